From an optimization exercise on the open Yosys and OpenROAD flow, aimed at small area; shortcuts taken in it are not production practice.
Function was checked by simulation only, so behaviour that the tests miss may differ from the original.
Runs are listed by start time; runs that overlapped did not see each other's results, and the first one shown may already differ from the original design.
Some runs may be left out. An edit can pass the tests and still lose a function that they never use.
No activity file was given, so power comes from the tool's default toggle rates.

### flow/config.mk
export PLATFORM = sky130hd
export DESIGN_NAME = glitch_and_exi
export DESIGN_NICKNAME = glitch_and_exi
export VERILOG_FILES = /design/flow/design.v
export SDC_FILE = /design/flow/constraint.sdc
export NUM_CORES = 4
export LEC_CHECK = 0
export CAP_MARGIN = 20
export CORE_MARGIN = 2
export CORE_UTILIZATION = 40
export SLEW_MARGIN = 20
### flow/constraint.sdc
create_clock -name core_clock -period 10.0 [get_ports {CLK}]
set_input_delay 2.0000 -clock core_clock [delete_from_list [all_inputs] [get_ports {CLK}]]
set_output_delay 2.0000 -clock core_clock [all_outputs]
set_load 0.01 [all_outputs]
### flow/design.v
module baud_tick_gen(
	input clk, rst, enable,
	output tick);
parameter clk_freq = 12000000;
parameter baud = 115200;
parameter oversampling = 1;
function integer log2(input integer v); begin log2=0; while(v >> log2) log2 = log2 + 1; end endfunction
localparam acc_width = log2(clk_freq / baud) + 8;  
reg [acc_width:0] acc;
localparam shiftlimiter = log2((baud * oversampling) >> (31 - acc_width));  
localparam inc = ((baud * oversampling << (acc_width - shiftlimiter)) + (clk_freq >> (shiftlimiter + 1))) / (clk_freq >> shiftlimiter);  
always @(posedge clk) if (rst) acc <= 0; else if (enable) acc <= acc[acc_width-1:0] + inc[acc_width:0]; else acc <= inc[acc_width:0];
assign tick = acc[acc_width];
endmodule
module uart_rx(
	input clk,
	input rst,
	input rx,
	output reg rx_ready,
	output reg [7:0] rx_data,  
	output rx_idle,  
	output reg rx_eop  
);
parameter clk_freq = 12000000;
parameter baud = 115200;
parameter oversampling = 8;  
localparam
	IDLE      = 4'b0000,
	BIT_START = 4'b0001,
	BIT0      = 4'b1000,
	BIT1      = 4'b1001,
	BIT2      = 4'b1010,
	BIT3      = 4'b1011,
	BIT4      = 4'b1100,
	BIT5      = 4'b1101,
	BIT6      = 4'b1110,
	BIT7      = 4'b1111,
	BIT_STOP  = 4'b0010;
reg [3:0] rx_state;
wire os_tick;
baud_tick_gen #(clk_freq, baud, oversampling) tickgen(.clk(clk), .rst(rst), .enable(1'b1), .tick(os_tick));
reg [1:0] rx_sync;
always @(posedge clk) if(rst) rx_sync <= 2'b11; else if(os_tick) rx_sync <= {rx_sync[0], rx};
reg [1:0] filter_cnt;
reg rx_bit;
always @(posedge clk)
	if(rst) begin
		filter_cnt <= 2'b11;
		rx_bit <= 1'b1;
	end else if(os_tick) begin
		if((rx_sync[1] == 1'b1) && (filter_cnt != 2'b11)) filter_cnt <= filter_cnt + 1'd1;
		if((rx_sync[1] == 1'b0) && (filter_cnt != 2'b00)) filter_cnt <= filter_cnt - 1'd1;
		if(filter_cnt == 2'b11) rx_bit <= 1'b1;
		else 
		if(filter_cnt == 2'b00) rx_bit <= 1'b0;
	end
function integer log2(input integer v); begin log2 = 0; while(v >> log2) log2 = log2 + 1; end endfunction
localparam l2o = log2(oversampling);
reg [l2o-2:0] os_cnt;
always @(posedge clk) if(rst) os_cnt <= 0; else if(os_tick) os_cnt <= (rx_state == IDLE) ? 1'd0 : os_cnt + 1'd1;
wire sample_now = os_tick && (os_cnt == ((oversampling / 2) - 1));
always @(posedge clk)
	if(rst) rx_state <= IDLE; else
	case(rx_state)
		IDLE:      if(~rx_bit) rx_state <= BIT_START;
		BIT_START: if(sample_now) rx_state <= BIT0;
		BIT0:      if(sample_now) rx_state <= BIT1;
		BIT1:      if(sample_now) rx_state <= BIT2;
		BIT2:      if(sample_now) rx_state <= BIT3;
		BIT3:      if(sample_now) rx_state <= BIT4;
		BIT4:      if(sample_now) rx_state <= BIT5;
		BIT5:      if(sample_now) rx_state <= BIT6;
		BIT6:      if(sample_now) rx_state <= BIT7;
		BIT7:      if(sample_now) rx_state <= BIT_STOP;
		BIT_STOP:  if(sample_now) rx_state <= IDLE;
		default:   rx_state <= IDLE;
	endcase
always @(posedge clk) begin
	if(rst) rx_data <= 0; else
	if(sample_now && rx_state[3]) begin
		rx_data <= {rx_bit, rx_data[7:1]};
	end
end
always @(posedge clk)
if(rst) rx_ready <= 0; else
begin
	rx_ready <= (sample_now && (rx_state == BIT_STOP) && rx_bit);  
end
reg [l2o+1:0] gap_cnt;
always @(posedge clk)
	if (rst) gap_cnt <= 0; else
	if (rx_state != IDLE) 
		gap_cnt <= 0;
	else
		if(os_tick & ~gap_cnt[l2o+1]) gap_cnt <= gap_cnt + 1'd1;
assign rx_idle = gap_cnt[l2o+1];
always @(posedge clk) if (rst) rx_eop <= 0; else rx_eop <= os_tick & ~gap_cnt[l2o+1] & &gap_cnt[l2o:0];
endmodule
module uart_tx(
	input clk,
	input rst,
	input tx_start,
	input [7:0] tx_data,
	output tx,
	output tx_busy);
parameter clk_freq = 12000000;
parameter baud = 115200;
wire bit_tick;
baud_tick_gen #(clk_freq, baud) tickgen(.clk(clk), .rst(rst), .enable(tx_busy), .tick(bit_tick));
localparam
	IDLE      = 4'b0000,  
	BIT_START = 4'b0100,  
	BIT0      = 4'b1000,  
	BIT1      = 4'b1001,  
	BIT2      = 4'b1010,  
	BIT3      = 4'b1011,  
	BIT4      = 4'b1100,  
	BIT5      = 4'b1101,  
	BIT6      = 4'b1110,  
	BIT7      = 4'b1111,  
	BIT_STOP1 = 4'b0010,  
	BIT_STOP2 = 4'b0011;  
reg [3:0] tx_state;
wire tx_ready = (tx_state == 0);
assign tx_busy = ~tx_ready;
reg [7:0] tx_shift;
always @(posedge clk)
if (rst) begin
	tx_shift <= 0;
	tx_state <= IDLE;
end else begin
	if (tx_ready & tx_start)
		tx_shift <= tx_data;
	else
	if (tx_state[3] & bit_tick)
		tx_shift <= (tx_shift >> 1);
	case (tx_state)
		IDLE:      if(tx_start) tx_state <= BIT_START;
		BIT_START: if(bit_tick) tx_state <= BIT0;
		BIT0:      if(bit_tick) tx_state <= BIT1;
		BIT1:      if(bit_tick) tx_state <= BIT2;
		BIT2:      if(bit_tick) tx_state <= BIT3;
		BIT3:      if(bit_tick) tx_state <= BIT4;
		BIT4:      if(bit_tick) tx_state <= BIT5;
		BIT5:      if(bit_tick) tx_state <= BIT6;
		BIT6:      if(bit_tick) tx_state <= BIT7;
		BIT7:      if(bit_tick) tx_state <= BIT_STOP1;
		BIT_STOP1: if(bit_tick) tx_state <= BIT_STOP2;
		BIT_STOP2: if(bit_tick) tx_state <= IDLE;
		default:   if(bit_tick) tx_state <= IDLE;
	endcase
end
assign tx = (tx_state < 4) | (tx_state[3] & tx_shift[0]);
endmodule
module glitch_and_exi (
	input  CLK,
	input  rst,  
	output TX,
	input RX,
	output LED1,
	output LED2,
	output LED3,
	output LED4,
	output LED5,
	input BTN1,
	input BTN2,
	input BTN3,
	output LEDR_N,
	output LEDG_N,
	input P1A9_in,
	output P1A9_out, P1A9_oe,
	input P1A1, P1A3, P1A4, P1A7, P1A8, P1A2, P1A10,
	input P1B1_in,  
	output P1B1_out, P1B1_oe,  
	output P1B3_oe,  
	input P1B7  
);
	localparam clk_freq = 12_000_000;  
	localparam baud = 1000000;
	localparam RESET_DURATION = 16'h10;
	localparam GLITCH_LEN_ROLLOVER = 16'h101;
	localparam GLITCH_ROLLOVER = 16'h300;
	localparam GLITCH_DELAY = 16'h001;  
	localparam GLITCH_LEN = 16'h180;
	localparam DELAY_0 = 24'h100000;
	localparam DELAY_1 = 16'h1FFF;
	localparam DELAY_2 = 16'h635;
	localparam DELAY_1_MAX = 16'h2000;
	wire [7:0] WIIU_DEBUG_LIVE;
	assign P1A9_out = wiiu_tx;
	assign P1A9_oe = is_serial;
	assign WIIU_DEBUG_LIVE = {P1A10, P1A9_in, P1A8, P1A7, P1A4, P1A3, P1A2, P1A1};
	reg [7:0] WIIU_DEBUG;
	reg [7:0] LAST_WIIU_DEBUG;
	reg wiiu_tx;
	reg [7:0] wiiu_tx_byte;
	wire wiiu_nrst;
	assign wiiu_nrst = P1B1_in;
	reg wiiu_nrst_read;
	reg last_wiiu_nrst_read;
	reg [511:0] uart_rx_queue;
	reg [7:0] uart_rx_queue_len;
	reg [511:0] WIIU_DEBUG_HISTORY;
	reg [7:0] WIIU_DEBUG_HISTORY_LEN;
	reg perma_stop_reset;
	wire clk_12mhz;
	assign clk_12mhz = CLK;
	reg tx1_start;
	reg [7:0] tx1_data;
	wire tx1_busy;
	uart_tx #(clk_freq, baud) utx1 (
		.clk(clk_12mhz),
		.rst(rst),
		.tx_start(tx1_start),
		.tx_data(tx1_data),
		.tx(TX),
		.tx_busy(tx1_busy)
	);
	wire rx1_ready;
	wire [7:0] rx1_data;
	uart_rx #(clk_freq, baud) urx1 (
		.clk(clk_12mhz),
		.rst(rst),
		.rx(RX),
		.rx_ready(rx1_ready),
		.rx_data(rx1_data)
	);
	reg buffer_btn1;
	reg buffer_btn2;
	reg last_buffer_btn1;
	reg last_buffer_btn2;
	reg data_check_busy;
	reg data_flag;
	reg [7:0] data_tx;
	reg reset_trigger;
	reg [15:0] button_delay_1_inc;
	reg [23:0] button_delay_0;
	reg [15:0] button_delay_1;
	reg [15:0] button_delay_2;
	reg [15:0] last_button_bounce_3;
	reg [15:0] last_button_bounce_2;
	reg [15:0] last_button_bounce;
	reg [15:0] button_bounce;
	reg [15:0] glitch_len_iter;
	reg [15:0] reset_counter;
	reg [15:0] glitch_counter;
	reg [15:0] glitch_counter_iter;
	reg [15:0] last_glitch_counter_iter;  
	reg exi_clk;
	reg last_exi_clk;
	reg [15:0] exi_clk_cnt;
	reg glitch_trigger;
	reg is_serial;
	reg [3:0] serial_bits;
	reg [7:0] serial_byte;
	reg got_bit;
	reg last_bit7;
	always @(posedge CLK) begin
		if (rst) begin
			WIIU_DEBUG <= 8'hAA;
			LAST_WIIU_DEBUG <= 8'h55;
			wiiu_tx <= 1'b0;
			wiiu_tx_byte <= 8'b0;
			wiiu_nrst_read <= 1'b1;
			last_wiiu_nrst_read <= 1'b1;
			perma_stop_reset <= 0;
			data_check_busy <= 0;
			data_flag <= 0;
			data_tx <= 0;
			reset_trigger <= 0;
			button_delay_1_inc <= DELAY_1;
			button_delay_0 <= 0;
			button_delay_1 <= 0;
			button_delay_2 <= 0;
			last_button_bounce_3 <= 0;
			last_button_bounce_2 <= 0;
			last_button_bounce <= 0;
			button_bounce <= 0;
			glitch_len_iter <= GLITCH_LEN;
			reset_counter <= 0;
			glitch_counter <= 0;
			glitch_counter_iter <= GLITCH_DELAY + GLITCH_LEN;
			last_glitch_counter_iter <= GLITCH_DELAY + GLITCH_LEN;
			exi_clk <= 0;
			last_exi_clk <= 0;
			exi_clk_cnt <= 0;
			glitch_trigger <= 0;
			is_serial <= 0;
			got_bit <= 0;
			last_bit7 <= 0;
			uart_rx_queue <= 0;
			uart_rx_queue_len <= 0;
			WIIU_DEBUG_HISTORY <= 0;
			WIIU_DEBUG_HISTORY_LEN <= 0;
			tx1_start <= 0;
			tx1_data <= 0;
			buffer_btn1 <= 0;
			buffer_btn2 <= 0;
			last_buffer_btn1 <= 0;
			last_buffer_btn2 <= 0;
			serial_bits <= 0;
			serial_byte <= 0;
		end else begin
			buffer_btn1 <= BTN1;
			last_buffer_btn1 <= buffer_btn1;
			buffer_btn2 <= BTN2;
			last_buffer_btn2 <= buffer_btn2;
			wiiu_nrst_read <= perma_stop_reset ? wiiu_nrst : 1'b1;
			last_wiiu_nrst_read <= wiiu_nrst_read;
			WIIU_DEBUG <= WIIU_DEBUG_LIVE;
			button_bounce <= button_bounce + 1;
			exi_clk <= P1B7;
			last_exi_clk <= exi_clk;
			last_glitch_counter_iter <= glitch_counter_iter;
			if(data_flag) begin
				if(data_check_busy) begin
				  	if(~tx1_busy) begin
				    	data_check_busy <= 0;
				  	end  
				end else begin  
				  	if(~tx1_busy) begin
				    	tx1_data <= data_tx;
				    	tx1_start <= 1'b1;
				  	end else begin  
				    	tx1_start <= 1'b0;
				    	data_flag <= 0;
				  	end
				end
			end
			if (rx1_ready) begin
				uart_rx_queue <= uart_rx_queue | (rx1_data << (8*uart_rx_queue_len));
				uart_rx_queue_len <= uart_rx_queue_len + 1;
			end
			else if (last_glitch_counter_iter != glitch_counter_iter && !perma_stop_reset) begin
				WIIU_DEBUG_HISTORY <= (WIIU_DEBUG_HISTORY << 72) | (16'h55aa << 56) | (exi_clk_cnt[15:0] << 40) | (exi_clk_cnt[15:0] << 24) | (exi_clk_cnt[15:0] << 8) | 8'h55;
				WIIU_DEBUG_HISTORY_LEN <= WIIU_DEBUG_HISTORY_LEN + 9;
			end
			else if (is_serial && (WIIU_DEBUG != LAST_WIIU_DEBUG) && !(BTN3 || (!wiiu_nrst_read && last_wiiu_nrst_read))) begin
				if (WIIU_DEBUG[7] && !LAST_WIIU_DEBUG[7] && ((WIIU_DEBUG & 8'h3E) == 8'h00)) begin
					if (serial_bits <= 7)  begin
						serial_byte <= (serial_byte << 1) | WIIU_DEBUG[0];
						serial_bits <= serial_bits + 1;
						wiiu_tx <= wiiu_tx_byte[7];
						wiiu_tx_byte <= wiiu_tx_byte << 1;
						WIIU_DEBUG_HISTORY <= WIIU_DEBUG_HISTORY;
						WIIU_DEBUG_HISTORY_LEN <= WIIU_DEBUG_HISTORY_LEN;
						got_bit <= 1;
					end
				end
				else if ((WIIU_DEBUG & 8'hBF) == 8'h8F && serial_bits >= 8) begin
					WIIU_DEBUG_HISTORY <= WIIU_DEBUG_HISTORY | (serial_byte << (8*WIIU_DEBUG_HISTORY_LEN));
					WIIU_DEBUG_HISTORY_LEN <= WIIU_DEBUG_HISTORY_LEN + 1;
					wiiu_tx_byte <= uart_rx_queue[7:0];
					uart_rx_queue_len <= uart_rx_queue_len - 1;
					got_bit <= 0;
					serial_byte <= 0;
					serial_bits <= 0;
				end
				else if ((WIIU_DEBUG & 8'hBF) == 8'h8F && serial_bits < 8) begin
					wiiu_tx_byte <= uart_rx_queue[7:0];
					uart_rx_queue_len <= uart_rx_queue_len - 1;
					got_bit <= 0;
					serial_byte <= 0;
					serial_bits <= 0;
				end
				else begin
					WIIU_DEBUG_HISTORY <= WIIU_DEBUG_HISTORY;
					WIIU_DEBUG_HISTORY_LEN <= WIIU_DEBUG_HISTORY_LEN;
					got_bit <= 0;
				end
				LAST_WIIU_DEBUG <= WIIU_DEBUG;
				if (WIIU_DEBUG == 8'h25) begin
					is_serial <= 0;
				end
				else if (WIIU_DEBUG == 8'h8F && LAST_WIIU_DEBUG == 8'h0F) begin
				end
				else if (WIIU_DEBUG == 8'hc3
						 || WIIU_DEBUG == 8'hda 
						 || WIIU_DEBUG == 8'he1 
						 || WIIU_DEBUG == 8'h0d 
						 || WIIU_DEBUG == 8'h1d) begin
				end
				if (buffer_btn2 && !last_buffer_btn2) begin
					is_serial <= 0;
				end
			end 
			else if (!is_serial && (WIIU_DEBUG != LAST_WIIU_DEBUG || (buffer_btn2 && !last_buffer_btn2)) && !(BTN3 || (!wiiu_nrst_read && last_wiiu_nrst_read))) begin
				WIIU_DEBUG_HISTORY <= WIIU_DEBUG_HISTORY | (WIIU_DEBUG << (8*WIIU_DEBUG_HISTORY_LEN));
				WIIU_DEBUG_HISTORY_LEN <= WIIU_DEBUG_HISTORY_LEN + 1;
				LAST_WIIU_DEBUG <= WIIU_DEBUG;
				if (WIIU_DEBUG == 8'h88) begin  
					perma_stop_reset <= 1;
					is_serial <= 0;
				end
				else if (WIIU_DEBUG == 8'h8F && LAST_WIIU_DEBUG == 8'h0F) begin
					is_serial <= 1;  
				end
				else if (WIIU_DEBUG == 8'hc3
						 || WIIU_DEBUG == 8'hda 
						 || WIIU_DEBUG == 8'he1 
						 || WIIU_DEBUG == 8'h0d 
						 || WIIU_DEBUG == 8'h1d) begin
					perma_stop_reset <= 0;
					is_serial <= 0;
				end
			end else begin
				if (!data_flag && WIIU_DEBUG_HISTORY_LEN) begin
					data_tx <= WIIU_DEBUG_HISTORY[7:0];
					WIIU_DEBUG_HISTORY_LEN <= WIIU_DEBUG_HISTORY_LEN - 1;
				    WIIU_DEBUG_HISTORY <= WIIU_DEBUG_HISTORY >> 8;
					data_flag <= 1;
					data_check_busy <= 1;
				end
			end
			if (reset_trigger) begin
				exi_clk_cnt <= 0;
			end
			else if (exi_clk && !last_exi_clk && !reset_trigger && exi_clk_cnt < 16'h80) begin
				exi_clk_cnt <= exi_clk_cnt + 1;
			end
			else if (!exi_clk && last_exi_clk && !reset_trigger && exi_clk_cnt < 16'h80) begin
			end
			if (buffer_btn1 && !last_buffer_btn1) begin
				last_button_bounce_3 <= last_button_bounce_2;
				last_button_bounce_2 <= last_button_bounce;
				last_button_bounce <= button_bounce;
				button_bounce <= 0;
				reset_counter <= RESET_DURATION;
				glitch_counter <= glitch_counter_iter; 
				if (glitch_counter_iter < GLITCH_ROLLOVER + glitch_len_iter) begin
					glitch_counter_iter <= glitch_counter_iter + 1;
				end
				else begin
					glitch_counter_iter <= GLITCH_DELAY + glitch_len_iter;
					if (glitch_len_iter < GLITCH_LEN_ROLLOVER) begin
						glitch_len_iter <= glitch_len_iter + 1;
					end
					else begin
						glitch_len_iter <= GLITCH_LEN;
					end
				end
			end
			if ((BTN3 || (!wiiu_nrst_read && last_wiiu_nrst_read))) begin
				reset_trigger <= 1;
				is_serial <= 0;
				perma_stop_reset <= 0;
			end
			else if (reset_counter) begin
				reset_counter <= reset_counter - 1;
				reset_trigger <= 1;
			end 
			else begin
				reset_trigger <= 0;
			end
			if ((BTN3 || (!wiiu_nrst_read && last_wiiu_nrst_read))) begin
				button_delay_0 <= DELAY_0;
				button_delay_1 <= button_delay_1_inc;
				button_delay_2 <= DELAY_2;
			end
			else if (button_delay_1) begin
				if (button_delay_1 == 1) begin
					buffer_btn1 <= 1;
				end
				button_delay_1 <= button_delay_1 - 1;
			end
			else if (button_delay_2) begin
				if (button_delay_2 == 1) begin
					buffer_btn1 <= 1;
				end
				button_delay_2 <= button_delay_2 - 1;
			end
			else if (button_delay_0) begin
				if (button_delay_0 == 1) begin
					buffer_btn1 <= 1;
				end
				button_delay_0 <= button_delay_0 - 1;
			end
			else begin
				button_delay_0 <= DELAY_0;
				if (button_delay_1_inc > DELAY_1+1) begin
					button_delay_1_inc <= DELAY_1;
				end
				else begin
					button_delay_1_inc <= button_delay_1_inc + 1;
				end
				button_delay_2 <= DELAY_2;
				button_delay_1 <= button_delay_1_inc;	
			end
		end
	end
	assign LEDR_N = ~data_tx[0];
	assign LEDG_N = ~data_tx[1];
	assign {LED1, LED2, LED3, LED4} = WIIU_DEBUG[7:4];
	assign P1B1_out = !(reset_trigger && !perma_stop_reset);
	assign P1B1_oe = !perma_stop_reset;
	assign {LED5} = buffer_btn1;
	assign P1B3_oe = !(exi_clk_cnt > 16'h10 && exi_clk_cnt < 16'h80); 
endmodule
### flow/run.sh
#!/bin/bash
# synth_recipe.tcl (not shown) runs the flow's synth.tcl, then flattens the netlist and writes it again
# the make line also repeats each setting of config.mk as NAME=value (left out here)
make -C /OpenROAD-flow-scripts/flow DESIGN_CONFIG=/design/flow/config.mk WORK_HOME=/design/flow/orfs CLKGATE_MAP_FILE= SYNTH_SCRIPT=/design/flow/synth_recipe.tcl finish
==> qor.csv, run 1 <==
metric,value,unit
largest family of logic cells by synthesized area,compound AO/OA/AOI/OAI gates,
die width,366,um
vias per cell,6.60,
drt pass-1 iters,8,
port bufs,28,
Crit path arrival time,6.14,ns
Starting Density,40.4,%
Flop pwr share,35.4,%
CP max-delay cell,and2_4,
run status,"complete, no violations",
worst-path fanout max,176,
Final Net Count,6619,
full die area,134000,um2
DRC viols,0,
synthesized net count,7195,
First DRT Iteration DRCs,6804,
FF-to-FF setup slack,4.85,ns
CTS sink count,814,
DP HPWL,104,mm
Hold WC Path Type,reg -> reg,
H-tree Lvls,3,
Int Pwr,0.00788,W
RSZ-0062 raised after global routing,no,
max-slew violations,0,
Final Hold Fails,0,
CP Launch Type,primary input,
crit end category,flip-flop,
worst setup margin,4.51,ns
Worst Skew,0.0452,ns
yosys warns,5,
hold_sp,urx1.tickgen.acc[0]$_SDFF_PP0_,
Final setup viols,0,
GPL Wtd Cong,0.846,
mux contribution to synthesized area,1.29,%
Mapped Avg Cell Area,7.36,um2
Sw Ratio,43.7,%
Root Driver,clkbuf_16,
Core Area,130000,um2
Max clock buf depth,3,
clk slew on worst S/H paths,0.06,ns
Yosys reg bits,814,
share of layout cells above drive strength 1,9.44,%
Post-CTS Resized,0,
final wirelength,191,mm
wire per inst,22.8,um
ANT nets after route,0,
worst r2r src,glitch_counter_iter[4]$_SDFFE_PP0P_,
mapped cell area,52500,um2
GRT Overall Usage,26.9,%
Pleak,17.9,nW
TritonCTS clock tree,yes,
CP peak stage delay,0.80,ns
Logic pwr share,37.6,%
vias in the first global route,50900,
Post-synth EDFFs,0,
Worst Path Required,10.65,ns
initial antenna violation count,1,
asr flop ratio synth,0,%
"Seq/Total Area, Yosys",31.1,%
worst-skew pair later-pin latency,0.75,ns
hold endpoint,urx1.tickgen.acc[0]$_SDFF_PP0_,
Post-Synth Simple-Gate Area,21.6,%
Setup WS pre-CTS,3.87,ns
Syn Inst Count,7125,
via count,55300,
"commonest cells after routing, fill and taps aside","a21oi_1, nor2_1, nor3_1",
num rows,132,
Net Sw Power,0.00612,W
number of buffers created by CTS,97,
final critical-path share of the clock period,54.9,%
"Hold-fix buffers, CTS",0,
total grt overflow,0,
"most common cell after layout, fill and taps aside",a21oi_1,
"Critical Path, Cell by Cell","clkdlybuf4s50_1, inv_1, o211ai_1, a31oi_4, buf_4, or4_1, and2_4, buf_12, a31oi_1, a211oi_2",
Post-CTS Setup Bufs,0,
ys flop type,dfxtp_1,
first-pass GRT wire length,299,mm
crit path kind,in -> reg,
reg2reg path depth,10,
Post-Synth XOR/XNOR Area,2.10,%
fin crit period,5.49,ns
total negative slack,0,ns
largest net degree at the start of global routing,225,
Pwr Density,249,nW/um2
maximum vdd drop,212,uV
Fmax,0.182,GHz
Worst Tran Pin Value,1.26,ns
max_cap viols,0,
post-synthesis compound-gate area fraction,35.9,%
hold path cells,1,
I/O Pins,29,
clock power share,26.9,%
Critical R2R Capture,WIIU_DEBUG_HISTORY[486]$_SDFFE_PP0P_,
DIE HEIGHT,366,um
Yosys cell types,80,
Rel. slew slack,15.6,%
area delta synth->final,7.08,%
Layout fillers,13100,
adder-cell share of the synthesized area,1.30,%
-- cell usage after synthesis, types with 17 or more instances --
library cell  number  area [um2]
a2111oi_0        160        1400
a211oi_1         240        1800
a211oi_2          24         300
a21o_1            19         143
a21oi_1         1034        5170
a311oi_2         261        3920
a31oi_1          477        2980
and2_1            24         150
buf_1             37         139
buf_2             48         240
buf_6             32         360
clkbuf_1         673        2530
dfxtp_1          814       16300
ha_1              53         663
inv_1             60         225
mux2i_1           60         601
nand2_1          188         706
nand2b_1          21         131
nand3_1          102         510
nand4_1           31         194
nor2_1           987        3700
nor2b_1           57         357
nor3_1           886        4430
nor4_1            37         231
o21ai_0          407        2040
or2_2             20         125
or3_1             17         106
xnor2_1           56         490
xor2_1            70         613
-- sequential cells by signal, summed over array words and instances, names as in the netlist, 13 cells and up --
signal,flops
glitch_counter_iter,16
WIIU_DEBUG_HISTORY,512
utx1.tickgen.acc,13
last_glitch_counter_iter,16
button_delay_1_inc,16
urx1.tickgen.acc,13
button_delay_2,16
reset_counter,16
glitch_len_iter,16
exi_clk_cnt,16
button_delay_1,16
button_delay_0,24
-- layer usage --
layer / wire length, um / share of wire (%) / GRT usage [%]
met1: 82000 / 43 / 36.2
met2: 84900 / 44 / 42.1
met3: 16400 / 8.6 / 4.84
met4: 7940 / 4.2 / 11.5
met5: 9 / 0.0047 / 0
-- power by group through the flow --
stage               Clock (W)  Sequential (W)  Combinational (W)
floorplan                   0         0.00462            0.00400
global placement            0         0.00497            0.00502
detailed placement          0         0.00499            0.00511
CTS                   0.00381         0.00493            0.00513
global route          0.00394         0.00507            0.00571
finish                0.00377         0.00496            0.00527
-- cells by family (layout without fill, tap and decap cells) --
logic type	after synthesis	count (layout)
AO/OA/AOI/OAI	2750	2750
XOR/XNOR	126	126
adder cells (fa/ha/maj)	54	54
buffers and inverters	865	368
flip-flops	814	814
multiplexers	67	67
other	0	1
AND/OR/NAND/NOR	2449	2449
-- stage by stage --
step / hold WS [ns] / cell area (um2) / util (%) / instances / total power, W
after floorplan: 0.410 / 52500 / - / 7125 / 0.00863
after global placement: 0.422 / 52800 / 40.7 / 8192 / 0.0100
after detailed placement: 0.432 / 52800 / 40.7 / 8192 / 0.0101
after CTS: 0.441 / 56200 / 43.3 / 8370 / 0.0139
after global routing: 0.457 / 56200 / 43.3 / 8370 / 0.0147
final: 0.438 / 56200 / 43.3 / 8371 / 0.0140
-- final cells by class --
class / instances / area (um2) / area share [%]
well taps: 1742 / 2180 / 3.88
diodes: 1 / 2.50 / 0.00445
flip-flops and latches: 814 / 16300 / 29.0
multi-input cells: 5446 / 32900 / 58.6
clock buffers: 147 / 2840 / 5.05
repair buffers: 129 / 1240 / 2.21
inverters: 61 / 229 / 0.408
clock inverters: 31 / 483 / 0.860
-- how the worst max path moves through the flow --
stage,slack [ns],to,startpoint,cells past startpoint
2_1_floorplan,6.13,WIIU_DEBUG_HISTORY[103]$_SDFFE_PP0P_,BTN3,10
3_3_place_gp,3.92,WIIU_DEBUG_HISTORY[24]$_SDFFE_PP0P_,BTN3,10
3_5_place_dp,3.87,WIIU_DEBUG_HISTORY[506]$_SDFFE_PP0P_,BTN3,10
4_1_cts,4.63,WIIU_DEBUG_HISTORY[506]$_SDFFE_PP0P_,BTN3,10
5_1_grt,4.31,WIIU_DEBUG_HISTORY[248]$_SDFFE_PP0P_,BTN3,10
6_report,4.51,WIIU_DEBUG_HISTORY[248]$_SDFFE_PP0P_,BTN3,10
-- critical path, delay by kind of cell --
| kind | cells | cell delay (ns) |
|---|---|---|
| buf+inv | 4 | 1.92 |
| simple gates | 2 | 1.27 |
| compound gates | 4 | 0.79 |
==> inputs of run 2 (changes only) <==
==> flow/design.v (replaced) <==
module baud_tick_gen(
	input clk, rst,
	output tick);
reg [12:0] acc;
always @(posedge clk) if (rst) acc <= 0; else acc <= acc[11:0] + 13'd2731;
assign tick = acc[12];
endmodule
module uart_rx(
	input clk,
	input rst,
	input rx,
	output reg rx_ready,
	output reg [7:0] rx_data
);
localparam
	IDLE      = 4'b0000,
	BIT_START = 4'b0001,
	BIT0      = 4'b1000,
	BIT7      = 4'b1111,
	BIT_STOP  = 4'b0010;
reg [3:0] rx_state;
wire os_tick;
baud_tick_gen tickgen(.clk(clk), .rst(rst), .tick(os_tick));
reg [1:0] rx_sync;
always @(posedge clk) if(rst) rx_sync <= 2'b11; else if(os_tick) rx_sync <= {rx_sync[0], rx};
reg [1:0] filter_cnt;
reg rx_bit;
always @(posedge clk)
	if(rst) begin
		filter_cnt <= 2'b11;
		rx_bit <= 1'b1;
	end else if(os_tick) begin
		if((rx_sync[1] == 1'b1) && (filter_cnt != 2'b11)) filter_cnt <= filter_cnt + 1'd1;
		if((rx_sync[1] == 1'b0) && (filter_cnt != 2'b00)) filter_cnt <= filter_cnt - 1'd1;
		if(filter_cnt == 2'b11) rx_bit <= 1'b1;
		else
		if(filter_cnt == 2'b00) rx_bit <= 1'b0;
	end
reg [2:0] os_cnt;
always @(posedge clk) if(rst) os_cnt <= 0; else if(os_tick) os_cnt <= (rx_state == IDLE) ? 3'd0 : os_cnt + 3'd1;
wire sample_now = os_tick && (os_cnt == 3'd3);
always @(posedge clk)
	if(rst) rx_state <= IDLE; else
	case(rx_state)
		IDLE:      if(~rx_bit) rx_state <= BIT_START;
		BIT_START: if(sample_now) rx_state <= BIT0;
		BIT7:      if(sample_now) rx_state <= BIT_STOP;
		BIT_STOP:  if(sample_now) rx_state <= IDLE;
		default:   if(sample_now) rx_state <= rx_state + 4'd1;  
	endcase
always @(posedge clk) begin
	if(rst) rx_data <= 0; else
	if(sample_now && rx_state[3]) begin
		rx_data <= {rx_bit, rx_data[7:1]};
	end
end
always @(posedge clk)
	if (rst) rx_ready <= 0;
	else rx_ready <= (sample_now && (rx_state == BIT_STOP) && rx_bit);
endmodule
module uart_tx(
	input clk,
	input rst,
	input tx_start,
	input [7:0] tx_data,
	output tx,
	output tx_busy);
localparam
	IDLE      = 4'b0000,
	BIT_START = 4'b0100,
	BIT0      = 4'b1000,
	BIT7      = 4'b1111,
	BIT_STOP1 = 4'b0010,
	BIT_STOP2 = 4'b0011;
reg [3:0] tx_state;
reg [3:0] bit_cnt;
wire tx_ready = (tx_state == IDLE);
assign tx_busy = ~tx_ready;
wire bit_tick = bit_cnt[3] & bit_cnt[2];  
always @(posedge clk)
	if (rst | tx_ready) bit_cnt <= 0;
	else bit_cnt <= bit_tick ? 4'd1 : bit_cnt + 4'd1;
reg [7:0] tx_shift;
always @(posedge clk)
if (rst) begin
	tx_shift <= 0;
	tx_state <= IDLE;
end else begin
	if (tx_ready & tx_start)
		tx_shift <= tx_data;
	else
	if (tx_state[3] & bit_tick)
		tx_shift <= (tx_shift >> 1);
	case (tx_state)
		IDLE:      if(tx_start) tx_state <= BIT_START;
		BIT_START: if(bit_tick) tx_state <= BIT0;
		BIT7:      if(bit_tick) tx_state <= BIT_STOP1;
		BIT_STOP1: if(bit_tick) tx_state <= BIT_STOP2;
		BIT_STOP2: if(bit_tick) tx_state <= IDLE;
		default:   if(bit_tick) tx_state <= tx_state + 4'd1;  
	endcase
end
assign tx = (tx_state < 4) | (tx_state[3] & tx_shift[0]);
endmodule
module glitch_and_exi (
	input  CLK,
	input  rst,  
	output TX,
	input RX,
	output LED1,
	output LED2,
	output LED3,
	output LED4,
	output LED5,
	input BTN1,
	input BTN2,
	input BTN3,
	output LEDR_N,
	output LEDG_N,
	input P1A9_in,
	output P1A9_out, P1A9_oe,
	input P1A1, P1A3, P1A4, P1A7, P1A8, P1A2, P1A10,
	input P1B1_in,  
	output P1B1_out, P1B1_oe,  
	output P1B3_oe,  
	input P1B7  
);
	localparam [4:0]  RESET_DURATION = 5'h10;
	localparam [20:0] DELAY_0 = 21'h100000;
	localparam [20:0] DELAY_2 = 21'h635;
	wire [7:0] WIIU_DEBUG_LIVE = {P1A10, P1A9_in, P1A8, P1A7, P1A4, P1A3, P1A2, P1A1};
	reg [7:0] WIIU_DEBUG;
	reg [7:0] LAST_WIIU_DEBUG;
	reg wiiu_tx;
	reg [7:0] wiiu_tx_byte;
	reg wiiu_nrst_read;
	reg last_wiiu_nrst_read;
	reg [7:0] uart_rx_queue;
	reg [7:0] uart_rx_queue_len;
	reg [511:0] hist;
	reg [7:0] hist_len;
	reg perma_stop_reset;
	reg buffer_btn1;
	reg buffer_btn2;
	reg last_buffer_btn1;
	reg last_buffer_btn2;
	reg data_check_busy;
	reg data_flag;
	reg [7:0] data_tx;
	reg tx1_start;
	wire tx1_busy;
	reg reset_trigger;
	reg [4:0] reset_counter;
	reg glitch_log;          
	reg [20:0] bdelay;
	reg [1:0] bphase;        
	reg [1:0] binc;          
	reg exi_clk;
	reg last_exi_clk;
	reg [7:0] exi_clk_cnt;   
	reg is_serial;
	reg [3:0] serial_bits;
	reg [7:0] serial_byte;
	uart_tx utx1 (
		.clk(CLK),
		.rst(rst),
		.tx_start(tx1_start),
		.tx_data(data_tx),
		.tx(TX),
		.tx_busy(tx1_busy)
	);
	wire rx1_ready;
	wire [7:0] rx1_data;
	uart_rx urx1 (
		.clk(CLK),
		.rst(rst),
		.rx(RX),
		.rx_ready(rx1_ready),
		.rx_data(rx1_data)
	);
	wire [20:0] delay_1 = (binc == 2'd0) ? 21'h1FFF : (binc == 2'd1) ? 21'h2000 : 21'h2001;
	wire ev = BTN3 || (!wiiu_nrst_read && last_wiiu_nrst_read);
	wire dbg_changed = WIIU_DEBUG != LAST_WIIU_DEBUG;
	wire btn2_rise = buffer_btn2 && !last_buffer_btn2;
	wire btn1_rise = buffer_btn1 && !last_buffer_btn1;
	wire is_8f = (WIIU_DEBUG & 8'hBF) == 8'h8F;
	wire ser_bit = WIIU_DEBUG[7] && !LAST_WIIU_DEBUG[7] && ((WIIU_DEBUG & 8'h3E) == 8'h00);
	wire do_rec  = !rx1_ready && glitch_log && !perma_stop_reset;
	wire br_ser  = !rx1_ready && !do_rec && is_serial && dbg_changed && !ev;
	wire br_nser = !rx1_ready && !do_rec && !is_serial && (dbg_changed || btn2_rise) && !ev;
	wire do_app_ser = br_ser && !ser_bit && is_8f && serial_bits[3];
	wire do_app  = do_app_ser || br_nser;
	wire do_pop  = !rx1_ready && !do_rec && !br_ser && !br_nser && !data_flag && (hist_len != 0);
	wire [7:0] app_byte = br_ser ? serial_byte : WIIU_DEBUG;
	wire h_rec  = do_rec & !rst;
	wire h_pop  = do_pop & !rst;
	wire h_keep = !do_rec & !do_pop & !rst;
	wire h_app  = do_app & !rst & (hist_len[7:6] == 2'b00);
	wire [71:0] rec_bytes = {8'h55, 8'haa, 8'h00, exi_clk_cnt, 8'h00, exi_clk_cnt, 8'h00, exi_clk_cnt, 8'h55};
	genvar j;
	generate
		for (j = 0; j < 64; j = j + 1) begin : hb
			wire [7:0] from_rec = (j >= 9) ? hist[8*j-72+7 -: 8] : rec_bytes[8*j+7 -: 8];
			wire [7:0] from_pop = (j < 63) ? hist[8*j+15 -: 8] : 8'h00;
			wire sel = h_app && (hist_len[5:0] == j);
			always @(posedge CLK)
				hist[8*j+7 -: 8] <= ({8{h_rec}} & from_rec) | ({8{h_pop}} & from_pop)
					| ({8{h_keep}} & hist[8*j+7 -: 8]) | ({8{sel}} & app_byte);
		end
	endgenerate
	always @(posedge CLK) begin
		if (rst) begin
			hist_len <= 0;
		end else if (do_rec) begin
			hist_len <= hist_len + 8'd9;
		end else if (do_app) begin
			hist_len <= hist_len + 8'd1;
		end else if (do_pop) begin
			hist_len <= hist_len - 8'd1;
		end
	end
	always @(posedge CLK) begin
		if (rst) begin
			WIIU_DEBUG <= 8'hAA;
			LAST_WIIU_DEBUG <= 8'h55;
			wiiu_tx <= 1'b0;
			wiiu_tx_byte <= 8'b0;
			wiiu_nrst_read <= 1'b1;
			last_wiiu_nrst_read <= 1'b1;
			perma_stop_reset <= 0;
			data_check_busy <= 0;
			data_flag <= 0;
			data_tx <= 0;
			tx1_start <= 0;
			reset_trigger <= 0;
			reset_counter <= 0;
			glitch_log <= 0;
			bdelay <= 0;
			bphase <= 0;
			binc <= 0;
			exi_clk <= 0;
			last_exi_clk <= 0;
			exi_clk_cnt <= 0;
			is_serial <= 0;
			uart_rx_queue <= 0;
			uart_rx_queue_len <= 0;
			buffer_btn1 <= 0;
			buffer_btn2 <= 0;
			last_buffer_btn1 <= 0;
			last_buffer_btn2 <= 0;
			serial_bits <= 0;
			serial_byte <= 0;
		end else begin
			buffer_btn1 <= BTN1;
			last_buffer_btn1 <= buffer_btn1;
			buffer_btn2 <= BTN2;
			last_buffer_btn2 <= buffer_btn2;
			wiiu_nrst_read <= perma_stop_reset ? P1B1_in : 1'b1;
			last_wiiu_nrst_read <= wiiu_nrst_read;
			WIIU_DEBUG <= WIIU_DEBUG_LIVE;
			exi_clk <= P1B7;
			last_exi_clk <= exi_clk;
			glitch_log <= btn1_rise;
			if (data_flag) begin
				if (data_check_busy) begin
					if (~tx1_busy) data_check_busy <= 0;
				end else begin
					if (~tx1_busy) begin
						tx1_start <= 1'b1;
					end else begin
						tx1_start <= 1'b0;
						data_flag <= 0;
					end
				end
			end
			if (rx1_ready) begin
				if (uart_rx_queue_len == 0)
					uart_rx_queue <= uart_rx_queue | rx1_data;
				uart_rx_queue_len <= uart_rx_queue_len + 1;
			end
			else if (do_rec) begin
			end
			else if (br_ser) begin
				if (ser_bit) begin
					if (!serial_bits[3]) begin
						serial_byte <= {serial_byte[6:0], WIIU_DEBUG[0]};
						serial_bits <= serial_bits + 1;
						wiiu_tx <= wiiu_tx_byte[7];
						wiiu_tx_byte <= {wiiu_tx_byte[6:0], 1'b0};
					end
				end
				else if (is_8f) begin
					wiiu_tx_byte <= uart_rx_queue;
					uart_rx_queue_len <= uart_rx_queue_len - 1;
					serial_byte <= 0;
					serial_bits <= 0;
				end
				LAST_WIIU_DEBUG <= WIIU_DEBUG;
				if (WIIU_DEBUG == 8'h25) is_serial <= 0;
				if (btn2_rise) is_serial <= 0;
			end
			else if (br_nser) begin
				LAST_WIIU_DEBUG <= WIIU_DEBUG;
				if (WIIU_DEBUG == 8'h88) begin
					perma_stop_reset <= 1;
					is_serial <= 0;
				end
				else if (WIIU_DEBUG == 8'h8F && LAST_WIIU_DEBUG == 8'h0F) begin
					is_serial <= 1;
				end
				else if (WIIU_DEBUG == 8'hc3
						 || WIIU_DEBUG == 8'hda
						 || WIIU_DEBUG == 8'he1
						 || WIIU_DEBUG == 8'h0d
						 || WIIU_DEBUG == 8'h1d) begin
					perma_stop_reset <= 0;
					is_serial <= 0;
				end
			end
			else if (do_pop) begin
				data_tx <= hist[7:0];
				data_flag <= 1;
				data_check_busy <= 1;
			end
			if (reset_trigger)
				exi_clk_cnt <= 0;
			else if (exi_clk && !last_exi_clk && !exi_clk_cnt[7])
				exi_clk_cnt <= exi_clk_cnt + 1;
			if (btn1_rise) reset_counter <= RESET_DURATION;
			if (ev) begin
				reset_trigger <= 1;
				is_serial <= 0;
				perma_stop_reset <= 0;
			end
			else if (reset_counter != 0) begin
				reset_counter <= reset_counter - 1;
				reset_trigger <= 1;
			end
			else begin
				reset_trigger <= 0;
			end
			if (ev) begin
				bphase <= 2'd1;
				bdelay <= delay_1;
			end
			else if (bdelay == 1) begin
				buffer_btn1 <= 1;
				if (bphase == 2'd1) begin
					bphase <= 2'd2;
					bdelay <= DELAY_2;
				end else if (bphase == 2'd2) begin
					bphase <= 2'd0;
					bdelay <= DELAY_0;
				end else begin
					bdelay <= 0;
				end
			end
			else if (bdelay != 0) begin
				bdelay <= bdelay - 1;
			end
			else begin
				bphase <= 2'd1;
				bdelay <= delay_1;
				binc <= (binc == 2'd2) ? 2'd0 : binc + 2'd1;
			end
		end
	end
	assign LEDR_N = ~data_tx[0];
	assign LEDG_N = ~data_tx[1];
	assign {LED1, LED2, LED3, LED4} = WIIU_DEBUG[7:4];
	assign P1B1_out = !(reset_trigger && !perma_stop_reset);
	assign P1B1_oe = !perma_stop_reset;
	assign LED5 = buffer_btn1;
	assign P1A9_out = wiiu_tx;
	assign P1A9_oe = is_serial;
	assign P1B3_oe = !(exi_clk_cnt > 8'h10 && exi_clk_cnt < 8'h80);
endmodule
--- a/flow/config.mk
+++ b/flow/config.mk
@@ -5,7 +5,8 @@
 export SDC_FILE = /design/flow/constraint.sdc
 export NUM_CORES = 4
 export LEC_CHECK = 0
+export ABC_AREA = 1
 export CAP_MARGIN = 20
 export CORE_MARGIN = 2
-export CORE_UTILIZATION = 40
+export CORE_UTILIZATION = 55
 export SLEW_MARGIN = 20
==> run 2 against run 1 <==
Maximum frequency increased by 7.8%. Clock skew decreased by 0.025 ns. Die area decreased by 50%. Final cell count decreased by 26%. Wire length decreased by 39%. Synthesized cell count decreased by 22%. Power decreased by 50%. Via count decreased by 36%. Utilization increased by 16 points. Critical endpoint is now hist[102]$_DFF_P_.
==> qor.csv, run 2 <==
metric,value,unit
Final setup viols,0,
Pleak,14.0,nW
Core Area,64500,um2
total grt overflow,0,
Placed Area,35500,um2
"Hold-fix buffers, CTS",0,
Biggest register,hist,
initial antenna violation count,0,
"most common cell after layout, fill and taps aside",nor2_1,
cell area after layout,37900,um2
Post-synth EDFFs,0,
CP Launch Type,primary input,
Worst Tran Pin Value,1.18,ns
worst-path fanout max,73,
Yosys top cell by area,dfxtp_1,
Rel. slew slack,21.3,%
Syn Inst Count,5546,
Diodes inserted,0,
asr flop ratio synth,0,%
DP HPWL,71.9,mm
synth top area cells,"dfxtp_1, nor2_1, nand4_1",
RSZ-0062 raised after global routing,no,
"count leader, synth",nor2_1,
Post-CTS Setup Bufs,0,
largest net degree at the start of global routing,224,
"commonest cells after routing, fill and taps aside","nor2_1, nand2_1, dfxtp_1",
ys flop type,dfxtp_1,
"Critical Path, Cell by Cell","clkdlybuf4s50_1, a21oi_4, nand2_2, nor2_1, nand2_4, nand3_4, nand2_4, nor2_8, buf_4, buf_4, nand2_1, nand3_1",
First DRT Iteration DRCs,5084,
Fmax,0.196,GHz
Worst Skew,0.0198,ns
CP max-delay cell,buf_4,
vias in the first global route,32400,
crit path kind,in -> reg,
maximum vdd drop,155,uV
CP peak stage delay,0.72,ns
final critical-path share of the clock period,50.9,%
clk slew on worst S/H paths,0.05,ns
TritonCTS clock tree,yes,
port bufs,28,
worst-skew pair later-pin latency,0.63,ns
WP buf/inv,3,
DRC viols,0,
Yosys reg bits,684,
Final Hold Fails,0,
area delta synth->final,5.67,%
Layout fillers,6550,
final wirelength,117,mm
fin crit period,5.09,ns
GRT Overall Usage,34.2,%
die width,259,um
drt pass-1 iters,8,
Hold WC Path Type,reg -> reg,
ANT nets after route,0,
Mapped Avg Cell Area,6.47,um2
CTS sink count,684,
share of layout cells above drive strength 1,3.83,%
wire per inst,18.8,um
run status,"complete, no violations",
Pwr Density,186,nW/um2
"top cells by count, synth","nor2_1, nand2_1, dfxtp_1",
Worst Path Required,10.56,ns
Yosys cell types,48,
DIE HEIGHT,259,um
full die area,67300,um2
max_cap viols,0,
I/O Pins,29,
Root Driver,clkbuf_16,
Post-CTS Resized,0,
CP top delay family,buffers and inverters,
num rows,93,
yosys warns,4,
Starting Density,55.7,%
vias per cell,5.66,
crit end category,flip-flop,
via count,35300,
"Seq/Total Area, Yosys",38.2,%
Max clock buf depth,3,
number of buffers created by CTS,77,
GPL Wtd Cong,0.860,
mapped cell area,35900,um2
post-synth top area share,38.2,%
max reg flops,512,
first-pass GRT wire length,184,mm
synthesized net count,5598,
total negative slack,0,ns
biggest regs,"hist (512), bdelay (21), urx1.tickgen.acc (13)",
Crit path arrival time,5.65,ns
Final Net Count,5382,
H-tree Lvls,3,
max-slew violations,0,
## run 2: cell types whose count changed in the layout (fill, tap and decap cells not counted), sizes merged, moves of 261 or more
cell | previous run | this run
nor3 | 887 | 20
nand2 | 188 | 813
a31oi | 477 | 13
o21ai | 410 | 90
nor2 | 987 | 1579
a21oi | 1035 | 110
a311oi | 277 | 0
nand3 | 102 | 581
nand4 | 31 | 530
a211oi | 264 | 3
inv | 62 | 668
## run 2: path summary, 6_finish.rpt
| kind | from | end | slack, ns | cells after the start |
|---|---|---|---|---|
| max reg2reg | hist_len[2]$_SDFFE_PP0P_ | hist[102]$_DFF_P_ | 5.98 | 11 |
| min reg2reg | urx1.tickgen.acc[0]$_SDFF_PP0_ | urx1.tickgen.acc[0]$_SDFF_PP0_ | 0.43 | 1 |
| min | urx1.tickgen.acc[0]$_SDFF_PP0_ | urx1.tickgen.acc[0]$_SDFF_PP0_ | 0.43 | 1 |
| max | BTN3 | hist[102]$_DFF_P_ | 4.91 | 12 |
## run 2: metal layers
layer	routed length [um]	global-route usage, %	vias up
li1	-	-	17300
met1	52600	49.6	16300
met2	51300	51.9	1396
met3	9670	5.60	239
met4	3690	10.6	2
met5	74	0.783	-
## run 2: final cells by class
class / instances / area (um2) / share of cell area [%]
flip-flops and latches: 684 / 13700 / 36.1
inverters: 670 / 2530 / 6.67
clock inverters: 10 / 57.6 / 0.152
multi-input cells: 3838 / 17700 / 46.6
repair buffers: 59 / 583 / 1.54
clock buffers: 118 / 2320 / 6.13
well taps: 855 / 1070 / 2.82
## run 2: power breakdown
group	switching [W]	internal, W
Clock	0.00116	0.00159
Sequential	0.0000971	0.00283
Combinational	0.00113	0.000264
Total	0.00238	0.00468
## run 2: cells by family after synthesis
| group | Yosys count | share of synthesized area, % |
|---|---|---|
| xor gates and xnor gates | 31 | 0.757 |
| AOI/OAI and AO/OA | 231 | 3.67 |
| adders and majority gates | 36 | 1.30 |
| and+or+nand+nor | 3540 | 43.4 |
| DFF | 684 | 38.2 |
| buffers and inverters | 1024 | 12.7 |
## run 2: through the flow
step | instances | total power, W | hold WS (ns) | utilization, % | setup WS [ns]
after floorplan | 5546 | 0.00405 | 0.394 | - | 5.60
after CTS | 6234 | 0.00706 | 0.433 | 58.8 | 4.97
after detailed placement | 6106 | 0.00433 | 0.424 | 55.1 | 4.31
final | 6234 | 0.00706 | 0.429 | 58.8 | 4.91
after global routing | 6234 | 0.00732 | 0.453 | 58.8 | 4.60
after global placement | 6106 | 0.00434 | 0.410 | 55.1 | 4.33
==> inputs of run 3 (changes only) <==
--- a/flow/design.v
+++ b/flow/design.v
@@ -65,42 +65,21 @@
 	input [7:0] tx_data,
 	output tx,
 	output tx_busy);
-localparam
-	IDLE      = 4'b0000,
-	BIT_START = 4'b0100,
-	BIT0      = 4'b1000,
-	BIT7      = 4'b1111,
-	BIT_STOP1 = 4'b0010,
-	BIT_STOP2 = 4'b0011;
-reg [3:0] tx_state;
+reg [11:0] frame;
 reg [3:0] bit_cnt;
-wire tx_ready = (tx_state == IDLE);
-assign tx_busy = ~tx_ready;
+assign tx_busy = |frame[11:1];
 wire bit_tick = bit_cnt[3] & bit_cnt[2];  
 always @(posedge clk)
-	if (rst | tx_ready) bit_cnt <= 0;
+	if (rst | ~tx_busy) bit_cnt <= 0;
 	else bit_cnt <= bit_tick ? 4'd1 : bit_cnt + 4'd1;
-reg [7:0] tx_shift;
 always @(posedge clk)
-if (rst) begin
-	tx_shift <= 0;
-	tx_state <= IDLE;
-end else begin
-	if (tx_ready & tx_start)
-		tx_shift <= tx_data;
-	else
-	if (tx_state[3] & bit_tick)
-		tx_shift <= (tx_shift >> 1);
-	case (tx_state)
-		IDLE:      if(tx_start) tx_state <= BIT_START;
-		BIT_START: if(bit_tick) tx_state <= BIT0;
-		BIT7:      if(bit_tick) tx_state <= BIT_STOP1;
-		BIT_STOP1: if(bit_tick) tx_state <= BIT_STOP2;
-		BIT_STOP2: if(bit_tick) tx_state <= IDLE;
-		default:   if(bit_tick) tx_state <= tx_state + 4'd1;  
-	endcase
-end
-assign tx = (tx_state < 4) | (tx_state[3] & tx_shift[0]);
+	if (rst)
+		frame <= 12'd1;
+	else if (~tx_busy) begin
+		if (tx_start) frame <= {3'b111, tx_data, 1'b0};
+	end else if (bit_tick)
+		frame <= {1'b0, frame[11:1]};
+assign tx = frame[0];
 endmodule
 module glitch_and_exi (
 	input  CLK,
@@ -159,8 +138,9 @@
 	reg last_exi_clk;
 	reg [7:0] exi_clk_cnt;   
 	reg is_serial;
-	reg [3:0] serial_bits;
-	reg [7:0] serial_byte;
+	reg [8:0] serial_sr;
+	wire serial_full = serial_sr[8];
+	wire [7:0] serial_byte = serial_sr[7:0];
 	uart_tx utx1 (
 		.clk(CLK),
 		.rst(rst),
@@ -188,7 +168,7 @@
 	wire do_rec  = !rx1_ready && glitch_log && !perma_stop_reset;
 	wire br_ser  = !rx1_ready && !do_rec && is_serial && dbg_changed && !ev;
 	wire br_nser = !rx1_ready && !do_rec && !is_serial && (dbg_changed || btn2_rise) && !ev;
-	wire do_app_ser = br_ser && !ser_bit && is_8f && serial_bits[3];
+	wire do_app_ser = br_ser && !ser_bit && is_8f && serial_full;
 	wire do_app  = do_app_ser || br_nser;
 	wire do_pop  = !rx1_ready && !do_rec && !br_ser && !br_nser && !data_flag && (hist_len != 0);
 	wire [7:0] app_byte = br_ser ? serial_byte : WIIU_DEBUG;
@@ -248,8 +228,7 @@
 			buffer_btn2 <= 0;
 			last_buffer_btn1 <= 0;
 			last_buffer_btn2 <= 0;
-			serial_bits <= 0;
-			serial_byte <= 0;
+			serial_sr <= 9'd1;
 		end else begin
 			buffer_btn1 <= BTN1;
 			last_buffer_btn1 <= buffer_btn1;
@@ -282,9 +261,8 @@
 			end
 			else if (br_ser) begin
 				if (ser_bit) begin
-					if (!serial_bits[3]) begin
-						serial_byte <= {serial_byte[6:0], WIIU_DEBUG[0]};
-						serial_bits <= serial_bits + 1;
+					if (!serial_full) begin
+						serial_sr <= {serial_sr[7:0], WIIU_DEBUG[0]};
 						wiiu_tx <= wiiu_tx_byte[7];
 						wiiu_tx_byte <= {wiiu_tx_byte[6:0], 1'b0};
 					end
@@ -292,8 +270,7 @@
 				else if (is_8f) begin
 					wiiu_tx_byte <= uart_rx_queue;
 					uart_rx_queue_len <= uart_rx_queue_len - 1;
-					serial_byte <= 0;
-					serial_bits <= 0;
+					serial_sr <= 9'd1;
 				end
 				LAST_WIIU_DEBUG <= WIIU_DEBUG;
 				if (WIIU_DEBUG == 8'h25) is_serial <= 0;
--- a/flow/config.mk
+++ b/flow/config.mk
@@ -5,8 +5,9 @@
 export SDC_FILE = /design/flow/constraint.sdc
 export NUM_CORES = 4
 export LEC_CHECK = 0
-export ABC_AREA = 1
 export CAP_MARGIN = 20
 export CORE_MARGIN = 2
 export CORE_UTILIZATION = 55
+export CTS_BUF_LIST = sky130_fd_sc_hd__clkbuf_4
+export CTS_CLUSTER_SIZE = 20
 export SLEW_MARGIN = 20
==> run 3 against run 2 <==
Die area down 15%. Largest power group unchanged. Combinational power about the same. Clock skew up 0.043 ns. Critical path type unchanged. Critical endpoint is now hist[405]$_DFF_P_.
==> qor.csv, run 3 <==
metric,value,unit
TritonCTS clock tree,yes,
Syn Inst Count,3309,
Mapped Avg Cell Area,9.15,um2
Starting Density,55.3,%
Pleak,11.3,nW
post-synth top area share,45.0,%
DP HPWL,67.3,mm
DIE HEIGHT,239,um
I/O Pins,29,
RSZ-0062 raised after global routing,no,
wl on met1,44.5,mm
multi-input gate area in the final layout,15300,um2
First DRT Iteration DRCs,4374,
Biggest register,hist,
Setup WS pre-CTS,4.32,ns
final wirelength,110,mm
crit path kind,in -> reg,
maximum vdd drop,259,uV
area delta synth->final,8.36,%
share of layout cells above drive strength 1,11.5,%
H-tree Lvls,4,
Layout fillers,4869,
Worst Path Required,10.94,ns
synth top area cells,"dfxtp_1, a22oi_1, a221o_1",
Yosys reg bits,681,
met2 WL,48.5,mm
ANT nets after route,0,
drt pass-1 iters,6,
CP Launch Type,primary input,
Worst Tran Pin Value,1.17,ns
"top cells by count, synth","dfxtp_1, nor2_1, nand2_1",
Max clock buf depth,3,
Final Net Count,3267,
Pwr Density,211,nW/um2
worst-path fanout max,215,
biggest regs,"hist (512), bdelay (21), urx1.tickgen.acc (13)",
max-slew violations,0,
vias in the first global route,27400,
wire per inst,27.1,um
Hold WC Path Type,reg -> reg,
Yosys cell types,74,
"Hold-fix buffers, CTS",0,
first-pass GRT wire length,165,mm
Post-synth EDFFs,0,
"count leader, synth",dfxtp_1,
DRC viols,0,
"most common cell after layout, fill and taps aside",dfxtp_1,
"Seq/Total Area, Yosys",45.0,%
Yosys top cell by area,dfxtp_1,
Post-CTS Setup Bufs,0,
max_cap viols,0,
Crit path arrival time,5.77,ns
synthesized net count,3357,
GRT Overall Usage,37.5,%
WL met3,11.3,mm
Fmax,0.207,GHz
Root Driver,clkbuf_4,
total grt overflow,0,
Post-CTS Resized,0,
fin crit period,4.84,ns
yosys warns,4,
mapped cell area,30300,um2
ys flop type,dfxtp_1,
vias per cell,7.15,
worst-skew pair later-pin latency,1.07,ns
Core Area,54800,um2
crit end category,flip-flop,
via count,29000,
clk slew on worst S/H paths,0.07,ns
total negative slack,0,ns
worst setup margin,5.16,ns
number of buffers created by CTS,179,
top sig layer,met5,
Rel. slew slack,21.7,%
CTS sink count,681,
asr flop ratio synth,0,%
Worst Skew,0.0628,ns
full die area,57000,um2
Final setup viols,0,
"commonest cells after routing, fill and taps aside","dfxtp_1, nor2_1, nand2_1",
die width,239,um
num rows,86,
GPL Wtd Cong,0.873,
final critical-path share of the clock period,48.4,%
largest net degree at the start of global routing,235,
port bufs,28,
sequential cell area,13600,um2
initial antenna violation count,4,
Final Hold Fails,0,
max reg flops,512,
run status,"complete, no violations",
run 3: changes by cell type in the layout (fill, tap and decap cells not counted), sizes merged, moves of 27 or more:
cell,previous run,this run
nor2b,0,27
a21oi,110,65
nand2,813,316
nor3,20,54
inv,668,43
nor2,1579,367
nand4,530,11
a22oi,0,284
nand3,581,54
mux2i,0,30
a32oi,0,209
clkbuf,118,276
a221o,0,208
o221ai,0,208
run 3: logic make-up (layout without fill, tap and decap cells):
logic type / count (synthesis) / in the layout / share of synthesized area [%]
buf+inv: 370 / 407 / 5.12
mux: 41 / 41 / 1.40
other cells: 0 / 7 / 0
compound gates: 1214 / 1214 / 32.4
xor+xnor: 41 / 41 / 1.26
flops: 681 / 681 / 45.0
simple gates: 930 / 930 / 13.4
fa+ha+maj: 32 / 32 / 1.37
run 3: worst paths after layout:
path | cells after the start | startpoint | slack [ns] | end
worst max register to register | 12 | WIIU_DEBUG[5]$_SDFF_PP1_ | 5.55 | hist_len[7]$_SDFFE_PP0P_
worst min register to register | 1 | last_buffer_btn1$_SDFF_PP0_ | 0.41 | glitch_log$_SDFF_PP0_
worst max-delay path | 9 | BTN3 | 5.16 | hist[405]$_DFF_P_
worst min-delay path | 1 | last_buffer_btn1$_SDFF_PP0_ | 0.41 | glitch_log$_SDFF_PP0_
run 3: layer usage:
| metal | vias up | track usage (%) |
|---|---|---|
| li1 | 12900 | - |
| met1 | 14000 | 50.5 |
| met2 | 1848 | 56.3 |
| met3 | 300 | 8.35 |
| met4 | 2 | 19.8 |
| met5 | - | 0 |
run 3: critical path: stages:
cell             delay (ns)
clkdlybuf4s50_1        0.46
inv_1                  0.08
and2_1                 0.32
o31ai_4                0.17
buf_12                 0.73
and2_4                 0.45
buf_12                 0.62
a22oi_1                0.25
o221ai_1               0.24
run 3: per-stage QoR:
stage          hold WS, ns  total power, W  instance area [um2]  std cells  util (%)
6_report             0.407         0.00693                32800       4057      59.9
5_1_grt              0.434         0.00720                32800       4055      59.9
3_3_place_gp         0.398         0.00441                30500       3742      55.7
3_5_place_dp         0.408         0.00445                30500       3742      55.7
4_1_cts              0.413         0.00690                32800       4050      59.9
2_1_floorplan        0.383         0.00406                30300       3309         -
run 3: cell type report:
type	instances	area share, %
Clock buffer	276	6.31
Clock inverter	32	0.621
Sequential cell	681	41.5
Inverter	37	0.423
Timing Repair Buffer	62	1.88
Tap cell	704	2.68
Multi-Input combinational cell	2258	46.5
Antenna cell	7	0.0534
run 3: power by group:
| group | total (W) | internal, W | switching, W |
|---|---|---|---|
| clock network | 0.00248 | 0.00132 | 0.00116 |
| registers | 0.00304 | 0.00285 | 0.000186 |
| logic | 0.00142 | 0.000325 | 0.00109 |
| total | 0.00693 | 0.00450 | 0.00244 |
==> inputs of run 4 (changes only) <==
==> flow/flow/run.sh (new file) <==
#!/bin/bash
# Standard ORFS layout, but with an area-oriented ABC mapping script (&nf) in
# synthesis. Everything else (synthesis passes, flattening, renaming, and all
# layout steps) is the standard flow.
set -euo pipefail
HERE=$(pwd)
rm -rf "$HERE/myscripts"
cp -r "$FLOW_HOME/scripts" "$HERE/myscripts"
cp "$HERE/flow/abc_map.script" "$HERE/myscripts/abc_speed.script"
cp "$HERE/flow/abc_map.script" "$HERE/myscripts/abc_area.script"
bash standard.sh SCRIPTS_DIR="$HERE/myscripts" synth > "$HERE/synth.log" 2>&1
bash standard.sh finish > "$HERE/layout.log" 2>&1
==> flow/flow/abc_map.script (new file) <==
strash
&get -n
&st
&dch
&nf -R 1000
&put
topo
==> flow/standard.sh (new file) <==
#!/bin/bash
# synth_recipe.tcl (not shown) runs the flow's synth.tcl, then flattens the netlist and writes it again
# the make line also repeats each setting of config.mk as NAME=value (left out here)
make -C /OpenROAD-flow-scripts/flow DESIGN_CONFIG=/design/flow/config.mk WORK_HOME=/design/flow/orfs CLKGATE_MAP_FILE= SYNTH_SCRIPT=/design/flow/synth_recipe.tcl "${@:-finish}"
removed: flow/run.sh
==> run 4 against run 3 <==
Highest routed layer is now met4. Count of clock-buffer cells in the layout down 19. Critical path depth up 4. Largest power group unchanged. Non-clock buffer count decreased by 5. Clock skew is 0.0063 ns lower. First-iteration DRC count grew 20%. Flip-flop and latch count unchanged. Utilization is 3.2 points higher. Global-route usage fell by 2.8 points. Cell area shrank 11%. Critical path type is now reg -> reg.
==> qor.csv, run 4 <==
metric,value,unit
run status,"complete, no violations",
Core Area,46300,um2
vias per cell,7.09,
maximum vdd drop,163,uV
worst-skew pair later-pin latency,1.05,ns
Pwr Density,215,nW/um2
Util after Layout,63.1,%
Yosys cell types,46,
Final Hold Fails,0,
clk slew on worst S/H paths,0.07,ns
Rel. slew slack,16.6,%
Post-synth EDFFs,0,
TritonCTS clock tree,yes,
first-pass GRT wire length,130,mm
Syn Inst Count,2481,
max-slew violations,0,
ys flop type,dfxtp_1,
Final Net Count,2760,
DIE HEIGHT,220,um
GRT Overall Usage,34.7,%
total grt overflow,0,
placed insts,3145,
die width,220,um
final critical-path share of the clock period,52.5,%
CTS sink count,681,
worst r2r src,LAST_WIIU_DEBUG[7]$_SDFFE_PP0P_,
DRC viols,0,
Setup crit start,LAST_WIIU_DEBUG[7]$_SDFFE_PP0P_,
Post-CTS Resized,0,
Crit path arrival time,6.17,ns
CP max-delay cell,nor4_1,
wire per inst,25.0,um
initial antenna violation count,3,
CP Launch Type,flip-flop,
"Critical Path, Cell by Cell","clkinv_1, ha_1, a21boi_0, o221ai_1, nor4_1, nor2_4, nor2_4, nand2_1, nor3_2, nor2b_4, buf_4, a222oi_1, o21ai_0",
ANT nets after route,0,
Starting Density,55.4,%
via count,24300,
Final setup viols,0,
synth top area cells,"dfxtp_1, a222oi_1, o21ai_0",
vias in the first global route,22100,
biggest regs,"hist (512), bdelay (21), urx1.tickgen.acc (13)",
crit end category,flip-flop,
I/O Pins,29,
hold_sp,urx1.tickgen.acc[0]$_SDFF_PP0_,
"most common cell after layout, fill and taps aside",dfxtp_1,
H-tree Lvls,4,
Fin Hold WS,0.440,ns
Worst Skew,0.0564,ns
drt pass-1 iters,22,
worst-path fanout max,94,
"commonest cells after routing, fill and taps aside","dfxtp_1, o21ai_0, a222oi_1",
"Seq/Total Area, Yosys",53.2,%
"top cells by count, synth","dfxtp_1, o21ai_0, a222oi_1",
Finished Layout Cells,3426,
Mapped Avg Cell Area,10.3,um2
RSZ-0062 raised after global routing,no,
mapped cell area,25600,um2
final wirelength,85.5,mm
max_cap viols,0,
num rows,79,
GPL Wtd Cong,0.895,
Yosys reg bits,681,
area delta synth->final,14.0,%
post-synth top area share,53.2,%
asr flop ratio synth,0,%
number of buffers created by CTS,172,
max reg flops,512,
fin crit period,5.25,ns
share of layout cells above drive strength 1,11.2,%
Placed Area,27100,um2
cell mode on critical path,nor2_4,
Worst Path Required,10.92,ns
Post-CTS Setup Bufs,0,
Max clock buf depth,3,
crit path kind,reg -> reg,
Pleak,9.85,nW
"Hold-fix buffers, CTS",0,
Fmax,0.190,GHz
yosys warns,4,
Root Driver,clkbuf_4,
"count leader, synth",dfxtp_1,
Worst Tran Pin Value,1.25,ns
total negative slack,0,ns
largest net degree at the start of global routing,256,
synthesized net count,2529,
port bufs,28,
First DRT Iteration DRCs,5254,
full die area,48300,um2
DP HPWL,53.9,mm
Yosys top cell by area,dfxtp_1,
Hold WC Path Type,reg -> reg,
Biggest register,hist,
CP peak stage delay,0.93,ns
cell area after layout,29200,um2
==> run 4: per-layer routing <==
metal	global-route usage, %	up-vias	routed length [um]
met1	44.3	11600	33700
met2	52.5	1369	38100
met5	0	-	0
li1	-	11100	-
met4	23.1	0	5850
met3	8.24	242	7880
==> run 4: final timing paths <==
kind                                         end  slack (ns)  cells after the start
setup / recovery               hist[449]$_DFF_P_        4.75                     13
hold / removal    urx1.tickgen.acc[0]$_SDFF_PP0_        0.44                      1
setup reg to reg               hist[449]$_DFF_P_        4.75                     13
hold reg to reg   urx1.tickgen.acc[0]$_SDFF_PP0_        0.44                      1
==> run 4: cell type report <==
class                           count  area [um2]
Tap cell                          607         759
Antenna cell                        6        15.0
Clock inverter                     18         121
Multi-Input combinational cell   1762       12000
Fill cell                        3960       17100
Inverter                           38         143
Timing Repair Buffer               57         571
Sequential cell                   681       13600
Clock buffer                      257        1930
==> run 4: kinds of logic (layout without fill, tap and decap cells) <==
group           Yosys count  in the layout  synth area share (%)
xor+xnor                 50             50                  1.71
fa+ha+maj                32             32                  1.62
compound gates         1215           1215                  34.2
mux                      19             19                 0.742
simple gates            446            446                  7.97
buf+inv                  38            370                 0.557
flops                   681            681                  53.2
other cells               0              6                     0
==> run 4: report_power, final <==
part / switching (W) / total (W) / internal, W
registers: 0.000157 / 0.00300 / 0.00284
clock network: 0.00108 / 0.00228 / 0.00120
logic: 0.000703 / 0.000997 / 0.000294
total: 0.00194 / 0.00628 / 0.00434
==> run 4: per-stage QoR <==
| stage | power (W) | setup slack, ns |
|---|---|---|
| floorplan | 0.00367 | -2.34 |
| global placement | 0.00399 | 4.27 |
| detailed placement | 0.00402 | 4.19 |
| CTS | 0.00629 | 4.85 |
| global route | 0.00658 | 4.35 |
| finish | 0.00628 | 4.75 |
==> run 4: critical path: cells and delay by family, from the launching register on <==
| family | cells | cell delay [ns] |
|---|---|---|
| simple gates | 6 | 2.85 |
| buf+inv | 2 | 0.98 |
| fa+ha+maj | 1 | 0.27 |
| compound gates | 4 | 0.64 |
| flops | 1 | 0.34 |
==> inputs of run 5 (changes only) <==
--- a/flow/design.v
+++ b/flow/design.v
@@ -37,7 +37,7 @@
 		if(filter_cnt == 2'b00) rx_bit <= 1'b0;
 	end
 reg [2:0] os_cnt;
-always @(posedge clk) if(rst) os_cnt <= 0; else if(os_tick) os_cnt <= (rx_state == IDLE) ? 3'd0 : os_cnt + 3'd1;
+always @(posedge clk) if(os_tick) os_cnt <= (rx_state == IDLE) ? 3'd0 : os_cnt + 3'd1;
 wire sample_now = os_tick && (os_cnt == 3'd3);
 always @(posedge clk)
 	if(rst) rx_state <= IDLE; else
@@ -49,7 +49,6 @@
 		default:   if(sample_now) rx_state <= rx_state + 4'd1;  
 	endcase
 always @(posedge clk) begin
-	if(rst) rx_data <= 0; else
 	if(sample_now && rx_state[3]) begin
 		rx_data <= {rx_bit, rx_data[7:1]};
 	end
@@ -70,7 +69,7 @@
 assign tx_busy = |frame[11:1];
 wire bit_tick = bit_cnt[3] & bit_cnt[2];  
 always @(posedge clk)
-	if (rst | ~tx_busy) bit_cnt <= 0;
+	if (~tx_busy) bit_cnt <= 0;  
 	else bit_cnt <= bit_tick ? 4'd1 : bit_cnt + 4'd1;
 always @(posedge clk)
 	if (rst)
@@ -105,8 +104,13 @@
 	input P1B7  
 );
 	localparam [4:0]  RESET_DURATION = 5'h10;
-	localparam [20:0] DELAY_0 = 21'h100000;
-	localparam [20:0] DELAY_2 = 21'h635;
+	localparam [20:0] L_ZERO = 21'h1FFFFF;
+	localparam [20:0] L_ONE  = 21'h0FFFFF;
+	localparam [20:0] L_D1_0 = 21'h07959C;  
+	localparam [20:0] L_D1_1 = 21'h03CACE;  
+	localparam [20:0] L_D1_2 = 21'h01E567;  
+	localparam [20:0] L_D2   = 21'h01649A;  
+	localparam [20:0] L_D0   = 21'h155400;  
 	wire [7:0] WIIU_DEBUG_LIVE = {P1A10, P1A9_in, P1A8, P1A7, P1A4, P1A3, P1A2, P1A1};
 	reg [7:0] WIIU_DEBUG;
 	reg [7:0] LAST_WIIU_DEBUG;
@@ -158,7 +162,7 @@
 		.rx_ready(rx1_ready),
 		.rx_data(rx1_data)
 	);
-	wire [20:0] delay_1 = (binc == 2'd0) ? 21'h1FFF : (binc == 2'd1) ? 21'h2000 : 21'h2001;
+	wire [20:0] delay_1 = (binc == 2'd0) ? L_D1_0 : (binc == 2'd1) ? L_D1_1 : L_D1_2;
 	wire ev = BTN3 || (!wiiu_nrst_read && last_wiiu_nrst_read);
 	wire dbg_changed = WIIU_DEBUG != LAST_WIIU_DEBUG;
 	wire btn2_rise = buffer_btn2 && !last_buffer_btn2;
@@ -215,7 +219,7 @@
 			reset_trigger <= 0;
 			reset_counter <= 0;
 			glitch_log <= 0;
-			bdelay <= 0;
+			bdelay <= L_ZERO;
 			bphase <= 0;
 			binc <= 0;
 			exi_clk <= 0;
@@ -320,26 +324,25 @@
 				bphase <= 2'd1;
 				bdelay <= delay_1;
 			end
-			else if (bdelay == 1) begin
-				buffer_btn1 <= 1;
-				if (bphase == 2'd1) begin
-					bphase <= 2'd2;
-					bdelay <= DELAY_2;
-				end else if (bphase == 2'd2) begin
-					bphase <= 2'd0;
-					bdelay <= DELAY_0;
-				end else begin
-					bdelay <= 0;
-				end
-			end
-			else if (bdelay != 0) begin
-				bdelay <= bdelay - 1;
-			end
-			else begin
+			else if (bdelay == L_ZERO) begin
 				bphase <= 2'd1;
 				bdelay <= delay_1;
 				binc <= (binc == 2'd2) ? 2'd0 : binc + 2'd1;
 			end
+			else begin
+				if (bdelay == L_ONE) begin
+					buffer_btn1 <= 1;
+					bphase <= 2'd0;
+				end
+				if (bdelay == L_ONE && bphase == 2'd1)
+					bdelay <= L_D2;
+				else if (bdelay == L_ONE && bphase == 2'd2)
+					bdelay <= L_D0;
+				else
+					bdelay <= {bdelay[19:0], bdelay[20] ^ bdelay[18]};
+				if (bdelay == L_ONE && bphase == 2'd1)
+					bphase <= 2'd2;
+			end
 		end
 	end
 	assign LEDR_N = ~data_tx[0];
==> flow/flow/run.sh (replaced) <==
#!/bin/bash
# Standard ORFS layout with three changes:
#  - synthesis maps with an area-oriented ABC script (&nf); all other
#    synthesis passes, flattening and renaming are the standard ones;
#  - CTS uses clkbuf_8 leaf clusters of up to 15 sinks and no dummy loads;
#  - port buffers are buf_1 cells.
set -euo pipefail
HERE=$(pwd)
rm -rf "$HERE/myscripts"
cp -r "$FLOW_HOME/scripts" "$HERE/myscripts"
cp "$HERE/flow/abc_map.script" "$HERE/myscripts/abc_speed.script"
cp "$HERE/flow/abc_map.script" "$HERE/myscripts/abc_area.script"
bash standard.sh SCRIPTS_DIR="$HERE/myscripts" synth > "$HERE/synth.log" 2>&1
export CTS_ARGS="-sink_clustering_enable -repair_clock_nets -dont_use_dummy_load -buf_list sky130_fd_sc_hd__clkbuf_8 -sink_clustering_size 15 -sink_clustering_max_diameter 50"
export BUFFER_PORTS_ARGS="-buffer_cell sky130_fd_sc_hd__buf_1"
bash standard.sh finish > "$HERE/layout.log" 2>&1
==> flow/config.mk (replaced) <==
export PLATFORM = sky130hd
export DESIGN_NAME = glitch_and_exi
export DESIGN_NICKNAME = glitch_and_exi
export VERILOG_FILES = /design/flow/design.v
export SDC_FILE = /design/flow/constraint.sdc
export NUM_CORES = 4
export LEC_CHECK = 0
export CAP_MARGIN = 0
export CELL_PAD_IN_SITES_DETAIL_PLACEMENT = 1
export CELL_PAD_IN_SITES_GLOBAL_PLACEMENT = 2
export CORE_MARGIN = 2
export CORE_UTILIZATION = 30
export PLACE_DENSITY = 0.4
export SLEW_MARGIN = 0
==> run 5 against run 4 <==
Synthesized area is 1.6% lower. Highest routed layer unchanged. Flip-flop and latch count stayed put. Count of clock-buffer cells in the layout is 151 lower. Register-to-register slack worse by 0.46 ns. Cell area is 2.2% lower. Worst setup slack worse by 0.73 ns. Power is 4.7% lower.
==> qor.csv, run 5 <==
metric,value,unit
ys flop type,dfxtp_1,
DIE HEIGHT,294,um
Final Net Count,2603,
post-synth top area share,53.2,%
Worst Tran Pin Value,1.24,ns
Pwr Density,210,nW/um2
Fin Hold WS,0.428,ns
die width,294,um
vias per cell,6.40,
Hold WC Path Type,reg -> reg,
"Most Used Layer, Global Route",met2,
"Critical Path, Cell by Cell","buf_1, a21o_1, nor4_1, or2_0, or4_1, nor2b_1, and2_4, buf_4, a222oi_1, o21ai_0",
share of layout cells above drive strength 1,5.91,%
cell area after layout,28600,um2
area delta synth->final,13.3,%
initial antenna violation count,2,
mapped cell area,25200,um2
final wirelength,107,mm
final critical-path share of the clock period,59.8,%
Post-synth EDFFs,11,
vias in the first global route,22700,
total grt overflow,0,
Max clock buf depth,3,
biggest regs,"hist (512), bdelay (21), urx1.tickgen.acc (13)",
DP HPWL,69.0,mm
Worst Skew,0.0559,ns
Biggest register,hist,
TritonCTS clock tree,yes,
Pleak,9.18,nW
largest net degree at the start of global routing,200,
via count,23300,
Root Driver,clkbuf_8,
worst-skew pair later-pin latency,0.73,ns
maximum vdd drop,98.5,uV
Crit path arrival time,6.60,ns
Fmax,0.167,GHz
Rel. slew slack,16.4,%
full die area,86400,um2
number of buffers created by CTS,106,
ANT nets after route,0,
wire per inst,29.5,um
Mapped Avg Cell Area,10.5,um2
CP peak stage delay,0.96,ns
Yosys top cell by area,dfxtp_1,
worst-path fanout max,108,
met1 Usage GRT,34.4,%
max reg flops,512,
"Hold-fix buffers, CTS",0,
Syn Inst Count,2392,
"count leader, synth",dfxtp_1,
first-pass GRT wire length,158,mm
Yosys reg bits,681,
Core Area,83400,um2
"Seq/Total Area, Yosys",54.5,%
drt pass-1 iters,13,
total negative slack,0,ns
DRC viols,0,
"top cells by count, synth","dfxtp_1, o21ai_0, a222oi_1",
run status,"complete, no violations",
fin crit period,5.98,ns
crit end category,flip-flop,
num rows,106,
Yosys cell types,49,
clk slew on worst S/H paths,0.07,ns
met3 global-route usage,2.68,%
synth top area cells,"dfxtp_1, a222oi_1, o21ai_0",
max_cap viols,0,
"most common cell after layout, fill and taps aside",dfxtp_1,
yosys warns,4,
CP Launch Type,primary input,
met2 Use GR,38.8,%
GPL Wtd Cong,0.782,
First DRT Iteration DRCs,3974,
Flop pwr share,50.3,%
max-slew violations,0,
Final setup viols,0,
Post-CTS Setup Bufs,0,
clock power share,33.1,%
GRT Overall Usage,24.2,%
asr flop ratio synth,0,%
Placed Area,27100,um2
Int Pwr,0.00404,W
Logic pwr share,16.6,%
Starting Density,30.2,%
crit path kind,in -> reg,
RSZ-0062 raised after global routing,no,
Worst Path Required,10.61,ns
Net Sw Power,0.00194,W
port bufs,28,
synthesized net count,2436,
Final Hold Fails,0,
Post-CTS Resized,0,
"commonest cells after routing, fill and taps aside","dfxtp_1, o21ai_0, a222oi_1",
CTS sink count,681,
H-tree Lvls,3,
I/O Pins,29,
Sw Ratio,32.5,%
CP max-delay cell,buf_4,
## run 5: cell count changes in the layout (fill, tap and decap cells not counted), moves of 11 or more
cell             change
clkinv_1            -18
o21ai_0             -20
edfxtp_1            +11
nand2_1             +23
nand3_1             -14
clkbuf_8           +106
clkbuf_4           -256
dfxtp_1             -11
nor2_1              -34
clkdlybuf4s50_1     -27
buf_1               +27
## run 5: cell families (layout without fill, tap and decap cells)
kind of cell	Yosys count	count (layout)	share of synthesized area [%]
multiplexers	17	17	0.675
buffers and inverters	31	196	0.461
other	0	2	0
flip-flops	681	681	54.5
AND/OR/NAND/NOR	396	396	7.10
AO/OA/AOI/OAI	1203	1203	34.6
XOR/XNOR	36	36	1.25
adder cells (fa/ha/maj)	28	28	1.45
## run 5: worst paths after layout
path	start	end	slack, ns	cells past startpoint
worst max-delay path	BTN3	hist[229]$_DFF_P_	4.02	10
worst min-delay path	bdelay[1]$_SDFF_PP1_	bdelay[2]$_SDFF_PP1_	0.43	2
worst min register to register	bdelay[1]$_SDFF_PP1_	bdelay[2]$_SDFF_PP1_	0.43	2
worst max register to register	urx1.rx_ready$_SDFF_PP0_	hist[229]$_DFF_P_	4.29	11
## run 5: worst max-delay path, delay by kind of cell
kind / cells / cell delay (ns)
buffers and inverters: 2 / 1.04
AND/OR/NAND/NOR: 5 / 2.77
AO/OA/AOI/OAI: 3 / 0.62
## run 5: power by group through the flow
stage	Sequential [W]	Combinational (W)	Clock, W
6_report	0.00301	0.000993	0.00198
4_1_cts	0.00301	0.000993	0.00206
3_5_place_dp	0.00307	0.000990	0
2_1_floorplan	0.00300	0.000641	0
3_3_place_gp	0.00306	0.000966	0
5_1_grt	0.00303	0.00110	0.00217
## run 5: final cells by class
class,instances,area (um2)
Fill cell,9291,54900
Antenna cell,2,5.00
Clock buffer,106,1460
Tap cell,1080,1350
Sequential cell,681,13700
Inverter,31,116
Multi-Input combinational cell,1680,11500
Timing Repair Buffer,59,404
## run 5: per-layer routing
| layer | routed length (um) | share of wire [%] | vias up |
|---|---|---|---|
| met5 | 0 | 0 | - |
| met4 | 2670 | 2.5 | 0 |
| met3 | 5750 | 5.3 | 141 |
| met2 | 49600 | 46 | 743 |
| met1 | 49500 | 46 | 11900 |
| li1 | - | - | 10500 |
## run 5: metrics by stage
step / setup slack [ns] / power, W / utilization, % / std cells
2_1_floorplan: 0.0632 / 0.00364 / - / 2392
3_3_place_gp: 3.47 / 0.00403 / 32.5 / 3531
3_5_place_dp: 3.38 / 0.00406 / 32.5 / 3531
4_1_cts: 4.18 / 0.00607 / 34.2 / 3637
5_1_grt: 3.66 / 0.00630 / 34.2 / 3639
6_report: 4.02 / 0.00599 / 34.2 / 3639
==> inputs of run 6 (changes only) <==
--- a/flow/design.v
+++ b/flow/design.v
@@ -127,10 +127,10 @@
 	reg buffer_btn2;
 	reg last_buffer_btn1;
 	reg last_buffer_btn2;
-	reg data_check_busy;
-	reg data_flag;
+	reg [1:0] flush;
+	wire data_flag = |flush;
 	reg [7:0] data_tx;
-	reg tx1_start;
+	wire tx1_start = flush[1] & ~flush[0];
 	wire tx1_busy;
 	reg reset_trigger;
 	reg [4:0] reset_counter;
@@ -175,6 +175,7 @@
 	wire do_app_ser = br_ser && !ser_bit && is_8f && serial_full;
 	wire do_app  = do_app_ser || br_nser;
 	wire do_pop  = !rx1_ready && !do_rec && !br_ser && !br_nser && !data_flag && (hist_len != 0);
+	wire q_dec = br_ser && !ser_bit && is_8f;
 	wire [7:0] app_byte = br_ser ? serial_byte : WIIU_DEBUG;
 	wire h_rec  = do_rec & !rst;
 	wire h_pop  = do_pop & !rst;
@@ -195,12 +196,8 @@
 	always @(posedge CLK) begin
 		if (rst) begin
 			hist_len <= 0;
-		end else if (do_rec) begin
-			hist_len <= hist_len + 8'd9;
-		end else if (do_app) begin
-			hist_len <= hist_len + 8'd1;
-		end else if (do_pop) begin
-			hist_len <= hist_len - 8'd1;
+		end else begin
+			hist_len <= hist_len + {{4{do_pop}}, do_rec | do_pop, {2{do_pop}}, do_rec | do_app | do_pop};
 		end
 	end
 	always @(posedge CLK) begin
@@ -212,10 +209,8 @@
 			wiiu_nrst_read <= 1'b1;
 			last_wiiu_nrst_read <= 1'b1;
 			perma_stop_reset <= 0;
-			data_check_busy <= 0;
-			data_flag <= 0;
+			flush <= 2'b00;
 			data_tx <= 0;
-			tx1_start <= 0;
 			reset_trigger <= 0;
 			reset_counter <= 0;
 			glitch_log <= 0;
@@ -244,22 +239,12 @@
 			exi_clk <= P1B7;
 			last_exi_clk <= exi_clk;
 			glitch_log <= btn1_rise;
-			if (data_flag) begin
-				if (data_check_busy) begin
-					if (~tx1_busy) data_check_busy <= 0;
-				end else begin
-					if (~tx1_busy) begin
-						tx1_start <= 1'b1;
-					end else begin
-						tx1_start <= 1'b0;
-						data_flag <= 0;
-					end
-				end
-			end
+			uart_rx_queue_len <= uart_rx_queue_len + {{7{q_dec}}, rx1_ready | q_dec};
+			flush[1] <= ~tx1_busy & (flush[1] | flush[0]);
+			flush[0] <= ~flush[1] & (flush[0] | do_pop);
 			if (rx1_ready) begin
 				if (uart_rx_queue_len == 0)
 					uart_rx_queue <= uart_rx_queue | rx1_data;
-				uart_rx_queue_len <= uart_rx_queue_len + 1;
 			end
 			else if (do_rec) begin
 			end
@@ -273,7 +258,6 @@
 				end
 				else if (is_8f) begin
 					wiiu_tx_byte <= uart_rx_queue;
-					uart_rx_queue_len <= uart_rx_queue_len - 1;
 					serial_sr <= 9'd1;
 				end
 				LAST_WIIU_DEBUG <= WIIU_DEBUG;
@@ -300,8 +284,6 @@
 			end
 			else if (do_pop) begin
 				data_tx <= hist[7:0];
-				data_flag <= 1;
-				data_check_busy <= 1;
 			end
 			if (reset_trigger)
 				exi_clk_cnt <= 0;
==> flow/flow/run.sh (replaced) <==
#!/bin/bash
# Standard ORFS layout with three changes:
#  - synthesis maps with an area-oriented ABC script (&nf); all other
#    synthesis passes, flattening and renaming are the standard ones;
#  - CTS uses clkbuf_8 leaf clusters of up to 12 sinks (80 um) and no dummy loads;
#  - port buffers are buf_1 cells.
set -euo pipefail
HERE=$(pwd)
rm -rf "$HERE/myscripts"
cp -r "$FLOW_HOME/scripts" "$HERE/myscripts"
cp "$HERE/flow/abc_map.script" "$HERE/myscripts/abc_speed.script"
cp "$HERE/flow/abc_map.script" "$HERE/myscripts/abc_area.script"
bash standard.sh SCRIPTS_DIR="$HERE/myscripts" synth > "$HERE/synth.log" 2>&1
export CTS_ARGS="-sink_clustering_enable -repair_clock_nets -dont_use_dummy_load -buf_list sky130_fd_sc_hd__clkbuf_8 -sink_clustering_size 12 -sink_clustering_max_diameter 80"
export BUFFER_PORTS_ARGS="-buffer_cell sky130_fd_sc_hd__buf_1"
bash standard.sh finish > "$HERE/layout.log" 2>&1
==> run 6 against run 5 <==
Cell area is 1.7% lower. Hold slack better by 0.022 ns. Die area is 0.16% lower. First-iteration DRC count is 6.3% lower. Clock skew is 0.0071 ns lower. Final cell count is 1.1% lower. Sequential power hardly changed. Critical path depth is 6 higher. Maximum frequency is 4.2% lower. Critical endpoint is now hist_len[7]$_SDFF_PP0_.
==> qor.csv, run 6 <==
metric,value,unit
run status,"complete, no violations",
Post-Synth XOR/XNOR Area,1.11,%
Core Area,83400,um2
Yosys top cell by area,dfxtp_1,
"Hold-fix buffers, CTS",0,
max_cap viols,0,
Post-Synth Simple-Gate Area,7.75,%
Final Net Count,2566,
"Critical Path, Cell by Cell","buf_1, a21oi_1, nand3_1, nor2_4, nor2_1, nand3_1, clkinv_1, ha_1, a21oi_1, nand2_1, a21o_1, a21o_1, a21o_1, a21oi_1, xor2_1, nor2_1",
CP peak stage delay,0.67,ns
DIE HEIGHT,294,um
hold path cells,2,
Final Hold Fails,0,
CP Launch Type,primary input,
ANT nets after route,0,
final wirelength,108,mm
Critical R2R Capture,hist_len[7]$_SDFF_PP0_,
Syn Inst Count,2381,
Crit path arrival time,6.79,ns
TritonCTS clock tree,yes,
adder-cell share of the synthesized area,1.60,%
mux contribution to synthesized area,0.676,%
Pleak,9.06,nW
num rows,106,
Post-CTS Setup Bufs,0,
share of layout cells above drive strength 1,5.01,%
max-slew violations,0,
Worst Tran Pin Value,1.14,ns
Mapped Avg Cell Area,10.6,um2
vias per cell,6.43,
hold_sp,bdelay[1]$_SDFF_PP1_,
Starting Density,30.2,%
Biggest register,hist,
WP buf/inv,2,
"commonest cells after routing, fill and taps aside","dfxtp_1, o21ai_0, a222oi_1",
"most common cell after layout, fill and taps aside",dfxtp_1,
Worst Skew,0.0487,ns
ys flop type,dfxtp_1,
Hold WC Path Type,reg -> reg,
clk slew on worst S/H paths,0.08,ns
worst r2r src,wiiu_nrst_read$_SDFF_PP1_,
total grt overflow,0,
"Seq/Total Area, Yosys",54.5,%
drt pass-1 iters,13,
full die area,86200,um2
hold endpoint,bdelay[2]$_SDFF_PP1_,
Max clock buf depth,3,
DRC viols,0,
mapped cell area,25200,um2
via count,23100,
DP HPWL,70.7,mm
synth top area cells,"dfxtp_1, a222oi_1, o21ai_0",
Rel. slew slack,24.2,%
vias in the first global route,22700,
H-tree Lvls,3,
worst-skew pair later-pin latency,0.69,ns
synthesized net count,2428,
max reg flops,512,
die width,294,um
Post-CTS Resized,0,
total negative slack,0,ns
initial antenna violation count,2,
area delta synth->final,11.6,%
yosys warns,4,
post-synthesis compound-gate area fraction,33.9,%
worst-path fanout max,16,
CTS sink count,680,
reg2reg path depth,16,
crit end category,flip-flop,
CP max-delay cell,nor2_4,
number of buffers created by CTS,67,
Finished Layout Cells,3598,
crit path kind,in -> reg,
"top cells by count, synth","dfxtp_1, o21ai_0, a222oi_1",
Worst Path Required,10.54,ns
asr flop ratio synth,0,%
fin crit period,6.24,ns
Fmax,0.160,GHz
Final setup viols,0,
Post-synth EDFFs,11,
First DRT Iteration DRCs,3722,
largest family of logic cells by synthesized area,compound AO/OA/AOI/OAI gates,
biggest regs,"hist (512), bdelay (21), urx1.tickgen.acc (13)",
GPL Wtd Cong,0.791,
maximum vdd drop,140,uV
largest net degree at the start of global routing,189,
wire per inst,30.1,um
I/O Pins,29,
Layout fillers,9201,
Util after Layout,33.7,%
post-synth top area share,53.2,%
RSZ-0062 raised after global routing,no,
Pwr Density,201,nW/um2
first-pass GRT wire length,160,mm
CP top delay family,simple AND/OR/NAND/NOR gates,
port bufs,28,
FF-to-FF setup slack,4.73,ns
Yosys cell types,45,
placed insts,3530,
Yosys reg bits,680,
GRT Overall Usage,24.5,%
Root Driver,clkbuf_8,
final critical-path share of the clock period,62.4,%
"count leader, synth",dfxtp_1,
run 6: worst min-delay path, cell delays in order, from the launching register on:
cell	delay (ns)
dfxtp_1	0.32
nand2_1	0.05
nand2_1	0.04
run 6: area by class of cell:
class / count / area, um2 / share of cell area, %
antenna: 1 / 2.50 / 0.00891
tap: 1080 / 1350 / 4.81
inverter: 33 / 124 / 0.441
timing repair buffer: 69 / 479 / 1.71
multi-input combinational: 1668 / 11500 / 40.9
sequential: 680 / 13700 / 48.9
clock buffer: 67 / 922 / 3.28
run 6: how the worst max path moves through the flow:
stage,slack (ns),depth (start not counted),end,from
after global placement,3.15,16,hist_len[7]$_SDFF_PP0_,BTN3
after CTS,3.73,16,hist_len[7]$_SDFF_PP0_,BTN3
after detailed placement,2.98,16,hist_len[7]$_SDFF_PP0_,BTN3
after global routing,3.30,16,hist_len[7]$_SDFF_PP0_,BTN3
after floorplan,0.0004,9,hist[278]$_DFF_P_,BTN3
final,3.76,16,hist_len[7]$_SDFF_PP0_,BTN3
run 6: metrics by stage:
step | power (W) | area (um2) | setup WS, ns | hold WS (ns)
2_1_floorplan | 0.00365 | 25200 | 0.000352 | 0.415
3_3_place_gp | 0.00411 | 27200 | 3.15 | 0.429
3_5_place_dp | 0.00413 | 27200 | 2.98 | 0.440
4_1_cts | 0.00571 | 28100 | 3.73 | 0.449
5_1_grt | 0.00593 | 28100 | 3.30 | 0.474
6_report | 0.00564 | 28100 | 3.76 | 0.451
run 6: report_power, final:
part	leakage, nW	total (W)	switching [W]	internal (W)
Combinational	3.06	0.00107	0.000788	0.000285
Sequential	5.51	0.00300	0.000153	0.00284
Clock	0.482	0.00157	0.000971	0.000600
Total	9.06	0.00564	0.00191	0.00373
run 6: layer usage:
layer  global-route usage [%]  vias up  part of all wire [%]
met2                     41.4      722                    48
met5                        0        -                     0
met1                     32.1    11800                    43
met4                     8.71        0                   3.8
li1                         -    10400                     -
met3                     2.97      155                   4.8
run 6: logic make-up (layout without fill, tap and decap cells):
kind of cell	after synthesis	in the layout
xor gates and xnor gates	32	32
muxes	17	17
DFF	680	680
and+or+nand+nor	410	410
buffers and inverters	33	169
AOI/OAI and AO/OA	1178	1178
adders and majority gates	31	31
other	0	1
==> inputs of run 7 (changes only) <==
==> flow/flow/run.sh (replaced) <==
#!/bin/bash
# Standard ORFS layout with three changes:
#  - synthesis maps with an area-oriented ABC script (&nf); all other
#    synthesis passes, flattening and renaming are the standard ones;
#  - CTS uses clkbuf_8 leaf clusters of up to 15 sinks (70 um) and no dummy loads;
#  - port buffers are buf_1 cells.
set -euo pipefail
HERE=$(pwd)
rm -rf "$HERE/myscripts"
cp -r "$FLOW_HOME/scripts" "$HERE/myscripts"
cp "$HERE/flow/abc_map.script" "$HERE/myscripts/abc_speed.script"
cp "$HERE/flow/abc_map.script" "$HERE/myscripts/abc_area.script"
bash standard.sh SCRIPTS_DIR="$HERE/myscripts" synth > "$HERE/synth.log" 2>&1
export CTS_ARGS="-sink_clustering_enable -repair_clock_nets -dont_use_dummy_load -buf_list sky130_fd_sc_hd__clkbuf_8 -sink_clustering_size 15 -sink_clustering_max_diameter 70"
export BUFFER_PORTS_ARGS="-buffer_cell sky130_fd_sc_hd__buf_1"
bash standard.sh finish > "$HERE/layout.log" 2>&1
==> flow/flow/abc_map.script (replaced) <==
strash
&get -n
&st
&dc2
&dch
&nf -p -R 2000
&put
topo
==> run 7 against run 6 <==
Worst setup slack gained 0.74 ns. Highest routed layer unchanged. Largest cell class unchanged. Power down 2.8%. Maximum frequency grew 14%. First-iteration DRC count shrank 3.9%. Clock skew up 0.015 ns.
==> qor.csv, run 7 <==
metric,value,unit
max reg flops,512,
RSZ-0062 raised after global routing,no,
die width,294,um
reg2reg path depth,11,
Syn Inst Count,2411,
Yosys cell types,46,
Final setup viols,0,
mapped cell area,25300,um2
Hold WC Path Type,reg -> reg,
CTS sink count,680,
share of layout cells above drive strength 1,4.38,%
Rel. slew slack,16.1,%
vias in the first global route,22400,
placed insts,3558,
Root Driver,clkbuf_8,
crit path kind,in -> reg,
total negative slack,0,ns
maximum vdd drop,127,uV
ANT nets after route,0,
DP HPWL,71.6,mm
asr flop ratio synth,0,%
"top cells by count, synth","dfxtp_1, o21ai_0, a222oi_1",
number of buffers created by CTS,55,
largest net degree at the start of global routing,215,
worst-path fanout max,214,
"Hold-fix buffers, CTS",0,
Post-CTS Setup Bufs,0,
post-synth top area share,53.0,%
Post-CTS Resized,0,
via count,23200,
final wirelength,108,mm
worst-skew pair later-pin latency,0.72,ns
Post-synth EDFFs,11,
GRT Overall Usage,24.4,%
"most common cell after layout, fill and taps aside",dfxtp_1,
drt pass-1 iters,13,
Fmax,0.182,GHz
vias per cell,6.42,
Starting Density,30.2,%
num rows,106,
Biggest register,hist,
fin crit period,5.50,ns
"commonest cells after routing, fill and taps aside","dfxtp_1, o21ai_0, a222oi_1",
Yosys top cell by area,dfxtp_1,
synthesized net count,2458,
TritonCTS clock tree,yes,
biggest regs,"hist (512), bdelay (21), urx1.tickgen.acc (13)",
first-pass GRT wire length,159,mm
DRC viols,0,
H-tree Lvls,2,
CP peak stage delay,0.78,ns
I/O Pins,29,
Max clock buf depth,3,
run status,"complete, no violations",
Worst Skew,0.0636,ns
FF-to-FF setup slack,4.90,ns
Mapped Avg Cell Area,10.5,um2
max_cap viols,0,
"Seq/Total Area, Yosys",54.3,%
cell mode on critical path,nand2_1,
synth top area cells,"dfxtp_1, a222oi_1, o21ai_0",
Finished Layout Cells,3615,
crit end category,flip-flop,
Worst Path Required,10.61,ns
Worst Tran Pin Value,1.25,ns
final critical-path share of the clock period,55.0,%
CP Launch Type,primary input,
"count leader, synth",dfxtp_1,
Yosys reg bits,680,
area delta synth->final,10.7,%
Final Hold Fails,0,
ys flop type,dfxtp_1,
CP max-delay cell,nor2_4,
Core Area,83600,um2
total grt overflow,0,
Final Net Count,2582,
"Critical Path, Cell by Cell","buf_1, a21oi_1, buf_4, nand2_1, a211oi_1, or3_1, nand2_1, nor2_4, buf_12, a222oi_1, o21ai_0",
port bufs,28,
initial antenna violation count,1,
max-slew violations,0,
yosys warns,4,
Pwr Density,196,nW/um2
hold path cells,2,
First DRT Iteration DRCs,3576,
Pleak,8.94,nW
Util after Layout,33.5,%
full die area,86600,um2
Crit path arrival time,6.12,ns
GPL Wtd Cong,0.777,
DIE HEIGHT,294,um
clk slew on worst S/H paths,0.10,ns
wire per inst,30.0,um
run 7: layout make-up:
cell class	count	area (um2)
fillers	9310	55600
flip-flops and latches	680	13700
multi-input cells	1703	11600
well taps	1080	1350
clock buffers	55	757
repair buffers	67	452
inverters	28	105
diodes	2	5.00
run 7: final timing paths:
| check | startpoint | endpoint |
|---|---|---|
| worst max-delay path | BTN3 | hist[502]$_DFF_P_ |
| worst min register to register | bdelay[16]$_SDFF_PP1_ | bdelay[17]$_SDFF_PP1_ |
| worst min-delay path | bdelay[16]$_SDFF_PP1_ | bdelay[17]$_SDFF_PP1_ |
| worst max register to register | WIIU_DEBUG[0]$_SDFF_PP0_ | hist[502]$_DFF_P_ |
run 7: layer usage:
metal	vias to the layer above	global-route usage [%]	share of wire (%)
met4	0	7.52	3.0
met2	684	41.1	48
li1	10500	-	-
met5	-	0	0
met1	11900	32.7	44
met3	131	2.73	4.9
run 7: per-stage QoR:
stage	hold slack [ns]	total power [W]	setup slack (ns)	cell area (um2)
after floorplan	0.408	0.00365	0.0245	25300
after global placement	0.419	0.00409	3.87	27200
after detailed placement	0.436	0.00411	3.85	27200
after CTS	0.453	0.00556	4.62	28000
after global routing	0.484	0.00578	4.22	28000
final	0.451	0.00548	4.50	28000
run 7: critical path, delay by kind of cell:
family | cells | cell delay, ns
simple gates | 4 | 1.66
compound gates | 4 | 1.14
buf+inv | 3 | 0.93
run 7: kinds of logic (layout without fill, tap and decap cells):
family,count (synthesis),after routing,share of synthesized area [%]
adders and majority gates,31,31,1.59
muxes,16,16,0.634
AOI/OAI and AO/OA,1190,1190,34.1
xor gates and xnor gates,12,12,0.416
other,0,2,0
buffers and inverters,28,150,0.416
and+or+nand+nor,454,454,8.51
DFF,680,680,54.3
run 7: report_power, final:
group | switching (W) | total [W] | leakage [nW] | internal [W]
clock network | 0.000935 | 0.00143 | 0.395 | 0.000490
registers | 0.000147 | 0.00298 | 5.51 | 0.00284
logic | 0.000815 | 0.00107 | 3.03 | 0.000258
total | 0.00190 | 0.00548 | 8.94 | 0.00358
==> inputs of run 8 (changes only) <==
==> flow/flow/run.sh (replaced) <==
#!/bin/bash
# Standard ORFS layout with three changes:
#  - synthesis maps with an area-oriented ABC script (&nf); all other
#    synthesis passes, flattening and renaming are the standard ones;
#  - CTS uses clkbuf_8 leaf clusters of up to 12 sinks (80 um) and no dummy loads;
#  - port buffers are buf_1 cells.
set -euo pipefail
HERE=$(pwd)
rm -rf "$HERE/myscripts"
cp -r "$FLOW_HOME/scripts" "$HERE/myscripts"
cp "$HERE/flow/abc_map.script" "$HERE/myscripts/abc_speed.script"
cp "$HERE/flow/abc_map.script" "$HERE/myscripts/abc_area.script"
bash standard.sh SCRIPTS_DIR="$HERE/myscripts" synth > "$HERE/synth.log" 2>&1
export CTS_ARGS="-sink_clustering_enable -repair_clock_nets -dont_use_dummy_load -buf_list sky130_fd_sc_hd__clkbuf_8 -sink_clustering_size 12 -sink_clustering_max_diameter 80"
export BUFFER_PORTS_ARGS="-buffer_cell sky130_fd_sc_hd__buf_1"
bash standard.sh finish > "$HERE/layout.log" 2>&1
==> run 8 against run 7 <==
Still clean. Count of clock-buffer cells in the layout rose by 11. Worst setup slack improved by 0.062 ns. Critical path depth did not move. Combinational power is essentially flat. Synthesized area unchanged. Power rose by 2.6%. Sequential power barely moved. Synthesized cell count unchanged. Critical endpoint is now hist[412]$_DFF_P_.
==> qor.csv, run 8 <==
metric,value,unit
run status,"complete, no violations",
Yosys top cell by area,dfxtp_1,
Worst Skew,0.0467,ns
Max clock buf depth,3,
first-pass GRT wire length,160,mm
Worst Tran Pin Value,1.18,ns
met2 Use GR,40.9,%
DIE HEIGHT,294,um
Final Net Count,2593,
CP peak stage delay,0.77,ns
Final setup viols,0,
CTS sink count,680,
Starting Density,30.2,%
Biggest register,hist,
asr flop ratio synth,0,%
vias per cell,6.43,
DRC viols,0,
yosys warns,4,
worst-path fanout max,214,
Layout fillers,9305,
total grt overflow,0,
initial antenna violation count,1,
crit end category,flip-flop,
First DRT Iteration DRCs,3396,
biggest regs,"hist (512), bdelay (21), urx1.tickgen.acc (13)",
Hold WC Path Type,reg -> reg,
port bufs,28,
num rows,106,
"Most Used Layer, Global Route",met2,
number of buffers created by CTS,66,
full die area,86600,um2
Crit path arrival time,6.02,ns
share of layout cells above drive strength 1,4.80,%
Worst Path Required,10.58,ns
synthesized net count,2458,
worst-skew pair later-pin latency,0.68,ns
via count,23300,
post-synth top area share,53.0,%
vias in the first global route,22500,
"Critical Path, Cell by Cell","buf_1, a21oi_1, buf_4, nand2_1, a211oi_1, or3_1, nand2_1, nor2_4, buf_12, a222oi_1, o21ai_0",
CP Launch Type,primary input,
max reg flops,512,
drt pass-1 iters,12,
Post-synth EDFFs,11,
max_cap viols,0,
TritonCTS clock tree,yes,
Post-CTS Setup Bufs,0,
CP max-delay cell,nor2_4,
crit path kind,in -> reg,
final wirelength,109,mm
mapped cell area,25300,um2
max-slew violations,0,
placed insts,3558,
Core Area,83600,um2
largest net degree at the start of global routing,215,
"top cells by count, synth","dfxtp_1, o21ai_0, a222oi_1",
Syn Inst Count,2411,
Fmax,0.184,GHz
"most common cell after layout, fill and taps aside",dfxtp_1,
"commonest cells after routing, fill and taps aside","dfxtp_1, o21ai_0, a222oi_1",
met1 Usage GRT,32.8,%
DP HPWL,71.6,mm
"Hold-fix buffers, CTS",0,
fin crit period,5.44,ns
Yosys reg bits,680,
Final Hold Fails,0,
ys flop type,dfxtp_1,
Mapped Avg Cell Area,10.5,um2
Root Driver,clkbuf_8,
GPL Wtd Cong,0.777,
met3 global-route usage,3.00,%
H-tree Lvls,3,
cell mode on critical path,nand2_1,
Rel. slew slack,20.8,%
"Seq/Total Area, Yosys",54.3,%
die width,294,um
Finished Layout Cells,3626,
total negative slack,0,ns
"count leader, synth",dfxtp_1,
Pleak,9.02,nW
GRT Overall Usage,24.6,%
wire per inst,30.0,um
synth top area cells,"dfxtp_1, a222oi_1, o21ai_0",
area delta synth->final,11.3,%
final critical-path share of the clock period,54.4,%
Pwr Density,200,nW/um2
maximum vdd drop,128,uV
RSZ-0062 raised after global routing,no,
Yosys cell types,46,
clk slew on worst S/H paths,0.08,ns
Post-CTS Resized,0,
ANT nets after route,0,
I/O Pins,29,
-- run 8: layout make-up --
class / count / area [um2] / share of cell area, %
diodes: 2 / 5.00 / 0.0178
clock buffers: 66 / 908 / 3.23
inverters: 28 / 105 / 0.373
multi-input cells: 1703 / 11600 / 41.2
flip-flops and latches: 680 / 13700 / 48.8
well taps: 1080 / 1350 / 4.80
repair buffers: 67 / 452 / 1.61
-- run 8: worst paths after layout --
kind         slack (ns)  cells after the start                           start                              to
max                4.56                     11                            BTN3               hist[412]$_DFF_P_
min                0.45                      1  urx1.tickgen.acc[0]$_SDFF_PP0_  urx1.tickgen.acc[0]$_SDFF_PP0_
min reg2reg        0.45                      1  urx1.tickgen.acc[0]$_SDFF_PP0_  urx1.tickgen.acc[0]$_SDFF_PP0_
max reg2reg        5.00                     11        WIIU_DEBUG[0]$_SDFF_PP0_               hist[412]$_DFF_P_
-- run 8: kinds of logic (layout without fill, tap and decap cells) --
logic type / count (synthesis) / after routing / synth area share (%)
compound gates: 1190 / 1190 / 34.1
xor+xnor: 12 / 12 / 0.416
fa+ha+maj: 31 / 31 / 1.59
buf+inv: 28 / 161 / 0.416
flops: 680 / 680 / 54.3
mux: 16 / 16 / 0.634
other cells: 0 / 2 / 0
simple gates: 454 / 454 / 8.51
-- run 8: metal layers --
metal	part of all wire, %	up-vias
met5	0	-
met4	3.7	0
met3	4.5	145
met2	48	673
met1	44	12000
li1	-	10500
-- run 8: power breakdown --
part           internal [W]  leakage (nW)  switching, W
registers           0.00284          5.51      0.000148
clock network      0.000592         0.475      0.000975
logic              0.000258          3.03      0.000813
total               0.00369          9.02       0.00194
-- run 8: stage by stage --
stage                     power (W)  area [um2]  setup WS [ns]  hold WS (ns)  util (%)
after global placement      0.00409       27200           3.87         0.419      32.6
after CTS                   0.00569       28100           4.58         0.450      33.7
final                       0.00562       28100           4.56         0.451      33.7
after detailed placement    0.00411       27200           3.85         0.436      32.6
after global routing        0.00593       28100           4.18         0.482      33.7
after floorplan             0.00365       25300         0.0245         0.408         -
-- run 8: worst max-delay path, delay by kind of cell --
| family | cells | cell delay, ns |
|---|---|---|
| compound gates | 4 | 1.12 |
| buf+inv | 3 | 0.90 |
| simple gates | 4 | 1.66 |
==> inputs of run 9 (changes only) <==
==> flow/flow/run.sh (replaced) <==
#!/bin/bash
# Standard ORFS layout with three changes:
#  - synthesis maps with an area-oriented ABC script (&nf); all other
#    synthesis passes, flattening and renaming are the standard ones;
#  - CTS uses clkbuf_8 leaf clusters of up to 15 sinks (70 um) and no dummy loads;
#  - port buffers are buf_1 cells.
set -euo pipefail
HERE=$(pwd)
rm -rf "$HERE/myscripts"
cp -r "$FLOW_HOME/scripts" "$HERE/myscripts"
cp "$HERE/flow/abc_map.script" "$HERE/myscripts/abc_speed.script"
cp "$HERE/flow/abc_map.script" "$HERE/myscripts/abc_area.script"
bash standard.sh SCRIPTS_DIR="$HERE/myscripts" synth > "$HERE/synth.log" 2>&1
export CTS_ARGS="-sink_clustering_enable -repair_clock_nets -dont_use_dummy_load -buf_list sky130_fd_sc_hd__clkbuf_8 -sink_clustering_size 15 -sink_clustering_max_diameter 70"
export BUFFER_PORTS_ARGS="-buffer_cell sky130_fd_sc_hd__buf_1"
bash standard.sh finish > "$HERE/layout.log" 2>&1
==> flow/flow/abc_map.script (replaced) <==
strash
&get -n
&st
&dch
&nf -R 1000
&put
topo
==> run 9 against run 8 <==
Via count down 0.83%. Power down 2.0%. Critical path depth up 5. Count of clock-buffer cells in the layout down 10.
==> qor.csv, run 9 <==
metric,value,unit
Yosys cell types,45,
Hold WC Path Type,reg -> reg,
hold endpoint,urx1.rx_data[1]$_DFFE_PP_,
vias per cell,6.44,
"most common cell after layout, fill and taps aside",dfxtp_1,
Post-Synth Simple-Gate Area,7.75,%
First DRT Iteration DRCs,3689,
DRC viols,0,
hold path cells,0,
die width,294,um
max_cap viols,0,
mapped cell area,25200,um2
wire per inst,30.2,um
Starting Density,30.2,%
RSZ-0062 raised after global routing,no,
final critical-path share of the clock period,62.0,%
Pleak,8.98,nW
maximum vdd drop,105,uV
full die area,86200,um2
Fmax,0.161,GHz
hold_sp,urx1.rx_data[2]$_DFFE_PP_,
H-tree Lvls,2,
TritonCTS clock tree,yes,
largest family of logic cells by synthesized area,compound AO/OA/AOI/OAI gates,
adder-cell share of the synthesized area,1.60,%
"Hold-fix buffers, CTS",0,
clk slew on worst S/H paths,0.10,ns
via count,23100,
crit end category,flip-flop,
"count leader, synth",dfxtp_1,
post-synthesis compound-gate area fraction,33.9,%
Pwr Density,197,nW/um2
Biggest register,hist,
worst r2r src,wiiu_nrst_read$_SDFF_PP1_,
max reg flops,512,
largest net degree at the start of global routing,189,
vias in the first global route,22700,
cell area after layout,27900,um2
biggest regs,"hist (512), bdelay (21), urx1.tickgen.acc (13)",
Mapped Avg Cell Area,10.6,um2
Max clock buf depth,3,
Yosys top cell by area,dfxtp_1,
CP Launch Type,primary input,
yosys warns,4,
final wirelength,108,mm
mux contribution to synthesized area,0.676,%
ys flop type,dfxtp_1,
Crit path arrival time,6.78,ns
"top cells by count, synth","dfxtp_1, o21ai_0, a222oi_1",
Post-CTS Resized,0,
num rows,106,
"commonest cells after routing, fill and taps aside","dfxtp_1, o21ai_0, a222oi_1",
crit path kind,in -> reg,
DIE HEIGHT,294,um
drt pass-1 iters,13,
synthesized net count,2428,
Post-synth EDFFs,11,
Layout fillers,9204,
synth top area cells,"dfxtp_1, a222oi_1, o21ai_0",
Critical R2R Capture,hist_len[7]$_SDFF_PP0_,
Worst Tran Pin Value,1.10,ns
port bufs,28,
initial antenna violation count,1,
run status,"complete, no violations",
Root Driver,clkbuf_8,
"Seq/Total Area, Yosys",54.5,%
Syn Inst Count,2381,
GRT Overall Usage,24.4,%
post-synth top area share,53.2,%
Post-CTS Setup Bufs,0,
I/O Pins,29,
total grt overflow,0,
Final setup viols,0,
Worst Skew,0.0644,ns
Final Hold Fails,0,
GPL Wtd Cong,0.791,
fin crit period,6.20,ns
share of layout cells above drive strength 1,4.59,%
Yosys reg bits,680,
Worst Path Required,10.59,ns
number of buffers created by CTS,56,
CTS sink count,680,
DP HPWL,70.7,mm
area delta synth->final,11.0,%
total negative slack,0,ns
reg2reg path depth,16,
worst-skew pair later-pin latency,0.73,ns
first-pass GRT wire length,160,mm
Placed Area,27200,um2
Final Net Count,2555,
Core Area,83400,um2
FF-to-FF setup slack,4.74,ns
ANT nets after route,0,
Rel. slew slack,26.5,%
asr flop ratio synth,0,%
Post-Synth XOR/XNOR Area,1.11,%
worst-path fanout max,16,
max-slew violations,0,
[run 9: area by class of cell]
cell class,instances,area (um2),area share [%]
multi-input cells,1668,11500,41.1
inverters,33,124,0.443
repair buffers,69,479,1.72
clock buffers,56,771,2.76
flip-flops and latches,680,13700,49.1
diodes,1,2.50,0.00896
well taps,1080,1350,4.84
[run 9: how the worst max path moves through the flow]
| stage | startpoint | cells after the start | end |
|---|---|---|---|
| 2_1_floorplan | BTN3 | 9 | hist[278]$_DFF_P_ |
| 3_3_place_gp | BTN3 | 16 | hist_len[7]$_SDFF_PP0_ |
| 3_5_place_dp | BTN3 | 16 | hist_len[7]$_SDFF_PP0_ |
| 4_1_cts | BTN3 | 16 | hist_len[7]$_SDFF_PP0_ |
| 5_1_grt | BTN3 | 16 | hist_len[7]$_SDFF_PP0_ |
| 6_report | BTN3 | 16 | hist_len[7]$_SDFF_PP0_ |
[run 9: critical path, cell delays in order]
cell	delay, ns
buf_1	0.10
a21oi_1	0.53
nand3_1	0.28
nor2_4	0.67
nor2_1	0.37
nand3_1	0.55
clkinv_1	0.54
ha_1	0.49
a21oi_1	0.18
nand2_1	0.10
a21o_1	0.18
a21o_1	0.19
a21o_1	0.18
a21oi_1	0.18
xor2_1	0.17
nor2_1	0.06
[run 9: power breakdown]
| group | switching (W) | internal, W | total, W |
|---|---|---|---|
| sequential | 0.000153 | 0.00284 | 0.00300 |
| combinational | 0.000787 | 0.000285 | 0.00107 |
| clock | 0.000943 | 0.000498 | 0.00144 |
| total | 0.00188 | 0.00363 | 0.00551 |
[run 9: layer usage]
metal,vias up,track usage [%],wire length [um]
li1,10400,-,-
met1,11800,32.1,46700
met2,711,41.0,51800
met3,163,2.49,5310
met4,0,9.53,4430
met5,-,0,0
[run 9: stage by stage]
stage / power (W) / util [%] / setup slack, ns / instances / hold WS, ns
5_1_grt: 0.00580 / 33.5 / 3.33 / 3587 / 0.428
4_1_cts: 0.00558 / 33.5 / 3.77 / 3586 / 0.397
3_5_place_dp: 0.00413 / 32.6 / 2.98 / 3530 / 0.440
3_3_place_gp: 0.00411 / 32.6 / 3.15 / 3530 / 0.429
2_1_floorplan: 0.00365 / - / 0.000352 / 2381 / 0.415
6_report: 0.00551 / 33.5 / 3.80 / 3587 / 0.411
[run 9: logic make-up (layout without fill, tap and decap cells)]
| logic type | after synthesis | after routing |
|---|---|---|
| AND/OR/NAND/NOR | 410 | 410 |
| flip-flops | 680 | 680 |
| XOR/XNOR | 32 | 32 |
| other | 0 | 1 |
| multiplexers | 17 | 17 |
| AO/OA/AOI/OAI | 1178 | 1178 |
| adder cells (fa/ha/maj) | 31 | 31 |
| buffers and inverters | 33 | 158 |
==> inputs of run 10 (changes only) <==
--- a/flow/config.mk
+++ b/flow/config.mk
@@ -10,5 +10,5 @@
 export CELL_PAD_IN_SITES_GLOBAL_PLACEMENT = 2
 export CORE_MARGIN = 2
 export CORE_UTILIZATION = 30
-export PLACE_DENSITY = 0.4
+export PLACE_DENSITY = 0.5
 export SLEW_MARGIN = 0
==> run 10 against run 9 <==
Still clean on timing, DRC and antenna. Critical path depth unchanged. Register-to-register slack about the same. Combinational power barely moved. Non-clock buffer count stayed put. Utilization did not move. Sequential share of layout area is the same. Highest routed layer unchanged.
==> qor.csv, run 10 <==
metric,value,unit
FF-to-FF setup slack,4.74,ns
total negative slack,0,ns
worst-path fanout max,16,
Crit path arrival time,6.78,ns
CP Launch Type,primary input,
"top cells by count, synth","dfxtp_1, o21ai_0, a222oi_1",
ANT nets after route,0,
hold endpoint,urx1.rx_data[1]$_DFFE_PP_,
max-slew violations,0,
synthesized net count,2428,
Yosys reg bits,680,
Starting Density,30.2,%
wire per inst,30.2,um
max_cap viols,0,
worst setup margin,3.80,ns
Critical R2R Capture,hist_len[7]$_SDFF_PP0_,
Root Driver,clkbuf_8,
share of layout cells above drive strength 1,4.59,%
DRC viols,0,
ys flop type,dfxtp_1,
Worst Tran Pin Value,1.10,ns
drt pass-1 iters,13,
hold_sp,urx1.rx_data[2]$_DFFE_PP_,
Hold WC Path Type,reg -> reg,
Pleak,8.98,nW
"commonest cells after routing, fill and taps aside","dfxtp_1, o21ai_0, a222oi_1",
Post-CTS Resized,0,
Net Sw Power,0.00188,W
num rows,106,
fin crit period,6.20,ns
mapped cell area,25200,um2
Final Hold Fails,0,
WP buf/inv,2,
placed insts,3530,
biggest regs,"hist (512), bdelay (21), urx1.tickgen.acc (13)",
vias per cell,6.44,
Worst Skew,0.0644,ns
Finished Layout Cells,3587,
clk slew on worst S/H paths,0.10,ns
reg2reg path depth,16,
Int Pwr,0.00363,W
Yosys top cell by area,dfxtp_1,
"Critical Path, Cell by Cell","buf_1, a21oi_1, nand3_1, nor2_4, nor2_1, nand3_1, clkinv_1, ha_1, a21oi_1, nand2_1, a21o_1, a21o_1, a21o_1, a21oi_1, xor2_1, nor2_1",
synth top area cells,"dfxtp_1, a222oi_1, o21ai_0",
Max clock buf depth,3,
crit end category,flip-flop,
CP top delay family,simple AND/OR/NAND/NOR gates,
via count,23100,
CP max-delay cell,nor2_4,
CTS sink count,680,
first-pass GRT wire length,160,mm
max reg flops,512,
Core Area,83400,um2
run status,"complete, no violations",
Logic pwr share,19.5,%
yosys warns,4,
CP peak stage delay,0.67,ns
number of buffers created by CTS,56,
hold path cells,0,
Setup WS pre-CTS,2.98,ns
post-synth top area share,53.2,%
Rel. slew slack,26.5,%
Placed Area,27200,um2
total grt overflow,0,
TritonCTS clock tree,yes,
initial antenna violation count,1,
First DRT Iteration DRCs,3689,
worst r2r src,wiiu_nrst_read$_SDFF_PP1_,
Fmax,0.161,GHz
vias in the first global route,22700,
Util after Layout,33.5,%
full die area,86200,um2
Yosys cell types,45,
DP HPWL,70.7,mm
Biggest register,hist,
RSZ-0062 raised after global routing,no,
maximum vdd drop,105,uV
port bufs,28,
Final Net Count,2555,
GPL Wtd Cong,0.791,
GRT Overall Usage,24.4,%
final critical-path share of the clock period,62.0,%
final wirelength,108,mm
H-tree Lvls,2,
Post-synth EDFFs,11,
"count leader, synth",dfxtp_1,
worst-skew pair later-pin latency,0.73,ns
area delta synth->final,11.0,%
die width,294,um
clock power share,26.2,%
Sw Ratio,34.2,%
I/O Pins,29,
Final setup viols,0,
Post-CTS Setup Bufs,0,
Worst Path Required,10.59,ns
Flop pwr share,54.4,%
Mapped Avg Cell Area,10.6,um2
"most common cell after layout, fill and taps aside",dfxtp_1,
crit path kind,in -> reg,
cell area after layout,27900,um2
largest net degree at the start of global routing,189,
"Seq/Total Area, Yosys",54.5,%
Syn Inst Count,2381,
DIE HEIGHT,294,um
Pwr Density,197,nW/um2
asr flop ratio synth,0,%
"Hold-fix buffers, CTS",0,
-- run 10: per-stage QoR --
step / total power (W) / hold slack (ns)
2_1_floorplan: 0.00365 / 0.415
3_3_place_gp: 0.00411 / 0.429
3_5_place_dp: 0.00413 / 0.440
4_1_cts: 0.00558 / 0.397
5_1_grt: 0.00580 / 0.428
6_report: 0.00551 / 0.411
-- run 10: cell type report --
class	instances	area (um2)
fill	9204	55500
sequential	680	13700
timing repair buffer	69	479
inverter	33	124
clock buffer	56	771
multi-input combinational	1668	11500
tap	1080	1350
antenna	1	2.50
-- run 10: metal layers --
| layer | wire length (um) | global-route usage, % | vias up | share of wire (%) |
|---|---|---|---|---|
| met5 | 0 | 0 | - | 0 |
| met4 | 4430 | 9.53 | 0 | 4.1 |
| met3 | 5310 | 2.49 | 163 | 4.9 |
| met2 | 51800 | 41.0 | 711 | 48 |
| met1 | 46700 | 32.1 | 11800 | 43 |
| li1 | - | - | 10400 | - |
-- run 10: worst max-delay path by stage --
| stage | slack (ns) | start | cells after the start | end |
|---|---|---|---|---|
| final | 3.80 | BTN3 | 16 | hist_len[7]$_SDFF_PP0_ |
| after detailed placement | 2.98 | BTN3 | 16 | hist_len[7]$_SDFF_PP0_ |
| after CTS | 3.77 | BTN3 | 16 | hist_len[7]$_SDFF_PP0_ |
| after floorplan | 0.0004 | BTN3 | 9 | hist[278]$_DFF_P_ |
| after global routing | 3.33 | BTN3 | 16 | hist_len[7]$_SDFF_PP0_ |
| after global placement | 3.15 | BTN3 | 16 | hist_len[7]$_SDFF_PP0_ |
-- run 10: kinds of logic after synthesis --
| logic type | Yosys count | synth area share (%) |
|---|---|---|
| AO/OA/AOI/OAI | 1178 | 33.9 |
| flip-flops | 680 | 54.5 |
| AND/OR/NAND/NOR | 410 | 7.75 |
| buffers and inverters | 33 | 0.492 |
| XOR/XNOR | 32 | 1.11 |
| adder cells (fa/ha/maj) | 31 | 1.60 |
| multiplexers | 17 | 0.676 |
-- run 10: power by group through the flow --
| stage | Clock (W) | Sequential, W | Combinational, W |
|---|---|---|---|
| floorplan | 0 | 0.00299 | 0.000667 |
| global placement | 0 | 0.00306 | 0.00105 |
| detailed placement | 0 | 0.00306 | 0.00107 |
| CTS | 0.00151 | 0.00300 | 0.00107 |
| global route | 0.00161 | 0.00301 | 0.00118 |
| finish | 0.00144 | 0.00300 | 0.00107 |
==> inputs of run 11 (changes only) <==
--- a/flow/config.mk
+++ b/flow/config.mk
@@ -10,5 +10,6 @@
 export CELL_PAD_IN_SITES_GLOBAL_PLACEMENT = 2
 export CORE_MARGIN = 2
 export CORE_UTILIZATION = 30
-export PLACE_DENSITY = 0.5
+export GPL_TIMING_DRIVEN = 0
+export PLACE_DENSITY = 0.4
 export SLEW_MARGIN = 0
==> run 11 against run 10 <==
Still clean on timing, DRC and antenna. Cell area increased by 3.5%. Count of clock-buffer cells in the layout decreased by 1. Register-to-register slack got worse by 0.29 ns. Die area unchanged. Largest power group unchanged.
==> qor.csv, run 11 <==
metric,value,unit
num rows,106,
Crit path arrival time,7.10,ns
CP Launch Type,primary input,
Setup WS pre-CTS,2.53,ns
first-pass GRT wire length,156,mm
Sw Ratio,33.7,%
H-tree Lvls,2,
Logic pwr share,20.8,%
maximum vdd drop,117,uV
max-slew violations,0,
Pwr Density,193,nW/um2
Yosys top cell by area,dfxtp_1,
synthesized net count,2428,
Post-synth EDFFs,11,
"Seq/Total Area, Yosys",54.5,%
drt pass-1 iters,11,
DP HPWL,74.5,mm
initial antenna violation count,2,
DIE HEIGHT,294,um
synth top area cells,"dfxtp_1, a222oi_1, o21ai_0",
"commonest cells after routing, fill and taps aside","dfxtp_1, o21ai_0, a222oi_1",
post-synth top area share,53.2,%
largest net degree at the start of global routing,44,
clk slew on worst S/H paths,0.11,ns
Flop pwr share,53.6,%
Layout fillers,9153,
Syn Inst Count,2381,
area delta synth->final,14.8,%
via count,23100,
vias per cell,6.39,
worst setup margin,3.46,ns
ANT nets after route,0,
vias in the first global route,22700,
DRC viols,0,
crit path kind,in -> reg,
Hold WC Path Type,reg -> reg,
Critical R2R Capture,hist_len[7]$_SDFF_PP0_,
Starting Density,30.2,%
Pleak,9.36,nW
final wirelength,105,mm
hold endpoint,bdelay[5]$_SDFF_PP1_,
Yosys reg bits,680,
I/O Pins,29,
Worst Path Required,10.56,ns
GPL Wtd Cong,0.788,
run status,"complete, no violations",
TritonCTS clock tree,yes,
ys flop type,dfxtp_1,
port bufs,28,
Max clock buf depth,3,
CTS sink count,680,
Biggest register,hist,
die width,294,um
"count leader, synth",dfxtp_1,
FF-to-FF setup slack,4.45,ns
Net Sw Power,0.00188,W
GRT Overall Usage,23.8,%
reg2reg path depth,16,
"top cells by count, synth","dfxtp_1, o21ai_0, a222oi_1",
crit end category,flip-flop,
worst r2r src,wiiu_nrst_read$_SDFF_PP1_,
share of layout cells above drive strength 1,5.64,%
clock power share,25.6,%
Worst Tran Pin Value,1.38,ns
yosys warns,4,
Post-CTS Resized,0,
total grt overflow,0,
mapped cell area,25200,um2
Core Area,83400,um2
hold_sp,bdelay[4]$_SDFF_PP1_,
Mapped Avg Cell Area,10.6,um2
First DRT Iteration DRCs,3838,
hold path cells,2,
full die area,86200,um2
max_cap viols,0,
"Hold-fix buffers, CTS",0,
RSZ-0062 raised after global routing,no,
Yosys cell types,45,
wire per inst,29.2,um
biggest regs,"hist (512), bdelay (21), urx1.tickgen.acc (13)",
max reg flops,512,
Worst Skew,0.0794,ns
total negative slack,0,ns
final critical-path share of the clock period,65.4,%
number of buffers created by CTS,55,
Rel. slew slack,7.85,%
Final Hold Fails,0,
worst-path fanout max,16,
worst-skew pair later-pin latency,0.72,ns
asr flop ratio synth,0,%
Final setup viols,0,
Fmax,0.153,GHz
"most common cell after layout, fill and taps aside",dfxtp_1,
fin crit period,6.54,ns
Post-CTS Setup Bufs,0,
Final Net Count,2583,
Root Driver,clkbuf_8,
Int Pwr,0.00371,W
run 11: cell counts after synthesis:
No cell type changed its count.
run 11: how the worst max path moves through the flow:
| stage | from | end | slack, ns |
|---|---|---|---|
| floorplan | BTN3 | hist[278]$_DFF_P_ | 0.0004 |
| global placement | rst | hist[127]$_DFF_P_ | -12.59 |
| detailed placement | BTN3 | hist_len[7]$_SDFF_PP0_ | 2.53 |
| CTS | BTN3 | hist_len[7]$_SDFF_PP0_ | 3.31 |
| global route | BTN3 | hist_len[7]$_SDFF_PP0_ | 2.90 |
| finish | BTN3 | hist_len[7]$_SDFF_PP0_ | 3.46 |
run 11: layer usage:
layer  GRT usage [%]  up-vias  wire (um)
li1                -    10500          -
met1            31.2    11900      45600
met2            40.2      655      50500
met3            2.28      136       4740
met4            9.76        0       4580
met5               0        -          0
run 11: kinds of logic (layout without fill, tap and decap cells):
logic type / Yosys count / after routing / synth area share (%)
compound gates: 1178 / 1178 / 33.9
xor+xnor: 32 / 32 / 1.11
flops: 680 / 680 / 54.5
mux: 17 / 17 / 0.676
other cells: 0 / 3 / 0
fa+ha+maj: 31 / 31 / 1.60
simple gates: 410 / 410 / 7.75
buf+inv: 33 / 186 / 0.492
run 11: final cells by class:
| class | instances | area, um2 | share of cell area, % |
|---|---|---|---|
| Timing Repair Buffer | 98 | 1460 | 5.03 |
| Inverter | 33 | 124 | 0.429 |
| Tap cell | 1080 | 1350 | 4.67 |
| Multi-Input combinational cell | 1668 | 11500 | 39.7 |
| Antenna cell | 3 | 7.51 | 0.0260 |
| Clock buffer | 55 | 757 | 2.62 |
| Sequential cell | 680 | 13700 | 47.5 |
run 11: critical path: stages:
cell	delay (ns)
buf_1	0.11
a21oi_1	0.57
nand3_1	0.31
nor2_4	0.68
nor2_1	0.37
nand3_1	0.63
clkinv_1	0.66
ha_1	0.54
a21oi_1	0.18
nand2_1	0.10
a21o_1	0.19
a21o_1	0.20
a21o_1	0.18
a21oi_1	0.16
xor2_1	0.16
nor2_1	0.05
run 11: stage by stage:
stage | instances | instance area (um2) | util (%) | total power, W | hold WS [ns]
6_report | 3617 | 28900 | 34.7 | 0.00559 | 0.437
5_1_grt | 3617 | 28900 | 34.7 | 0.00589 | 0.472
4_1_cts | 3614 | 28900 | 34.6 | 0.00568 | 0.443
3_5_place_dp | 3559 | 28100 | 33.7 | 0.00423 | 0.438
3_3_place_gp | 3489 | 26700 | 32.0 | 0.00405 | 0.430
2_1_floorplan | 2381 | 25200 | - | 0.00365 | 0.415
run 11: power groups by stage:
stage	Combinational [W]	Sequential, W	Clock [W]
after floorplan	0.000667	0.00299	0
after global placement	0.000991	0.00306	0
after detailed placement	0.00117	0.00306	0
after CTS	0.00117	0.00300	0.00151
after global routing	0.00129	0.00301	0.00160
final	0.00116	0.00300	0.00143

-- what the ideal ports hide --
Ports are ideal in the flow. The routed layouts listed here were re-timed in OpenROAD. Step 1, drivers: a clkbuf_16 drives CLK and a buf_2 each remaining input, both assumed. Step 2 also shifts input and output timing later by t, the mid clock arrival at the registers, as if the neighbouring blocks saw the same clock. a / b / c = no drivers / after step 1 / after step 2; a / b = the first two.
run | shift t [ns] | slack for setup (ns) | worst setup path at the end | clock arrival spread, ns | worst data-port slew with drivers (ns)
run 1 | 0.805 | 4.507 / 4.556 / 3.750 | input to register | 0.046 / 0.045 | 0.05
run 2 | 0.695 | 4.906 / 4.952 / 4.258 | input to register | 0.020 / 0.019 | 0.05
run 3 | 1.093 | 5.164 / 5.197 / 4.104 | input to register | 0.062 / 0.063 | 0.08
run 4 | 1.082 | 4.745 / 4.745 / 3.974 | input to register | 0.056 / 0.057 | 0.03
run 5 | 0.768 | 4.018 / 4.058 / 3.290 | input to register | 0.057 / 0.057 | 0.03
run 6 | 0.722 | 3.755 / 3.792 / 3.071 | input to register | 0.049 / 0.049 | 0.03
run 7 | 0.748 | 4.498 / 4.533 / 3.785 | input to register | 0.064 / 0.064 | 0.04
run 8 | 0.716 | 4.560 / 4.596 / 3.880 | input to register | 0.051 / 0.052 | 0.04
run 9 | 0.770 | 3.805 / 3.851 / 3.081 | input to register | 0.065 / 0.065 | 0.03
run 10 | 0.770 | 3.805 / 3.851 / 3.081 | input to register | 0.065 / 0.065 | 0.03
run 11 | 0.747 | 3.462 / 3.500 / 2.753 | input to register | 0.080 / 0.080 | 0.03
After both steps every run listed still meets setup and hold. The setup slack of run 3, which loses most, moves by +0.033 ns with the drivers and by -1.060 ns with both steps.
